This design comes from an exercise in tuning for small area on the open sky130 flow, not from production work. Where RTL was checked, it was by simulation tests only, not by an equivalence proof against the original. The runs stand in the order in which they began. Some may have run side by side, so a run need not build on the results above it, and the first need not be the original design. Not every run is shown, and edits may drop behaviour that the tests do not exercise. The RTL of run 5 was laid out without a check of its function. The clock port is modelled as an ideal driver; clocking choices that lean on that would not hold on a real chip. No activity file was given, so power comes from the tool's default toggle rates.

--- flow/design.v ---
module clock(input clk, input reset, output clk_2hz, output clk_1hz, output fst_tick, output clk_4hz);
  reg [13:0] counter1;
  reg [12:0] counter2;  
  reg [12:0] counter4;
  reg [4:0] counterfst;
assign clk_1hz = (counter1 == 9999)? 1'b1 : 1'b0;
assign clk_2hz = (counter2 == 4999)? 1'b1 : 1'b0;
assign fst_tick = (counterfst == 19)? 1'b1 : 1'b0;
assign clk_4hz = (counter4 >= 1250)? 1'b0 : 1'b1;
  always @(posedge clk)
    begin
      if (reset) begin
        counter1 <= 0;
        counter2 <= 0;
        counter4 <= 0;
        counterfst <= 0;
      end
      else begin
        counter1 <= (counter1 + 1) % 10000;
        counter2 <= (counter2 + 1) % 5000;
        counter4 <= (counter4 + 1) % 5000;
        counterfst <= (counterfst + 1) % 20;
      end
    end
endmodule  
module count_digit #(parameter [3:0] max_val = 4'd9) (
	input clk,
	input incr,
	input select,
	input reset,
	input pause,
	input adjust,
	output reg [3:0] value,
	output reg incr_next);
	always@(posedge clk)
	begin
		if (reset) begin
			value <= 0;
			incr_next <= 0;
		end
		else if (incr) begin
			if (value == max_val)
				incr_next <= 1;
			else
				incr_next <= 0;
			value <= (value + 1) % (max_val + 1);
		end
		else
			incr_next <= 0;
	end		
endmodule
module counter(
	clk, clk_1hz, clk_2hz, fst_tick, clk_4hz,
	pause_d, rst_d, select, adj, disNum, select_digit, 
	counter_sec);
   input clk;
   input clk_1hz;
   input clk_2hz;
   input fst_tick;
   input clk_4hz;
   input pause_d;
   input rst_d;
   input select;
   input adj;
   output reg [3:0] select_digit;
   output reg [6:0] disNum;
   wire [3:0] 	counterm10;
   wire [3:0] 	counterm1;
   wire [3:0] 	counters10;
   wire [3:0] 	counters1;
   wire s1_incr;
   wire s10_incr;
   wire m1_incr;
   wire m1_interm;
   wire m10_incr;
   wire m10_of;
   output [5:0]   counter_sec;
   reg          freeze;
   function [6:0] numToLED;
      input [3:0] num;
      begin
	 case(num)
	   4'd0: numToLED = 7'h3F;  
	   4'd1: numToLED = 7'h06;  
	   4'd2: numToLED = 7'h5B;  
	   4'd3: numToLED = 7'h4F;  
	   4'd4: numToLED = 7'h66;  
	   4'd5: numToLED = 7'h6D;  
	   4'd6: numToLED = 7'h7D;  
	   4'd7: numToLED = 7'h07;  
	   4'd8: numToLED = 7'h7F;  
	   4'd9: numToLED = 7'h6F;  
	   default: numToLED = 7'h00;
	 endcase  
      end
   endfunction  
	assign counter_sec = 6'd0;
	assign s1_incr = (adj & select)? clk_2hz : clk_1hz & ~freeze;
	count_digit #(.max_val(4'b1001)) s1(
		.clk(clk),
		.incr(s1_incr),
		.select(select),
		.reset(rst_d),
		.pause(pause_d),
		.adjust(adj),
		.value(counters1),
		.incr_next(s10_incr)
	);
	count_digit #(.max_val(4'b0101)) s10(
		.clk(clk),
		.incr(s10_incr),
		.select(select),
		.reset(rst_d),
		.pause(pause_d),
		.adjust(adj),
		.value(counters10),
		.incr_next(m1_incr)
	);
	assign m1_interm = (adj & ~select)? clk_2hz : m1_incr;
	count_digit #(.max_val(4'b1001)) m1(
		.clk(clk),
		.incr(m1_interm),
		.select(select),
		.reset(rst_d),
		.pause(pause_d),
		.adjust(adj),
		.value(counterm1),
		.incr_next(m10_incr)
	);
	count_digit #(.max_val(4'b0101)) m10(
		.clk(clk),
		.incr(m10_incr),
		.select(select),
		.reset(rst_d),
		.pause(pause_d),
		.adjust(adj),
		.value(counterm10),
		.incr_next(m10_of)
	);
	always@(posedge clk)
	begin
		if (adj || 
			pause_d || 
			(counterm10 == 5 && counterm1 == 9 && counters10 == 5 && counters1 == 9))
			freeze <= 1;
		else if (rst_d)
			freeze <= 0;
		else if (~pause_d)
			freeze <= 0;
	end
	always@(posedge clk)  
	begin
		if (rst_d) begin
			disNum <= 7'b1111111;
			select_digit <= 4'b1110;
		end
		else if (fst_tick)
		case(select_digit)
		4'b0111:
		begin
			if (adj && select && clk_4hz)
				disNum <= 7'b1111111;
			else
				disNum <= ~numToLED(counters1);  
			select_digit <= 4'b1110;
		end
		4'b1110:
		begin
			if (adj && select && clk_4hz)
				disNum <= 7'b1111111;
			else
				disNum <= ~numToLED(counters10);  
			select_digit <= 4'b1101;
		end
		4'b1101:
		begin
			if (adj && ~select && clk_4hz)
				disNum <= 7'b1111111;
			else
				disNum <= ~numToLED(counterm1);  
			select_digit <= 4'b1011;
		end
		4'b1011:
		begin
			if (adj && ~select && clk_4hz)
				disNum <= 7'b1111111;
			else
				disNum <= ~numToLED(counterm10);  
			select_digit <= 4'b0111;
		end
		endcase
	end
endmodule  
`timescale 1ns / 1ps
module top_module(
    input pause,
    input reset,
    input select,
    input adjust,
    input clk,
	output [6:0] disNum,
	output [3:0] select_digit,
	output [5:0] counter_sec,
	output clk_1hz
    );
wire clk_2hz;
wire clk_4hz;
wire fst_tick;
clock clock(
	.clk(clk), 
	.reset(reset),
	.clk_1hz(clk_1hz), 
	.clk_2hz(clk_2hz), 
	.clk_4hz(clk_4hz),
	.fst_tick(fst_tick)
	);
counter counter(
	.clk(clk), 
	.clk_1hz(clk_1hz), 
	.clk_2hz(clk_2hz), 
	.fst_tick(fst_tick),
	.clk_4hz(clk_4hz),
	.pause_d(pause), 
	.rst_d(reset), 
	.select(select), 
	.adj(adjust), 
	.disNum(disNum), 
	.select_digit(select_digit),
	.counter_sec(counter_sec));
endmodule
--- flow/run.sh ---
#!/bin/bash
# synth_recipe.tcl (not shown) runs the flow's synth.tcl, then flattens the netlist and writes it again
# the make line also repeats each setting of config.mk as NAME=value (left out here)
make -C /OpenROAD-flow-scripts/flow DESIGN_CONFIG=/design/flow/config.mk WORK_HOME=/design/flow/orfs CLKGATE_MAP_FILE= SYNTH_SCRIPT=/design/flow/synth_recipe.tcl finish
--- flow/config.mk ---
export PLATFORM = sky130hd
export DESIGN_NAME = top_module
export DESIGN_NICKNAME = top_module
export VERILOG_FILES = /design/flow/design.v
export SDC_FILE = /design/flow/constraint.sdc
export NUM_CORES = 4
export LEC_CHECK = 0
export CAP_MARGIN = 20
export CORE_MARGIN = 2
export CORE_UTILIZATION = 40
export SLEW_MARGIN = 20
--- flow/constraint.sdc ---
create_clock -name core_clock -period 10.0 [get_ports {clk}]
set_input_delay 2.0000 -clock core_clock [delete_from_list [all_inputs] [get_ports {clk}]]
set_output_delay 2.0000 -clock core_clock [all_outputs]
set_load 0.01 [all_outputs]
==> results of run 1 <==
report_power, final:
part | internal (mW) | leakage (nW) | total (mW) | switching (mW)
Sequential | 0.419 | 0.842 | 0.429 | 0.0102
Clock | 0.174 | 0.145 | 0.345 | 0.171
Combinational | 0.0128 | 2.09 | 0.0347 | 0.0219
cell usage in the layout, fill, tap and decap left out, types with 5 or more instances in the layout:
cell type / n
dfxtp_1: 104
nor2_1: 78
a21oi_1: 77
nand2_1: 75
ha_1: 56
o21ai_0: 54
inv_1: 49
nand3_1: 38
xnor2_1: 30
nor3_1: 27
xor2_1: 21
nand4_1: 18
a31oi_1: 17
and2_1: 16
and3_1: 15
clkdlybuf4s50_1: 15
mux2i_1: 14
or3_1: 12
a21o_1: 11
o211ai_1: 11
o41ai_1: 11
nor4_1: 9
nor2b_1: 9
clkbuf_16: 9
or4_1: 8
nand3b_1: 8
o31ai_1: 8
nor3b_1: 7
o311ai_0: 7
nand2b_1: 7
and4_1: 6
o22ai_1: 6
o21a_1: 6
conb_1: 6
a221oi_1: 5
nand4b_1: 5
a211oi_1: 5
routing by layer:
metal  routed length (um)  up-vias  GRT usage, %
met2                 7780      159          27.0
met5                    0        -             0
met1                 8530     3169          24.5
met4                  179        0          3.37
li1                     -     3489             -
met3                  805       15          3.63
cell type report:
type                            instances  area share, %
Clock buffer                            9           2.78
Clock inverter                          7          0.786
Timing Repair Buffer                   18           2.10
Multi-Input combinational cell        765           62.8
Sequential cell                       104           25.7
Tap cell                              234           3.61
Inverter                               49           2.27
logic make-up (layout without fill, tap and decap cells):
| group | count (synthesis) | count (layout) | share of synthesized area [%] |
|---|---|---|---|
| simple gates | 367 | 367 | 25.7 |
| compound gates | 268 | 268 | 23.4 |
| buf+inv | 113 | 83 | 6.37 |
| flops | 104 | 104 | 27.2 |
| fa+ha+maj | 57 | 57 | 9.29 |
| xor+xnor | 51 | 51 | 5.84 |
| mux | 16 | 16 | 2.13 |
| other cells | 1 | 6 | 0.0490 |
metrics by stage:
| step | worst slack (ps) | cell area (um^2) | power (mW) | std cells |
|---|---|---|---|---|
| after global placement | 5450 | 7830 | 0.473 | 1170 |
| after CTS | 5580 | 8110 | 0.818 | 1186 |
| after floorplan | 6220 | 7660 | 0.466 | 982 |
| after detailed placement | 5400 | 7830 | 0.473 | 1170 |
| after global routing | 5370 | 8110 | 0.839 | 1186 |
| final | 5590 | 8110 | 0.809 | 1186 |
worst max-delay path: stages, from the launching register on:
cell and delay (ps):
dfxtp_1 410, ha_1 290, nand4_1 240, nor4_2 480, clkdlybuf4s50_1 630
worst max-delay path by stage:
stage                    to              start  slack, ps
finish              clk_1hz  clock.counter1[0]       5590
global placement       flop              reset       5450
CTS                 clk_1hz  clock.counter1[0]       5580
detailed placement     flop             adjust       5400
floorplan              flop             select       6220
global route           flop             adjust       5370
==> flow_summary.toml, run 1 <==
[status]
status = "timing/DRC/antenna clean"

[final_layout]
multiInputGateArea_um2 = 5100
antenna_cells = 0
area_growth_pct = 6.12
final_util_pct = 43.4
drive_gt1_share_pct = 5.25
fin_nets = 1008
fillers = 1866
register_area_um2 = 2080

[floorplanning]
ios = 23
die_y_um = 142
die-area_um2 = 20200
die_x_um = 142
initial_core_util_pct = 40.9
core_um2 = 18700
rows = 50

[setup_path]
crit_type = "flop to output pin"
timing.rr.start = "counter.m10.value[0]"
critPathRequiredTime_ps = 8000
cp-start-kind = "flop"
r2r_cells = 13
arrival_ps = 2410
worstPathMaxFanout = 6
cp-end-kind = "output pin"
rrSetupSlack_ps = 6040

[clock_network]
cts_made_buffers = 9
cts-root-buf = "clkbuf_16"
htreeDepth = 3
hold_buffers = 0
clk_pin_slew_ps = 80
cts_setup_buffers = 0
cts_resized = 0
clock_latency_ps = 360
cts_buffer_depth = 2
cts.sinks = 104
tritoncts = "built"

[place]
port_buffers = 16
dpl.hpwl_um = 12600
finalWeightedCongestion = 0.862

[min_path]
hold_depth = 2
min_from = "counter.disNum[0]"
hold_end = "counter.disNum[0]"
hp-class = "flop to flop"

[timing]
finalSetupViolCount = 0
fin_skew_ps = 9.05
hold_viol = 0
fin_hold_ws_ps = 473
period_needed_ps = 4410
setup_tns_ps = 0
drv_slew = 0
worst_pin_slew_ps = 975
fmaxAchievable_ghz = 0.227
rsz0062_at_grt = "false"
post-route-period-util_pct = 44.1
max_slew_margin_pct = 35.0

[yosys]
ys_seq_area_share_pct = 27.2
synth_area_um2 = 7650
synth_top_area_cell = "dfxtp_1"
syn-mean-instance-area_um2 = 7.83
yosys-top-cells-count = "dfxtp_1 (104), nor2_1 (78), a21oi_1 (77)"
ys_warn_count = 4
synth-seq-cells = 104
synth.distinct_cells = 88
yosysMostFrequentCell = "dfxtp_1"
async_flop_share_pct = 0
synth_top_flop_cell = "dfxtp_1"
synth_edf_count = 0
synth_area_leaders = "dfxtp_1 (27%), ha_1 (9.2%), a21oi_1 (5.0%), nor2_1 (3.8%), nand2_1 (3.7%)"
synth.top_cell.area_share_pct = 27.2
syn_inst = 977

[route]
drc_errors = 0
dr.first_iter.drc_count = 506
dr.pass1.iters = 5
routed_via_density = 5.76
routed_wl_um = 17300
routedWlPerCell_um = 14.6
drtAntennaViolNets = 0
vias = 6832

[global_routing]
antenna_found_initial = 0
grt_pass1_vias = 5952
grtUsageTotal_pct = 17.2
grt_max_degree = 41
overflow = 0
grt_pass1_wl_um = 29100

[power]
p_per_area_nw_per_um2 = 99.7
ir_drop_v = 0.0000730
cellLeakagePower_nw = 3.08

[job]
maxCapViolations = 0
==> run 2, diff against run 1 <==
==> flow/design.v (replaced) <==
module clock(input clk, input reset, output clk_1hz, output t2, output sc,
             output bl, output [1:0] pos);
  reg [3:0] b;
  reg [6:0] v;
  reg [2:0] k;
  wire b9   = b[3] & b[0];
  wire v124 = &v[6:2];
  always @(posedge clk) begin
    if (reset) begin
      b <= 0;
      v <= 0;
      k <= 0;
    end
    else begin
      b <= b9 ? 4'd0 : b + 4'd1;
      if (b9) begin
        v <= v124 ? 7'd0 : v + 7'd1;
        if (v124)
          k <= k + 3'd1;
      end
    end
  end
  assign t2      = b9 & v124 & k[1] & k[0];
  assign clk_1hz = t2 & k[2];
  assign bl      = ~(k[1] | k[0]);
  assign sc      = b9 & (v[0] ^ k[0]);
  wire [2:0] y = v[2:0] + {k[2] ^ k[0], k[1], k[0]};
  assign pos = y[2:1];
endmodule
module counter(input clk, input reset, input pause, input adjust, input select,
               input clk_1hz, input t2, input sc, input bl, input [1:0] pos,
               output [6:0] disNum, output [3:0] select_digit);
  reg [3:0] s1, m1;
  reg [2:0] s10, m10;
  reg       freeze;
  reg [3:0] code;    
  wire s1c  = s1[3] & s1[1];
  wire s10c = s10[2] & s10[1];
  wire m1c  = m1[3] & m1[1];
  wire inc_s1 = (adjust & select) ? t2 : (clk_1hz & ~freeze);
  wire inc_m1 = (adjust & ~select) ? t2 : s10c;
  wire at_end = s1[3] & s1[0] & s10[2] & s10[0] & m1[3] & m1[0] & m10[2] & m10[0];
  always @(posedge clk) begin
    freeze <= adjust | pause | at_end;
    if (reset) begin
      s1  <= 0;
      s10 <= 0;
      m1  <= 0;
      m10 <= 0;
    end
    else begin
      s1  <= s1c  ? 4'd0 : s1 + {3'd0, inc_s1};
      s10 <= s10c ? 3'd0 : s10 + {2'd0, s1c};
      m1  <= m1c  ? 4'd0 : m1 + {3'd0, inc_m1};
      if (m1c)
        m10 <= (m10[2] & m10[0]) ? 3'd0 : m10 + 3'd1;
    end
  end
  wire [3:0] s10x = {s10c, s10[2] & ~s10[1], s10[1], s10[0]};
  reg  [3:0] dsel;
  always @(*) begin
    case (pos)
      2'd0: dsel = s10x;
      2'd1: dsel = m1;
      2'd2: dsel = {1'b0, m10};
      default: dsel = s1;
    endcase
  end
  wire secs  = ~(pos[1] ^ pos[0]);
  wire blank = adjust & bl & ~(select ^ secs);
  always @(posedge clk) begin
    if (reset)
      code <= 4'hF;
    else if (sc)
      code <= blank ? 4'hF : dsel;
  end
  assign disNum[0] = (code[2] & ~code[1] & ~code[0]) | (code[3] & code[2]) | (~code[3] & ~code[2] & ~code[1] & code[0]);
  assign disNum[1] = ~((~code[1] & ~code[0]) | (~code[2]) | (~code[3] & code[1] & code[0]));
  assign disNum[2] = (code[3] & code[2]) | (~code[3] & ~code[2] & code[1] & ~code[0]);
  assign disNum[3] = (code[2] & ~code[1] & ~code[0]) | (code[2] & code[1] & code[0]) | (~code[3] & ~code[2] & ~code[1] & code[0]);
  assign disNum[4] = (code[0]) | (code[2] & ~code[1]);
  assign disNum[5] = (code[1] & code[0]) | (~code[3] & ~code[2] & code[0]) | (~code[3] & ~code[2] & code[1]);
  assign disNum[6] = (code[2] & code[1] & code[0]) | (code[3] & code[1]) | (~code[3] & ~code[2] & ~code[1]);
  assign select_digit = ~(4'b0001 << pos);
endmodule
module top_module(
    input pause,
    input reset,
    input select,
    input adjust,
    input clk,
    output [6:0] disNum,
    output [3:0] select_digit,
    output [5:0] counter_sec,
    output clk_1hz
    );
  wire t2, sc, bl;
  wire [1:0] pos;
  clock clock(.clk(clk), .reset(reset), .clk_1hz(clk_1hz), .t2(t2), .sc(sc),
              .bl(bl), .pos(pos));
  counter counter(.clk(clk), .reset(reset), .pause(pause), .adjust(adjust),
                  .select(select), .clk_1hz(clk_1hz), .t2(t2), .sc(sc), .bl(bl),
                  .pos(pos), .disNum(disNum), .select_digit(select_digit));
  assign counter_sec = 6'd0;
endmodule
--- a/flow/config.mk
+++ b/flow/config.mk
@@ -6,4 +6,5 @@
 export NUM_CORES = 4
 export LEC_CHECK = 0
+export ABC_AREA = 1
 export CAP_MARGIN = 20
 export CORE_MARGIN = 2
==> run 2 against run 1 <==
Clock power is 73% lower. Clock skew is 2.7 ps lower. Via count is 77% lower. Hold slack hardly changed. Critical endpoint is now select_digit[2]. Sequential share of layout area is 5.1 points higher. Largest cell class unchanged.
==> flow_summary.toml, run 2 <==
[clock_network]
clk_pin_slew_ps = 70
hold_buffers = 0
cts_setup_buffers = 0
cts.sinks = 33
cts_resized = 0
tritoncts = "built"
clock_latency_ps = 280
cts_made_buffers = 5
cts-root-buf = "clkbuf_8"
htreeDepth = 2
cts_buffer_depth = 2

[final_layout]
final_util_pct = 48.4
final_area_um2 = 2150
antenna_cells = 0
drive_gt1_share_pct = 5.71
area_growth_pct = 14.0
largest_reg_flops = 7
final_cell_mix = "nand2_1 (55), inv_1 (41), dfxtp_1 (33), nor2_1 (29), nand3_1 (19)"
largest-register = "clock.v"
final_common_cell = "nand2_1"
fin_nets = 304

[yosys]
ys_warn_count = 2
synth_top_flop_cell = "dfxtp_1"
synth_area_leaders = "dfxtp_1 (35%), ha_1 (11%), nand2_1 (11%), inv_1 (8.2%), nor2_1 (5.8%)"
synth_area_um2 = 1890
yosys-top-cells-count = "nand2_1 (55), inv_1 (41), dfxtp_1 (33)"
synth_edf_count = 0
synth_top_area_cell = "dfxtp_1"
yosysMostFrequentCell = "nand2_1"
syn-mean-instance-area_um2 = 7.23
synth.distinct_cells = 25
async_flop_share_pct = 0
ys_seq_area_share_pct = 35.0
synth.top_cell.area_share_pct = 35.0
synth-seq-cells = 33
syn_inst = 261

[setup_path]
path_buf_inv = 3
critPathRequiredTime_ps = 8000
crit_type = "flop to output pin"
worstPathMaxFanout = 5
cp-start-kind = "flop"
crit_chain = "ha_1 -> fa_1 -> xor2_1 -> xor2_1 -> inv_1 -> ha_1 -> inv_1 -> clkdlybuf4s50_1"
slowest_delay_ps = 530
crit_slowest_cell = "clkdlybuf4s50_1"
cp-end-kind = "output pin"
arrival_ps = 2680
cp_top_family = "adder cells"

[route]
routed_via_density = 4.82
routed_wl_um = 3590
routedWlPerCell_um = 10.8
dr.first_iter.drc_count = 57
dr.pass1.iters = 4
drtAntennaViolNets = 0
vias = 1601
drc_errors = 0

[timing]
worst_slack_ps = 5320
fmaxAchievable_ghz = 0.213
finalSetupViolCount = 0
fin_skew_ps = 6.34
setup_tns_ps = 0
period_needed_ps = 4680
rsz0062_at_grt = "false"
post-route-period-util_pct = 46.8
hold_viol = 0
drv_slew = 0

[floorplanning]
initial_core_util_pct = 42.5
rows = 24
die_y_um = 72.7
die-area_um2 = 5280
ios = 23
core_um2 = 4440
die_x_um = 72.7

[global_routing]
overflow = 0
grt_pass1_vias = 1522
grt_pass1_wl_um = 6460
antenna_found_initial = 0
grtUsageTotal_pct = 15.5
grt_max_degree = 10

[status]
status = "timing/DRC/antenna clean"

[place]
dpl-instance-area_um2 = 2080
finalWeightedCongestion = 0.815
port_buffers = 16
dp_slack_ps = 5610
dpl.hpwl_um = 2820

[power]
p_per_area_nw_per_um2 = 110
cellLeakagePower_nw = 0.969
ir_drop_v = 0.0000766

[job]
maxCapViolations = 0

[min_path]
hp-class = "flop to flop"
[run 2: cell types whose count changed after synthesis, moves of 16 or more]
cell      change
dfxtp_1      -71
nand2_1      -20
and2_1       -16
nand3_1      -19
o21ai_0      -43
ha_1         -39
clkbuf_1     -35
a21oi_1      -59
xnor2_1      -25
a31oi_1      -17
nor2_1       -49
xor2_1       -18
nor3_1       -24
[run 2: logic make-up (layout without fill, tap and decap cells)]
| family | count (synthesis) | after routing | share of synthesized area, % |
|---|---|---|---|
| buf+inv | 49 | 63 | 11.0 |
| flops | 33 | 33 | 35.0 |
| other cells | 1 | 6 | 0.199 |
| compound gates | 32 | 32 | 8.95 |
| simple gates | 120 | 120 | 28.8 |
| fa+ha+maj | 18 | 18 | 12.3 |
| xor+xnor | 8 | 8 | 3.71 |
[run 2: worst reg2reg max path: stages (launching register included)]
cell	delay [ps]
dfxtp_1	360
ha_1	240
fa_1	430
xor2_1	160
xor2_1	260
inv_1	130
ha_1	300
nor2_1	90
nor2_1	60
nand2_1	90
nand3_1	90
nand2_1	80
nand2_1	50
[run 2: worst paths after layout]
path | start | endpoint | slack, ps | cells past startpoint
worst min register to register | clock.b[1] | clock.b[3] | 470 | 2
worst min-delay path | clock.b[1] | clock.b[3] | 470 | 2
worst max-delay path | clock.k[0] | select_digit[2] | 5320 | 8
worst max register to register | clock.k[0] | counter.code[3] | 7570 | 12
[run 2: per-stage QoR]
step / power, mW / hold WS, ps / std cells
6_report: 0.236 / 473 / 332
3_3_place_gp: 0.146 / 462 / 326
3_5_place_dp: 0.146 / 465 / 326
5_1_grt: 0.248 / 492 / 332
2_1_floorplan: 0.144 / 437 / 266
4_1_cts: 0.239 / 475 / 332
[run 2: metal layers]
layer,part of all wire (%),vias to the layer above,GRT usage [%]
li1,-,847,-
met1,50,716,19.8
met2,44,32,25.1
met3,4.0,6,3.87
met4,1.5,0,6.17
met5,0,-,0
[run 2: where the power goes]
part / switching, mW / internal [mW] / leakage, nW / total [mW]
clock network: 0.0471 / 0.0457 / 0.0399 / 0.0929
logic: 0.00589 / 0.00339 / 0.662 / 0.00928
registers: 0.000900 / 0.133 / 0.267 / 0.134
[run 2: layout make-up]
type | instances | area, um^2
repair buffers | 16 | 160
clock buffers | 5 | 68.8
clock inverters | 1 | 5.00
fillers | 458 | 2290
inverters | 41 | 154
flip-flops and latches | 33 | 661
well taps | 52 | 65.1
multi-input cells | 184 | 1040
==> run 3, diff against run 2 <==
--- a/flow/design.v
+++ b/flow/design.v
@@ -4,25 +4,25 @@
   reg [6:0] v;
   reg [2:0] k;
-  wire b9   = b[3] & b[0];
-  wire v124 = &v[6:2];
+  wire [4:0]  bn = {1'b0, b} + 5'd1;
+  wire        cb = bn[4];
+  wire [7:0]  vn = {1'b0, v} + {7'd0, cb};
+  wire        cv = vn[7];
+  wire [2:0]  kn = k + {2'd0, cv};
   always @(posedge clk) begin
     if (reset) begin
-      b <= 0;
-      v <= 0;
-      k <= 0;
+      b <= 4'd6;
+      v <= 7'd3;
+      k <= 3'd1;
     end
     else begin
-      b <= b9 ? 4'd0 : b + 4'd1;
-      if (b9) begin
-        v <= v124 ? 7'd0 : v + 7'd1;
-        if (v124)
-          k <= k + 3'd1;
-      end
+      b <= bn[3:0] | {1'b0, cb, cb, 1'b0};
+      v <= vn[6:0] | {5'd0, cv, cv};
+      k <= kn;
     end
   end
-  assign t2      = b9 & v124 & k[1] & k[0];
-  assign clk_1hz = t2 & k[2];
-  assign bl      = ~(k[1] | k[0]);
-  assign sc      = b9 & (v[0] ^ k[0]);
+  assign t2      = cv & ~k[1] & ~k[0];
+  assign clk_1hz = t2 & ~k[2];
+  assign bl      = ~k[1] & k[0];
+  assign sc      = cb & (v[0] ^ k[0]);
   wire [2:0] y = v[2:0] + {k[2] ^ k[0], k[1], k[0]};
   assign pos = y[2:1];
==> flow/flow/run.sh (new file) <==
#!/bin/bash
# Layout flow: the standard ORFS flow (standard.sh) with
#  - synthesis: the standard flow's script, but abc maps with this folder's abc_area.script and
#    the half/full-adder extraction is skipped (ADDER_MAP_FILE empty),
#  - port buffers made from sky130_fd_sc_hd__buf_1,
#  - a small clock tree (clkbuf cells listed in CTS_ARGS, no dummy loads),
#  - one tie cell shared by the constant outputs.
set -uo pipefail
here=$(pwd)
{
  echo "proc abc {args} { set i [lsearch -exact \$args -script]; if {\$i >= 0} { lset args [expr {\$i+1}] $here/flow/abc_area.script }; yosys abc {*}\$args }"
  cat synth_recipe.tcl
} > my_synth.tcl
export BUFFER_PORTS_ARGS="-buffer_cell sky130_fd_sc_hd__buf_1"
export CTS_ARGS="-sink_clustering_enable -repair_clock_nets -buf_list sky130_fd_sc_hd__clkbuf_4 -root_buf sky130_fd_sc_hd__clkbuf_4 -dont_use_dummy_load -sink_clustering_size 50 -sink_clustering_max_diameter 200"
bash standard.sh SYNTH_SCRIPT=$here/my_synth.tcl ADDER_MAP_FILE= SKIP_REPAIR_TIE_FANOUT=1 finish > standard.log 2>&1
==> flow/flow/abc_area.script (new file) <==
strash
&get -n
&st
&dch -f
&nf -R 1000
&put
strash
&get -n
&dch -f
&nf -R 1000
&put
topo
==> flow/standard.sh (new file) <==
#!/bin/bash
# synth_recipe.tcl (not shown) runs the flow's synth.tcl, then flattens the netlist and writes it again
# the make line also repeats each setting of config.mk as NAME=value (left out here)
make -C /OpenROAD-flow-scripts/flow DESIGN_CONFIG=/design/flow/config.mk WORK_HOME=/design/flow/orfs CLKGATE_MAP_FILE= SYNTH_SCRIPT=/design/flow/synth_recipe.tcl "${@:-finish}"
removed: flow/run.sh
==> run 3 against run 2 <==
Combinational power increased to 2.6 times the previous value. Critical path depth did not move. Count of clock-buffer cells in the layout did not move. Area after synthesis down 19%. Utilization shrank 3.7 points. Highest routed layer unchanged. Routed wire length decreased by 13%. Total power fell by 5.4%. Die area shrank 18%. First-iteration DRC count down 7.0%. Final cell count shrank 25%. Still clean.
==> flow_summary.toml, run 3 <==
[status]
status = "timing/DRC/antenna clean"

[place]
dp_slack_ps = 5940
dpl-instance-area_um2 = 1600
port_buffers = 16
finalWeightedCongestion = 0.843
dpl.hpwl_um = 2320
placed_cells = 245

[yosys]
ys_seq_area_share_pct = 43.4
synthSimpleGateAreaFrac_pct = 24.2
synth_area_leaders = "dfxtp_1 (43%), a21oi_1 (7.9%), nor2_1 (6.2%), xnor2_1 (5.8%), and3_1 (4.1%)"
synth_edf_count = 0
synth_top_flop_cell = "dfxtp_1"
yosys-top-cells-count = "dfxtp_1 (33), nor2_1 (25), a21oi_1 (24)"
synthAdderAreaFrac_pct = 0
synth_top_area_cell = "dfxtp_1"
async_flop_share_pct = 0
syn_inst = 187
synth-seq-cells = 33
yosysMostFrequentCell = "dfxtp_1"
synth.distinct_cells = 28
synth_top_family_by_area = "simple AND/OR/NAND/NOR gates"
ys_warn_count = 2
synth_area_um2 = 1520
synth_xor_area_share_pct = 8.63
syn-mean-instance-area_um2 = 8.14
synth_compound_area_share_pct = 19.3
synth.top_cell.area_share_pct = 43.4
synth.area.mux_share_pct = 0

[timing]
fin_skew_ps = 8.66
rsz0062_at_grt = "false"
fmaxAchievable_ghz = 0.226
period_needed_ps = 4430
max_slew_margin_pct = 44.4
post-route-period-util_pct = 44.3
finalSetupViolCount = 0
worst_pin_slew_ps = 834
setup_tns_ps = 0
worst_slack_ps = 5570
hold_viol = 0
drv_slew = 0

[job]
maxCapViolations = 0

[final_layout]
final_cell_mix = "dfxtp_1 (33), nor2_1 (25), a21oi_1 (24), buf_1 (16), nand2_1 (14)"
finalNonFillerCells = 250
final_common_cell = "dfxtp_1"
fillers = 379
drive_gt1_share_pct = 2.48
largest-register = "clock.v"
largest_reg_flops = 7
final_area_um2 = 1640
antenna_cells = 0
fin_nets = 209
area_growth_pct = 7.40

[route]
drtAntennaViolNets = 0
routed_via_density = 5.36
dr.first_iter.drc_count = 53
dr.pass1.iters = 4
routed_wl_um = 3120
drc_errors = 0
vias = 1341
routedWlPerCell_um = 12.5

[power]
intPower_mw = 0.166
power_mw = 0.223
clkPwrFrac_pct = 28.4
p_seq_share_pct = 60.9
cellLeakagePower_nw = 0.606
p_per_area_nw_per_um2 = 136
ir_drop_v = 0.0000781
comb_power_share_pct = 10.8
netSwitchingFraction_pct = 25.7
p_switching_mw = 0.0574

[clock_network]
cts.sinks = 33
cts_resized = 0
tritoncts = "built"
clock_latency_ps = 330
cts_buffer_depth = 2
cts_setup_buffers = 0
htreeDepth = 2
hold_buffers = 0
cts-root-buf = "clkbuf_4"
cts_made_buffers = 5
clk_pin_slew_ps = 80

[floorplanning]
die-area_um2 = 4320
rows = 22
ios = 23
die_y_um = 65.7
core_um2 = 3660
die_x_um = 65.7
initial_core_util_pct = 41.6

[global_routing]
grtUsageTotal_pct = 16.5
antenna_found_initial = 0
grt_pass1_vias = 1302
overflow = 0
grt_pass1_wl_um = 5510
grt_max_degree = 20

[setup_path]
critPathRequiredTime_ps = 8000
arrival_ps = 2430
cp-start-kind = "flop"
crit_type = "flop to output pin"
cp-end-kind = "output pin"
worstPathMaxFanout = 5

[min_path]
hp-class = "flop to flop"
-- run 3: cell count changes after synthesis, moves of 5 or more --
cell | previous run | this run
ha_1 | 17 | 0
nand3_1 | 19 | 6
clkinv_1 | 0 | 5
nand2_1 | 55 | 14
inv_1 | 41 | 0
a21oi_1 | 18 | 24
nor3_1 | 3 | 9
xnor2_1 | 5 | 10
and3_1 | 0 | 10
-- run 3: metrics by stage --
step | hold slack [ps] | util, %
after global placement | 444 | 43.6
after global routing | 500 | 44.7
after detailed placement | 465 | 43.6
final | 481 | 44.7
after floorplan | 433 | -
after CTS | 485 | 44.7
-- run 3: cell type report --
class | count | area (um^2) | area share [%]
multi-input combinational | 143 | 798 | 48.8
tap | 48 | 60.1 | 3.67
inverter | 5 | 18.8 | 1.15
clock buffer | 5 | 37.5 | 2.30
timing repair buffer | 16 | 60.1 | 3.67
sequential | 33 | 661 | 40.4
-- run 3: cells by family after synthesis --
group	after synthesis
simple gates	77
compound gates	50
flops	33
xor+xnor	15
buf+inv	11
other cells	1
-- run 3: path summary, 6_finish.rpt --
| check | startpoint | end | slack [ps] | cells past startpoint |
|---|---|---|---|---|
| setup reg to reg | clock.b[0] | counter.m1[2] | 7220 | 10 |
| hold / removal | clock.b[0] | clock.b[0] | 480 | 1 |
| setup / recovery | clock.b[0] | clk_1hz | 5570 | 8 |
| hold reg to reg | clock.b[0] | clock.b[0] | 480 | 1 |
-- run 3: power by group through the flow --
stage	logic, mW	clock network, mW	registers (mW)
after floorplan	0.0189	0	0.138
after global placement	0.0234	0	0.139
after detailed placement	0.0238	0	0.139
after CTS	0.0240	0.0661	0.136
after global routing	0.0272	0.0709	0.136
final	0.0240	0.0633	0.136
-- run 3: metal layers --
metal / GRT usage [%] / vias up / routed length [um]
met4: 10.2 / 0 / 72
met3: 3.25 / 7 / 178
li1: - / 686 / -
met1: 20.4 / 609 / 1460
met2: 26.4 / 39 / 1420
met5: 0 / - / 0
-- run 3: critical path: stages, from the launching register on --
cell and delay, ps:
dfxtp_1 390, and3_1 220, and3_1 240, and3_1 250, and3_1 250, nand3_1 150
or3_1 340, nor2_1 100, buf_1 150
==> run 4, diff against run 3 <==
--- a/flow/design.v
+++ b/flow/design.v
@@ -2,29 +2,27 @@
              output bl, output [1:0] pos);
   reg [3:0] b;
-  reg [6:0] v;
-  reg [2:0] k;
-  wire [4:0]  bn = {1'b0, b} + 5'd1;
-  wire        cb = bn[4];
-  wire [7:0]  vn = {1'b0, v} + {7'd0, cb};
-  wire        cv = vn[7];
-  wire [2:0]  kn = k + {2'd0, cv};
+  reg [2:0] yl;
+  reg [6:0] yh;
+  wire [4:0] bn = {1'b0, b} + 5'd1;
+  wire       cb = bn[4];
+  wire [7:0] hn = {1'b0, yh} + {7'd0, cb};
+  wire       ch = hn[7];
   always @(posedge clk) begin
     if (reset) begin
-      b <= 4'd6;
-      v <= 7'd3;
-      k <= 3'd1;
+      b  <= 4'd6;
+      yl <= 3'd0;
+      yh <= 7'd3;
     end
     else begin
-      b <= bn[3:0] | {1'b0, cb, cb, 1'b0};
-      v <= vn[6:0] | {5'd0, cv, cv};
-      k <= kn;
+      b  <= bn[3:0] | {1'b0, cb, cb, 1'b0};
+      yl <= yl + {2'd0, cb};
+      yh <= hn[6:0] | {5'd0, ch, ch};
     end
   end
-  assign t2      = cv & ~k[1] & ~k[0];
-  assign clk_1hz = t2 & ~k[2];
-  assign bl      = ~k[1] & k[0];
-  assign sc      = cb & (v[0] ^ k[0]);
-  wire [2:0] y = v[2:0] + {k[2] ^ k[0], k[1], k[0]};
-  assign pos = y[2:1];
+  assign t2      = ch & yl[1] & yl[0];
+  assign clk_1hz = t2 & yl[2];
+  assign sc      = cb & yl[0];
+  assign pos     = yl[2:1];
+  assign bl      = (yl[0] ^ yh[0]) & ~(yl[1] ^ yh[1] ^ yh[0]);
 endmodule
 module counter(input clk, input reset, input pause, input adjust, input select,
==> run 4 against run 3 <==
Hold slack lost 12 ps. Register-to-register slack worse by 80 ps. Sequential share of layout area increased by 1.3 points. Still clean on timing, DRC and antenna. Setup slack worse by 190 ps.
==> flow_summary.toml, run 4 <==
[global_routing]
grt_max_degree = 20
overflow = 0
grt_pass1_vias = 1232
grt_pass1_wl_um = 5090
antenna_found_initial = 0
grtUsageTotal_pct = 15.6

[timing]
period_needed_ps = 4620
fin_skew_ps = 20.8
worst_slack_ps = 5380
rsz0062_at_grt = "false"
worst_pin_slew_ps = 833
hold_viol = 0
finalSetupViolCount = 0
post-route-period-util_pct = 46.2
fmaxAchievable_ghz = 0.216
setup_tns_ps = 0
drv_slew = 0
max_slew_margin_pct = 44.5

[yosys]
synth.top_cell.area_share_pct = 44.9
synth_area_leaders = "dfxtp_1 (45%), nor2_1 (9.2%), xnor2_1 (5.4%), a21oi_1 (4.8%), nor3_1 (3.7%)"
synth_top_flop_cell = "dfxtp_1"
syn-mean-instance-area_um2 = 8.09
ys_seq_area_share_pct = 44.9
synth-seq-cells = 33
async_flop_share_pct = 0
synth_area_um2 = 1470
synth_edf_count = 0
syn_inst = 182
synth_top_area_cell = "dfxtp_1"
yosysMostFrequentCell = "nor2_1"
synth.distinct_cells = 31
yosys-top-cells-count = "nor2_1 (36), dfxtp_1 (33), a21oi_1 (14)"
ys_warn_count = 2

[place]
placed_cells = 240
port_buffers = 16
dp_slack_ps = 5730
dpl.hpwl_um = 2220
finalWeightedCongestion = 0.803

[floorplanning]
die_x_um = 64.7
die_y_um = 64.7
ios = 23
die-area_um2 = 4180
rows = 22
initial_core_util_pct = 40.8
core_um2 = 3610

[route]
dr.first_iter.drc_count = 60
dr.pass1.iters = 6
routed_via_density = 5.32
vias = 1304
routedWlPerCell_um = 12.0
drc_errors = 0
drtAntennaViolNets = 0
routed_wl_um = 2950

[clock_network]
cts_resized = 0
clk_pin_slew_ps = 100
cts_made_buffers = 5
htreeDepth = 2
cts_buffer_depth = 2
cts-root-buf = "clkbuf_4"
clock_latency_ps = 330
tritoncts = "built"
cts_setup_buffers = 0
hold_buffers = 0
cts.sinks = 33

[final_layout]
final_common_cell = "nor2_1"
final_util_pct = 44.0
final_cell_mix = "nor2_1 (36), dfxtp_1 (33), buf_1 (16), a21oi_1 (14), nand2_1 (13)"
finalNonFillerCells = 245
antenna_cells = 0
largest-register = "clock.yh"
fin_nets = 204
largest_reg_flops = 7
area_growth_pct = 7.65
drive_gt1_share_pct = 2.54

[setup_path]
cp-end-kind = "output pin"
path_buf_inv = 1
cp-start-kind = "flop"
timing.rr.start = "clock.b[0]"
crit_top_cell = "nor2_1"
worstPathMaxFanout = 9
cp_top_family = "simple AND/OR/NAND/NOR gates"
slowest_delay_ps = 450
r2r_end = "counter.m1[3]"
startpoint = "clock.b[0]"
rrSetupSlack_ps = 7140
crit_slowest_cell = "nor2_1"
crit_chain = "nand3_1 -> nor2_1 -> nand2_1 -> nor2_1 -> and3_1 -> and3_1 -> nand3_1 -> nor2_1 -> buf_1"
crit_path_end = "clk_1hz"
critPathRequiredTime_ps = 8000
crit_type = "flop to output pin"
arrival_ps = 2620
r2r_cells = 12
path_depth = 9

[min_path]
hp-class = "flop to flop"

[status]
status = "timing/DRC/antenna clean"

[job]
maxCapViolations = 0

[power]
p_per_area_nw_per_um2 = 135
cellLeakagePower_nw = 0.575
ir_drop_v = 0.0000754
run 4: routing by layer:
metal  GRT usage, %  share of wire, %  wire length (um)  vias to the layer above
met5              0                 0                 0                        -
met4           6.38               1.6                46                        0
met3           4.86               5.0               148                        5
met2           26.8                46              1370                       31
met1           18.0                47              1390                      601
li1               -                 -                 -                      667
run 4: logic make-up after synthesis:
| family | count (synthesis) | share of synthesized area [%] |
|---|---|---|
| flops | 33 | 44.9 |
| simple gates | 87 | 27.2 |
| buf+inv | 12 | 4.59 |
| xor+xnor | 11 | 6.54 |
| compound gates | 38 | 16.6 |
| other cells | 1 | 0.255 |
run 4: layout make-up:
| cell class | instances | area [um^2] |
|---|---|---|
| fill | 399 | 2020 |
| timing repair buffer | 16 | 60.1 |
| inverter | 6 | 22.5 |
| multi-input combinational | 137 | 744 |
| sequential | 33 | 661 |
| tap | 48 | 60.1 |
| clock buffer | 5 | 37.5 |
run 4: worst min-delay path by stage:
| stage | end | cells past startpoint | start | slack [ps] |
|---|---|---|---|---|
| floorplan | clock.yh[6] | 1 | clock.yh[6] | 430 |
| global placement | clock.yh[6] | 1 | clock.yh[6] | 440 |
| detailed placement | clock.yh[6] | 1 | clock.yh[6] | 450 |
| CTS | clock.yh[6] | 1 | clock.yh[6] | 470 |
| global route | clock.yh[6] | 1 | clock.yh[6] | 480 |
| finish | clock.yh[6] | 1 | clock.yh[6] | 470 |
run 4: power by group:
part | internal (mW) | switching, mW
sequential | 0.135 | 0.00345
clock | 0.0234 | 0.0394
combinational | 0.00523 | 0.00789
run 4: through the flow:
stage / instance area (um^2) / power (mW) / hold WS [ps]
3_5_place_dp: 1550 / 0.154 / 449
6_report: 1590 / 0.214 / 469
5_1_grt: 1590 / 0.224 / 484
4_1_cts: 1590 / 0.217 / 470
3_3_place_gp: 1550 / 0.153 / 443
2_1_floorplan: 1470 / 0.152 / 432
==> run 5, diff against run 4 <==
--- a/flow/design.v
+++ b/flow/design.v
@@ -55,9 +55,8 @@
     end
   end
-  wire [3:0] s10x = {s10c, s10[2] & ~s10[1], s10[1], s10[0]};
   reg  [3:0] dsel;
   always @(*) begin
     case (pos)
-      2'd0: dsel = s10x;
+      2'd0: dsel = {1'b0, s10};
       2'd1: dsel = m1;
       2'd2: dsel = {1'b0, m10};
@@ -73,11 +72,11 @@
       code <= blank ? 4'hF : dsel;
   end
-  assign disNum[0] = (code[2] & ~code[1] & ~code[0]) | (code[3] & code[2]) | (~code[3] & ~code[2] & ~code[1] & code[0]);
+  assign disNum[0] = (code[2] & ~code[1] & ~code[0]) | (code[3] & code[1]) | (~code[3] & ~code[2] & ~code[1] & code[0]);
   assign disNum[1] = ~((~code[1] & ~code[0]) | (~code[2]) | (~code[3] & code[1] & code[0]));
-  assign disNum[2] = (code[3] & code[2]) | (~code[3] & ~code[2] & code[1] & ~code[0]);
+  assign disNum[2] = (~code[2] & code[1] & ~code[0]) | (code[3] & code[1]);
   assign disNum[3] = (code[2] & ~code[1] & ~code[0]) | (code[2] & code[1] & code[0]) | (~code[3] & ~code[2] & ~code[1] & code[0]);
   assign disNum[4] = (code[0]) | (code[2] & ~code[1]);
-  assign disNum[5] = (code[1] & code[0]) | (~code[3] & ~code[2] & code[0]) | (~code[3] & ~code[2] & code[1]);
-  assign disNum[6] = (code[2] & code[1] & code[0]) | (code[3] & code[1]) | (~code[3] & ~code[2] & ~code[1]);
+  assign disNum[5] = (code[1] & code[0]) | (~code[2] & code[1]) | (~code[3] & ~code[2] & code[0]);
+  assign disNum[6] = (code[2] & code[1] & code[0]) | (~code[3] & ~code[2] & ~code[1]);
   assign select_digit = ~(4'b0001 << pos);
 endmodule
==> flow/flow/run.sh (replaced) <==
#!/bin/bash
# Layout flow: the standard ORFS flow (standard.sh) with
#  - synthesis: the standard flow's script, but abc maps with this folder's abc_area.script,
#    and the half/full-adder extraction is skipped (ADDER_MAP_FILE empty);
#  - port buffers made from sky130_fd_sc_hd__buf_1;
#  - one tie cell shared by the constant outputs;
#  - the clock buffered by clk_tree.tcl (a few clock buffers fed by the clock
#    port, one per compact group of flip-flops) instead of CTS's H-tree; the
#    smallest choice whose estimated clock-pin slew is within CLK_SLEW_LIMIT.
# Each tool's output goes to a log file in this folder.
set -uo pipefail
here=$(pwd)
export FLOWDIR=$here/flow
export RESULTS=$here/orfs/results/sky130hd/top_module/base
{
  echo "proc abc {args} { set i [lsearch -exact \$args -script]; if {\$i >= 0} { lset args [expr {\$i+1}] $FLOWDIR/abc_area.script }; yosys abc {*}\$args }"
  cat synth_recipe.tcl
} > my_synth.tcl
export BUFFER_PORTS_ARGS="-buffer_cell sky130_fd_sc_hd__buf_1"
export CTS_ARGS="-sink_clustering_enable -repair_clock_nets -buf_list sky130_fd_sc_hd__clkbuf_4 -root_buf sky130_fd_sc_hd__clkbuf_4 -dont_use_dummy_load"
args=(SYNTH_SCRIPT=$here/my_synth.tcl ADDER_MAP_FILE= SKIP_REPAIR_TIE_FANOUT=1)

bash standard.sh "${args[@]}" place > standard_place.log 2>&1 || exit 1

export CLK_SLEW_LIMIT=0.108
pick=""
for c in "3 clkbuf_4" "1 clkbuf_16" "2 clkbuf_8" "4 clkbuf_4" "3 clkbuf_8"; do
  set -- $c
  s=$(CLK_GROUPS=$1 CLK_BUF=$2 openroad -no_init -exit $FLOWDIR/clk_pick.tcl 2>&1 | tee -a clk_pick.log | sed -n 's/^SLEW //p')
  echo "choice $c: slew $s" >> clk_pick.log
  if [[ -n "$s" ]] && awk -v s="$s" -v l="$CLK_SLEW_LIMIT" 'BEGIN { exit !(s <= l) }'; then pick="$c"; break; fi
done
[[ -z "$pick" ]] && pick="4 clkbuf_8"
echo "picked $pick" >> clk_pick.log
set -- $pick
export CLK_GROUPS=$1 CLK_BUF=$2
export PRE_CTS_TCL=$FLOWDIR/clk_tree.tcl

bash standard.sh "${args[@]}" finish > standard.log 2>&1
==> flow/flow/abc_area.script (replaced) <==
strash
&get -n
&deepsyn -T 30
&dch -f
&nf -p -R 1000
&put
topo
==> flow/flow/clk_pick.tcl (new file) <==
# Estimate, on the placed design, the worst flip-flop clock-pin slew that
# clk_tree.tcl gives with CLK_GROUPS buffers of type CLK_BUF (placement parasitics).
set P $::env(FLOW_HOME)/platforms/sky130hd
set R $::env(RESULTS)
read_lef $P/lef/sky130_fd_sc_hd.tlef
read_lef $P/lef/sky130_fd_sc_hd_merged.lef
read_liberty $P/lib/sky130_fd_sc_hd__tt_025C_1v80.lib
read_db $R/3_place.odb
read_sdc $R/3_place.sdc
source $P/setRC.tcl
source $::env(FLOWDIR)/clk_tree.tcl
set_propagated_clock [all_clocks]
estimate_parasitics -placement
set mx 0
foreach p [get_pins -hierarchical */CLK] {
  foreach s [list [get_property $p slew_max_rise] [get_property $p slew_max_fall]] { if {$s > $mx} { set mx $s } }
}
puts "SLEW $mx"
==> flow/flow/clk_tree.tcl (new file) <==
# Clock buffering (sourced before CTS): split the clock sinks into CLK_GROUPS
# compact groups (recursive median cuts on x and y) and drive each group from one
# CLK_BUF clock buffer at its centroid, fed straight from the clock port. CTS
# then finds the clock already buffered and leaves it.
set K $::env(CLK_GROUPS)
set cell sky130_fd_sc_hd__$::env(CLK_BUF)
set block [ord::get_db_block]
set sinks {}
foreach it [[$block findNet clk] getITerms] {
  set bb [[$it getInst] getBBox]
  lappend sinks [list [expr {([$bb xMin] + [$bb xMax]) / 2}] [expr {([$bb yMin] + [$bb yMax]) / 2}] [[$it getInst] getName] [[$it getMTerm] getName]]
}
proc cut {sinks k} {
  if {$k <= 1} { return [list $sinks] }
  set xs [lsort -integer [lmap s $sinks {lindex $s 0}]]
  set ys [lsort -integer [lmap s $sinks {lindex $s 1}]]
  set idx [expr {([lindex $xs end] - [lindex $xs 0]) >= ([lindex $ys end] - [lindex $ys 0]) ? 0 : 1}]
  set sorted [lsort -integer -index $idx $sinks]
  set k1 [expr {$k / 2}]
  set n1 [expr {int(round(double([llength $sinks]) * $k1 / $k))}]
  return [concat [cut [lrange $sorted 0 [expr {$n1 - 1}]] $k1] [cut [lrange $sorted $n1 end] [expr {$k - $k1}]]]
}
set g 0
foreach grp [cut $sinks $K] {
  set sx 0; set sy 0; set pins {}
  foreach s $grp {
    set sx [expr {$sx + [lindex $s 0]}]; set sy [expr {$sy + [lindex $s 1]}]
    lappend pins [get_pins "[lindex $s 2]/[lindex $s 3]"]
  }
  set m [llength $grp]
  insert_buffer -buffer_cell $cell -net clk -load_pins $pins -buffer_name clkbuf_g$g -net_name clk_g$g \
    -location [list [expr {$sx / $m / 1000.0}] [expr {$sy / $m / 1000.0}]]
  incr g
}
==> run 5 against run 4 <==
Area after synthesis is 3.9% lower. Total power rose by 24%. Via count fell by 3.8%. Clock skew is 4.7 ps higher. Routed wire length hardly changed. Register-to-register slack improved by 50 ps. Largest power group unchanged. Critical path type unchanged. Combinational power is 58% higher. Sequential power about the same. Still clean on timing, DRC and antenna. Largest cell class unchanged.
==> flow_summary.toml, run 5 <==
[timing]
period_needed_ps = 4860
post-route-period-util_pct = 48.6
fmaxAchievable_ghz = 0.206
worst_pin_slew_ps = 734
setup_tns_ps = 0
max_slew_margin_pct = 51.1
rsz0062_at_grt = "false"
drv_slew = 0
fin_skew_ps = 25.5
finalSetupViolCount = 0
worst_slack_ps = 5140
hold_viol = 0

[power]
p_per_area_nw_per_um2 = 168
intPower_mw = 0.201
cellLeakagePower_nw = 0.584
clkPwrFrac_pct = 39.7
p_switching_mw = 0.0649
ir_drop_v = 0.000116
power_mw = 0.266
p_seq_share_pct = 52.6
netSwitchingFraction_pct = 24.4
comb_power_share_pct = 7.8

[floorplanning]
die_y_um = 63.5
initial_core_util_pct = 42.1
die-area_um2 = 4030
ios = 23
rows = 21
core_um2 = 3360
die_x_um = 63.5

[clock_network]
clock_latency_ps = 640
cts_resized = 0
tritoncts = "built"
hold_buffers = 0
clk_pin_slew_ps = 90
cts_setup_buffers = 0

[job]
maxCapViolations = 0

[setup_path]
crit_chain = "nand3_1 -> nor2b_1 -> and3_1 -> and3_1 -> and3_1 -> and2_0 -> nand3_1 -> nor2_1 -> buf_1"
arrival_ps = 2860
cp-end-kind = "output pin"
crit_slowest_cell = "dfxtp_1"
worstPathMaxFanout = 7
critPathRequiredTime_ps = 8000
crit_type = "flop to output pin"
path_buf_inv = 1
cp_top_family = "simple AND/OR/NAND/NOR gates"
slowest_delay_ps = 410
crit_top_cell = "and3_1"
cp-start-kind = "flop"

[final_layout]
area_growth_pct = 11.8
largest_reg_flops = 7
fillers = 383
final_common_cell = "dfxtp_1"
final_cell_mix = "dfxtp_1 (33), nor2_1 (29), buf_1 (16), nand2_1 (12), a21oi_1 (12)"
drive_gt1_share_pct = 5.73
largest-register = "clock.yh"
multiInputGateArea_um2 = 702
register_area_um2 = 661
antenna_cells = 0
fin_nets = 199

[route]
drc_errors = 0
routed_wl_um = 2950
dr.first_iter.drc_count = 62
dr.pass1.iters = 4
routedWlPerCell_um = 12.4
routed_via_density = 5.27
vias = 1254
drtAntennaViolNets = 0

[yosys]
synth.top_cell.area_share_pct = 46.7
synth.distinct_cells = 28
synth_top_area_cell = "dfxtp_1"
syn_inst = 171
async_flop_share_pct = 0
syn-mean-instance-area_um2 = 8.28
synth_edf_count = 0
synth_top_flop_cell = "dfxtp_1"
yosys-top-cells-count = "dfxtp_1 (33), nor2_1 (29), a21oi_1 (12), nand2_1 (12), o21ai_0 (10)"
synth_area_um2 = 1420
synth-seq-cells = 33
synth_area_leaders = "dfxtp_1 (47%), nor2_1 (7.7%), a21oi_1 (4.2%), o21a_1 (3.7%), o21ai_0 (3.5%)"
ys_seq_area_share_pct = 46.7
ys_warn_count = 2
yosysMostFrequentCell = "dfxtp_1"

[global_routing]
antenna_found_initial = 0
grt_max_degree = 18
grtUsageTotal_pct = 16.0
overflow = 0
grt_pass1_wl_um = 5040
grt_pass1_vias = 1227

[place]
port_buffers = 16
dp_slack_ps = 5820
dpl.hpwl_um = 2130
finalWeightedCongestion = 0.832

[status]
status = "timing/DRC/antenna clean"

[min_path]
hp-class = "flop to flop"
run 5: cell types whose count changed in the layout (fill, tap and decap cells not counted), moves of 5 or more:
cell	before	now
xnor2_1	9	2
o21a_1	1	7
o22ai_1	0	6
nor2_1	36	29
o21ai_0	5	10
run 5: cell families after synthesis:
family	after synthesis	share of synthesized area (%)
buffers and inverters	8	3.71
other	1	0.265
DFF	33	46.7
AOI/OAI and AO/OA	45	19.5
xor gates and xnor gates	6	3.71
and+or+nand+nor	78	26.2
run 5: area by class of cell, clock buffers not listed:
type | count | share of cell area [%]
inverter | 2 | 0.474
multi-input combinational | 130 | 44.3
sequential | 33 | 41.7
tap | 46 | 3.64
timing repair buffer | 16 | 3.79
run 5: stage by stage:
stage / util [%] / instances / instance area (um^2) / hold WS (ps)
2_1_floorplan: - / 171 / 1420 / 434
3_3_place_gp: 44.2 / 227 / 1490 / 451
3_5_place_dp: 44.2 / 227 / 1490 / 460
4_1_cts: 47.1 / 238 / 1580 / 484
5_1_grt: 47.1 / 238 / 1580 / 522
6_report: 47.1 / 238 / 1580 / 478
run 5: worst paths after layout:
kind | cells after the start | slack (ps) | startpoint | endpoint
setup reg to reg | 12 | 7190 | clock.b[0] | counter.m1[2]
hold / removal | 1 | 480 | clock.yh[6] | clock.yh[6]
setup / recovery | 9 | 5140 | clock.b[0] | clk_1hz
hold reg to reg | 1 | 480 | clock.yh[6] | clock.yh[6]
run 5: routing by layer:
layer | global-route usage [%] | vias up | share of wire, %
li1 | - | 641 | -
met3 | 5.71 | 6 | 7.3
met4 | 7.07 | 0 | 1.2
met2 | 27.4 | 38 | 47
met5 | 0 | - | 0
met1 | 17.7 | 569 | 45
run 5: power by group through the flow:
stage                     clock, mW  combinational, mW  sequential (mW)
after detailed placement          0             0.0205            0.143
after CTS                     0.108             0.0206            0.140
after floorplan                   0             0.0167            0.142
after global routing          0.118             0.0231            0.141
after global placement            0             0.0200            0.143
final                         0.105             0.0207            0.140
==> run 6, diff against run 5 <==
--- a/flow/design.v
+++ b/flow/design.v
@@ -36,9 +36,9 @@
   wire s10c = s10[2] & s10[1];
   wire m1c  = m1[3] & m1[1];
-  wire inc_s1 = (adjust & select) ? t2 : (clk_1hz & ~freeze);
+  wire at_end = s1[3] & s1[0] & s10[2] & s10[0] & m1[3] & m1[0] & m10[2] & m10[0];
+  wire inc_s1 = (adjust & select) ? t2 : (clk_1hz & ~freeze & ~at_end);
   wire inc_m1 = (adjust & ~select) ? t2 : s10c;
-  wire at_end = s1[3] & s1[0] & s10[2] & s10[0] & m1[3] & m1[0] & m10[2] & m10[0];
   always @(posedge clk) begin
-    freeze <= adjust | pause | at_end;
+    freeze <= adjust | pause;
     if (reset) begin
       s1  <= 0;
--- a/flow/flow/run.sh
+++ b/flow/flow/run.sh
@@ -18,5 +18,4 @@
 } > my_synth.tcl
 export BUFFER_PORTS_ARGS="-buffer_cell sky130_fd_sc_hd__buf_1"
-export CTS_ARGS="-sink_clustering_enable -repair_clock_nets -buf_list sky130_fd_sc_hd__clkbuf_4 -root_buf sky130_fd_sc_hd__clkbuf_4 -dont_use_dummy_load"
 args=(SYNTH_SCRIPT=$here/my_synth.tcl ADDER_MAP_FILE= SKIP_REPAIR_TIE_FANOUT=1)
 
@@ -36,4 +35,6 @@
 export CLK_GROUPS=$1 CLK_BUF=$2
 export PRE_CTS_TCL=$FLOWDIR/clk_tree.tcl
+# CTS leaves nets already driven by a buffer from its list
+export CTS_ARGS="-buf_list sky130_fd_sc_hd__$CLK_BUF -root_buf sky130_fd_sc_hd__$CLK_BUF -dont_use_dummy_load"
 
 bash standard.sh "${args[@]}" finish > standard.log 2>&1
==> run 6 against run 5 <==
Utilization shrank 1.9 points. Final cell count is 3.4% lower. Area after synthesis rose by 0.27%. Critical path type unchanged. Critical endpoint unchanged. Highest routed layer unchanged.
==> flow_summary.toml, run 6 <==
[timing]
max_slew_margin_pct = 52.5
drv_slew = 0
hold_viol = 0
worst_pin_slew_ps = 713
post-route-period-util_pct = 44.8
fmaxAchievable_ghz = 0.223
fin_skew_ps = 10.8
setup_tns_ps = 0
fin_hold_ws_ps = 472
finalSetupViolCount = 0
rsz0062_at_grt = "false"
period_needed_ps = 4480

[clock_network]
cts_setup_buffers = 0
hold_buffers = 0
clock_latency_ps = 160
cts_resized = 0
clk_pin_slew_ps = 100

[setup_path]
path_buf_inv = 1
slowest_delay_ps = 410
worstPathMaxFanout = 7
cp_top_family = "simple AND/OR/NAND/NOR gates"
crit_type = "flop to output pin"
crit_slowest_cell = "dfxtp_1"
timing.rr.start = "clock.b[0]"
cp-end-kind = "output pin"
r2r_end = "counter.m1[2]"
cp-start-kind = "flop"
rrSetupSlack_ps = 7150
r2r_cells = 12
critPathRequiredTime_ps = 8000
crit_top_cell = "and3_1"
arrival_ps = 2480
crit_chain = "nand3_1 -> nor2b_1 -> and3_1 -> and3_1 -> and3_1 -> and2_0 -> and3_1 -> and2_0 -> buf_1"

[yosys]
syn-mean-instance-area_um2 = 8.25
yosys-top-cells-count = "dfxtp_1 (33), nor2_1 (22), a21oi_1 (16)"
synth.top_cell.area_share_pct = 46.6
ys_seq_area_share_pct = 46.6
synth_area_um2 = 1420
synth-seq-cells = 33
synth.distinct_cells = 28
yosysMostFrequentCell = "dfxtp_1"
synth_top_area_cell = "dfxtp_1"
synth_edf_count = 0
ys_warn_count = 2
syn_inst = 172
async_flop_share_pct = 0
synth_top_flop_cell = "dfxtp_1"
synth_area_leaders = "dfxtp_1 (47%), nor2_1 (5.8%), a21oi_1 (5.6%), and3_1 (4.0%), nor3_1 (3.9%)"

[final_layout]
largest_reg_flops = 7
antenna_cells = 0
final_area_um2 = 1520
final_common_cell = "dfxtp_1"
fin_nets = 191
final_cell_mix = "dfxtp_1 (33), nor2_1 (22), a21oi_1 (16), buf_1 (16), nand2_1 (14)"
fillers = 369
drive_gt1_share_pct = 1.09
area_growth_pct = 7.05
largest-register = "clock.yh"

[floorplanning]
initial_core_util_pct = 42.2
core_um2 = 3360
ios = 23
die-area_um2 = 4040
die_x_um = 63.6
die_y_um = 63.6
rows = 21

[power]
ir_drop_v = 0.0000529
cellLeakagePower_nw = 0.575
p_per_area_nw_per_um2 = 138

[global_routing]
grt_pass1_wl_um = 4800
antenna_found_initial = 0
grtUsageTotal_pct = 14.1
grt_max_degree = 18
overflow = 0
grt_pass1_vias = 1102

[route]
routed_via_density = 5.30
drc_errors = 0
drtAntennaViolNets = 0
routedWlPerCell_um = 12.2
routed_wl_um = 2800
dr.pass1.iters = 4
dr.first_iter.drc_count = 96
vias = 1218

[job]
maxCapViolations = 0

[min_path]
min_from = "clock.yh[6]"
hold_depth = 1
hp-class = "flop to flop"
hold_end = "clock.yh[6]"

[place]
port_buffers = 16
dpl-instance-area_um2 = 1490
finalWeightedCongestion = 0.807
dpl.hpwl_um = 2180

[status]
status = "timing/DRC/antenna clean"
==> run 6: cell count changes in the layout (fill, tap and decap cells not counted), sizes merged, moves of 4 or more <==
cell	delta
nand3	-4
nor2b	-4
a21oi	+4
and3	+4
nor2	-7
clkbuf	-9
==> run 6: cell families after synthesis <==
family / Yosys count / synth area share [%]
AOI/OAI and AO/OA: 46 / 19.0
buffers and inverters: 11 / 4.50
and+or+nand+nor: 75 / 25.9
other: 1 / 0.264
DFF: 33 / 46.6
xor gates and xnor gates: 6 / 3.70
==> run 6: where the power goes <==
group | internal (mW) | switching [mW] | total (mW)
Combinational | 0.00755 | 0.0119 | 0.0194
Sequential | 0.135 | 0.00417 | 0.139
Clock | 0.0186 | 0.0324 | 0.0510
==> run 6: worst max-delay path by stage <==
stage / start / slack, ps / cells past startpoint / end
after detailed placement: clock.b[0] / 5690 / 9 / clk_1hz
final: clock.b[0] / 5520 / 9 / clk_1hz
after global routing: clock.b[0] / 5240 / 9 / clk_1hz
after floorplan: clock.b[0] / 6030 / 8 / clk_1hz
after global placement: clock.b[0] / 5800 / 9 / clk_1hz
after CTS: clock.b[0] / 5670 / 9 / clk_1hz
==> run 6: cell type report, clock buffers not listed <==
class	instances	area (um^2)	share of cell area (%)
sequential	33	661	43.5
timing repair buffer	16	60.1	3.95
tap	46	57.6	3.79
inverter	5	18.8	1.24
multi-input combinational	128	694	45.7
==> run 6: metrics by stage <==
| step | util [%] | setup slack [ps] | total power, mW | std cells |
|---|---|---|---|---|
| 3_5_place_dp | 44.3 | 5690 | 0.161 | 228 |
| 2_1_floorplan | - | 6030 | 0.157 | 172 |
| 3_3_place_gp | 44.3 | 5800 | 0.161 | 228 |
| 5_1_grt | 45.2 | 5240 | 0.221 | 230 |
| 6_report | 45.2 | 5520 | 0.209 | 230 |
| 4_1_cts | 45.2 | 5670 | 0.200 | 230 |
==> run 6: routing by layer <==
layer / up-vias / routed length [um] / part of all wire, % / global-route usage (%)
met1: 555 / 1370 / 49 / 20.1
met4: 0 / 20 / 0.71 / 1.09
met2: 37 / 1240 / 44 / 24.5
met5: - / 0 / 0 / 0
met3: 3 / 175 / 6.2 / 0.714
li1: 623 / - / - / -
==> run 6: worst reg2reg max path: cells and delay by family (launching register included) <==
family / cells / cell delay (ps)
AND/OR/NAND/NOR: 10 / 1990
flip-flops: 1 / 410
AO/OA/AOI/OAI: 1 / 200
XOR/XNOR: 1 / 150
==> run 7, diff against run 6 <==
--- a/flow/design.v
+++ b/flow/design.v
@@ -4,16 +4,16 @@
   reg [2:0] yl;
   reg [6:0] yh;
-  wire [4:0] bn = {1'b0, b} + 5'd1;
-  wire       cb = bn[4];
+  wire       fb = ~((b[3] & ~b[0]) | (~b[3] & b[1] & b[0]));
+  wire       cb = b[3] & ~b[2] & ~b[0];       
   wire [7:0] hn = {1'b0, yh} + {7'd0, cb};
   wire       ch = hn[7];
   always @(posedge clk) begin
     if (reset) begin
-      b  <= 4'd6;
+      b  <= 4'd0;
       yl <= 3'd0;
       yh <= 7'd3;
     end
     else begin
-      b  <= bn[3:0] | {1'b0, cb, cb, 1'b0};
+      b  <= {b[2:0], fb};
       yl <= yl + {2'd0, cb};
       yh <= hn[6:0] | {5'd0, ch, ch};
--- a/flow/flow/run.sh
+++ b/flow/flow/run.sh
@@ -1,5 +1,6 @@
 #!/bin/bash
 # Layout flow: the standard ORFS flow (standard.sh) with
-#  - synthesis: the standard flow's script, but abc maps with this folder's abc_area.script,
+#  - synthesis: the standard flow's script, but abc maps with each of this folder's
+#    abc_*.script files and keeps the smallest mapping (abc_pick.tcl),
 #    and the half/full-adder extraction is skipped (ADDER_MAP_FILE empty);
 #  - port buffers made from sky130_fd_sc_hd__buf_1;
@@ -14,5 +15,5 @@
 export RESULTS=$here/orfs/results/sky130hd/top_module/base
 {
-  echo "proc abc {args} { set i [lsearch -exact \$args -script]; if {\$i >= 0} { lset args [expr {\$i+1}] $FLOWDIR/abc_area.script }; yosys abc {*}\$args }"
+  cat $FLOWDIR/abc_pick.tcl
   cat synth_recipe.tcl
 } > my_synth.tcl
==> flow/flow/abc_ds1.script (new file) <==
strash
&get -n
&deepsyn -T 30 -S 1
&dch -f
&nf -p -R 1000
&put
topo
==> flow/flow/abc_ds2.script (new file) <==
strash
&get -n
&deepsyn -T 30 -S 2
&dch -f
&nf -p -R 1000
&put
topo
==> flow/flow/abc_ds3.script (new file) <==
strash
&get -n
&deepsyn -T 30 -S 3
&dch -f
&nf -p -R 1000
&put
topo
==> flow/flow/abc_ds4.script (new file) <==
strash
&get -n
&deepsyn -T 30 -S 4
&dch -f
&nf -p -R 1000
&put
topo
==> flow/flow/abc_nf.script (new file) <==
strash
&get -n
&st
&dch -f
&nf -p -R 1000
&put
strash
&get -n
&dch -f
&nf -p -R 1000
&put
topo
==> flow/flow/abc_pick.tcl (new file) <==
# Sourced before the standard flow's synthesis script: abc maps the design once with each of
# this folder's abc_*.script files and keeps the mapping with the smallest area.
proc abc {args} {
  set si [lsearch -exact $args -script]
  set lib [lindex $args [expr {[lsearch -exact $args -liberty] + 1}]]
  design -save abc_pre
  set best_area 1e18
  foreach s [lsort [glob $::env(FLOWDIR)/abc_*.script]] {
    design -load abc_pre
    lset args [expr {$si + 1}] $s
    yosys abc {*}$args
    set st [tee -q -s result.string stat -liberty $lib]
    if {![regexp {Chip area for module '[^']*': ([0-9.]+)} $st -> a]} { continue }
    puts "abc with [file tail $s]: area $a"
    if {$a < $best_area} {
      set best_area $a
      design -save abc_best
    }
  }
  design -load abc_best
  puts "abc kept area $best_area"
}
removed: flow/flow/abc_area.script
==> run 7 against run 6 <==
Setup slack improved by 140 ps. Routed wire length increased by 0.25%. Flip-flop and latch count unchanged. Register-to-register slack got worse by 70 ps. Hold slack got worse by 0.87 ps. Sequential share of layout area increased by 0.18 points. Largest power group unchanged.
==> flow_summary.toml, run 7 <==
[min_path]
hp-class = "flop to flop"
min_from = "clock.b[1]"

[route]
drc_errors = 0
drtAntennaViolNets = 0
routed_wl_um = 2810
dr.pass1.iters = 4
routed_via_density = 5.27
dr.first_iter.drc_count = 63
routedWlPerCell_um = 12.7
vias = 1170

[setup_path]
startpoint = "clock.b[3]"
timing.rr.start = "clock.b[3]"
rrSetupSlack_ps = 7080
cp-end-kind = "output pin"
worstPathMaxFanout = 8
critPathRequiredTime_ps = 8000
crit_type = "flop to output pin"
cp-start-kind = "flop"
arrival_ps = 2340

[timing]
drv_slew = 0
hold_viol = 0
finalSetupViolCount = 0
rsz0062_at_grt = "false"
setup_tns_ps = 0
max_slew_margin_pct = 40.4
post-route-period-util_pct = 43.4
period_needed_ps = 4340
worst_pin_slew_ps = 894
fin_hold_ws_ps = 471
fmaxAchievable_ghz = 0.230
fin_skew_ps = 5.91

[global_routing]
antenna_found_initial = 0
overflow = 0
grtUsageTotal_pct = 14.2
grt_pass1_wl_um = 4820
grt_max_degree = 21
grt_pass1_vias = 1123

[power]
netSwitchingFraction_pct = 19.8
ir_drop_v = 0.0000487
p_seq_share_pct = 69.7
cellLeakagePower_nw = 0.540
comb_power_share_pct = 3.9
clkPwrFrac_pct = 26.4
power_mw = 0.192
p_switching_mw = 0.0379
intPower_mw = 0.154
p_per_area_nw_per_um2 = 127

[yosys]
synth_area_leaders = "dfxtp_1 (47%), a21oi_1 (6.0%), nor3_1 (4.3%), nand2b_1 (4.0%), nor2_1 (3.7%)"
async_flop_share_pct = 0
synth.top_cell.area_share_pct = 46.8
synth_top_area_cell = "dfxtp_1"
syn_inst = 164
synth.area.mux_share_pct = 0
synth-seq-cells = 33
synthAdderAreaFrac_pct = 0
synth_xor_area_share_pct = 3.10
syn-mean-instance-area_um2 = 8.61
synth_top_family_by_area = "simple AND/OR/NAND/NOR gates"
yosysMostFrequentCell = "dfxtp_1"
ys_seq_area_share_pct = 46.8
synthSimpleGateAreaFrac_pct = 26.4
synth_area_um2 = 1410
synth_compound_area_share_pct = 20.0
synth.distinct_cells = 29
synth_edf_count = 0
yosys-top-cells-count = "dfxtp_1 (33), a21oi_1 (17), nor2_1 (14)"
ys_warn_count = 2
synth_top_flop_cell = "dfxtp_1"

[place]
port_buffers = 16
dpl.hpwl_um = 2100
finalWeightedCongestion = 0.847
dpl-instance-area_um2 = 1490

[clock_network]
cts_setup_buffers = 0
cts_resized = 0
hold_buffers = 0
clk_pin_slew_ps = 100
clock_latency_ps = 160

[final_layout]
largest-register = "clock.yh"
largest_reg_flops = 7
final_cell_mix = "dfxtp_1 (33), a21oi_1 (17), buf_1 (16), nor2_1 (14), nor3_1 (12)"
final_util_pct = 45.0
final_common_cell = "dfxtp_1"
final_area_um2 = 1510
area_growth_pct = 7.09
fin_nets = 183
antenna_cells = 0
drive_gt1_share_pct = 1.14
fillers = 379

[job]
maxCapViolations = 0

[floorplanning]
die-area_um2 = 4020
rows = 21
die_y_um = 63.4
die_x_um = 63.4
ios = 23
core_um2 = 3360
initial_core_util_pct = 42.0

[status]
status = "timing/DRC/antenna clean"
-- run 7: critical path: stages (launching register included) --
cell     delay [ps]
dfxtp_1         340
nor2b_1         160
nor2b_1         470
and4_1          350
and3_1          210
and2_0          220
nand3_1         150
nor2b_1         130
buf_1           160
-- run 7: power by group through the flow --
stage                     logic (mW)  registers [mW]  clock network (mW)
final                        0.00747           0.134              0.0506
after global routing         0.00848           0.134              0.0586
after CTS                    0.00754           0.137              0.0383
after detailed placement     0.00749           0.137                   0
after global placement       0.00736           0.137                   0
after floorplan              0.00656           0.136                   0
-- run 7: stage by stage --
step,worst slack [ps],instances
global placement,5960,220
floorplan,6180,164
CTS,5840,222
finish,5660,222
global route,5320,222
detailed placement,5850,220
-- run 7: cells by family (layout without fill, tap and decap cells) --
logic type | after synthesis | after routing
other | 1 | 1
XOR/XNOR | 5 | 5
AND/OR/NAND/NOR | 71 | 71
buffers and inverters | 7 | 19
flip-flops | 33 | 33
AO/OA/AOI/OAI | 47 | 47
-- run 7: layout make-up, clock buffers not listed --
type	count	area, um^2	share of cell area (%)
inverters	1	3.75	0.248
multi-input cells	124	703	46.5
flip-flops and latches	33	661	43.7
well taps	46	57.6	3.80
repair buffers	16	60.1	3.97
-- run 7: layer usage --
| layer | routed length [um] | vias to the layer above | global-route usage [%] |
|---|---|---|---|
| met5 | 0 | - | 0 |
| met4 | 53 | 0 | 3.26 |
| met3 | 122 | 6 | 0.893 |
| met2 | 1330 | 27 | 25.4 |
| met1 | 1310 | 529 | 18.6 |
| li1 | - | 608 | - |
-- run 7: final timing paths --
check             depth (start not counted)             to
setup / recovery                          8        clk_1hz
hold / removal                            1     clock.b[2]
setup reg to reg                         10  counter.m1[2]
hold reg to reg                           1     clock.b[2]
==> run 8, diff against run 7 <==
==> flow/flow/abc_ds5.script (new file) <==
strash
&get -n
&deepsyn -T 30 -S 5
&dch -f
&nf -p -R 1000
&put
topo
==> flow/flow/abc_ds6.script (new file) <==
strash
&get -n
&deepsyn -T 30 -S 6
&dch -f
&nf -p -R 1000
&put
topo
==> flow/flow/abc_ds7.script (new file) <==
strash
&get -n
&deepsyn -T 30 -S 7
&dch -f
&nf -p -R 1000
&put
topo
==> flow/flow/abc_ds8.script (new file) <==
strash
&get -n
&deepsyn -T 30 -S 8
&dch -f
&nf -p -R 1000
&put
topo
==> run 8 against run 7 <==
Utilization unchanged. Die area unchanged. First-iteration DRC count unchanged. Sequential share of layout area unchanged. Combinational power about the same. Sequential power about the same. Fmax unchanged. Setup slack unchanged. Routed wire length unchanged. Design area unchanged. Hold slack unchanged. Flip-flop and latch count unchanged.
==> flow_summary.toml, run 8 <==
[setup_path]
critPathRequiredTime_ps = 8000
arrival_ps = 2340
r2r_end = "counter.m1[2]"
cp-start-kind = "flop"
worstPathMaxFanout = 8
r2r_cells = 10
timing.rr.start = "clock.b[3]"
rrSetupSlack_ps = 7080
crit_type = "flop to output pin"
cp-end-kind = "output pin"

[power]
cellLeakagePower_nw = 0.540
ir_drop_v = 0.0000487
p_seq_share_pct = 69.7
clkPwrFrac_pct = 26.4
intPower_mw = 0.154
comb_power_share_pct = 3.9
p_per_area_nw_per_um2 = 127
netSwitchingFraction_pct = 19.8
power_mw = 0.192
p_switching_mw = 0.0379

[floorplanning]
die_x_um = 63.4
core_um2 = 3360
die-area_um2 = 4020
die_y_um = 63.4
initial_core_util_pct = 42.0
rows = 21
ios = 23

[route]
vias = 1170
routedWlPerCell_um = 12.7
drtAntennaViolNets = 0
routedLengthMet1_um = 1310
routed_wl_um = 2810
drc_errors = 0
wl_met3_um = 122
route.met2.wl_um = 1330
routed_via_density = 5.27
top_layer_used = "met4"
dr.first_iter.drc_count = 63
dr.pass1.iters = 4

[global_routing]
grtUsageTotal_pct = 14.2
overflow = 0
grt_max_degree = 21
antenna_found_initial = 0
grt_pass1_wl_um = 4820
grt_pass1_vias = 1123

[yosys]
ys_warn_count = 2
synth_top_flop_cell = "dfxtp_1"
synth.top_cell.area_share_pct = 46.8
yosysMostFrequentCell = "dfxtp_1"
syn_inst = 164
ys_seq_area_share_pct = 46.8
syn-mean-instance-area_um2 = 8.61
synth-seq-cells = 33
synth_area_leaders = "dfxtp_1 (47%), a21oi_1 (6.0%), nor3_1 (4.3%), nand2b_1 (4.0%), nor2_1 (3.7%)"
synth_area_um2 = 1410
synth_edf_count = 0
yosys-top-cells-count = "dfxtp_1 (33), a21oi_1 (17), nor2_1 (14)"
synth.distinct_cells = 29
synth_top_area_cell = "dfxtp_1"
async_flop_share_pct = 0

[final_layout]
area_growth_pct = 7.09
final_util_pct = 45.0
multiInputGateArea_um2 = 703
final_cell_mix = "dfxtp_1 (33), a21oi_1 (17), buf_1 (16), nor2_1 (14), nor3_1 (12)"
largest-register = "clock.yh"
fin_nets = 183
antenna_cells = 0
fillers = 379
largest_reg_flops = 7
final_common_cell = "dfxtp_1"
drive_gt1_share_pct = 1.14
register_area_um2 = 661

[timing]
post-route-period-util_pct = 43.4
hold_viol = 0
drv_slew = 0
rsz0062_at_grt = "false"
worst_pin_slew_ps = 894
setup_tns_ps = 0
finalSetupViolCount = 0
max_slew_margin_pct = 40.4
fin_skew_ps = 5.91
fmaxAchievable_ghz = 0.230
period_needed_ps = 4340

[clock_network]
clk_pin_slew_ps = 100
clock_latency_ps = 160
hold_buffers = 0
cts_setup_buffers = 0
cts_resized = 0

[place]
port_buffers = 16
dpl.hpwl_um = 2100
finalWeightedCongestion = 0.847

[min_path]
min_from = "clock.b[1]"
hp-class = "flop to flop"
hold_end = "clock.b[2]"
hold_depth = 1

[job]
maxCapViolations = 0

[status]
status = "timing/DRC/antenna clean"
[run 8: cell counts after synthesis]
No cell type changed its count.
[run 8: worst max-delay path by stage]
stage / start / to / slack [ps] / depth (start not counted)
2_1_floorplan: clock.b[3] / clk_1hz / 6180 / 7
3_3_place_gp: clock.b[3] / clk_1hz / 5960 / 8
3_5_place_dp: clock.b[3] / clk_1hz / 5850 / 8
4_1_cts: clock.b[3] / clk_1hz / 5840 / 8
5_1_grt: clock.b[3] / clk_1hz / 5320 / 8
6_report: clock.b[3] / clk_1hz / 5660 / 8
[run 8: critical path, stage by stage (launching register included)]
cell	delay [ps]
dfxtp_1	340
nor2b_1	160
nor2b_1	470
and4_1	350
and3_1	210
and2_0	220
nand3_1	150
nor2b_1	130
buf_1	160
[run 8: metal layers]
| layer | vias to the layer above | track usage (%) |
|---|---|---|
| li1 | 608 | - |
| met1 | 529 | 18.6 |
| met2 | 27 | 25.4 |
| met3 | 6 | 0.893 |
| met4 | 0 | 3.26 |
| met5 | - | 0 |
[run 8: cells by family after synthesis]
kind of cell,after synthesis,synth area share (%)
AND/OR/NAND/NOR,71,26.4
other,1,0.265
XOR/XNOR,5,3.10
AO/OA/AOI/OAI,47,20.0
buffers and inverters,7,3.45
flip-flops,33,46.8
[run 8: power groups by stage]
stage	logic (mW)	registers (mW)	clock network, mW
2_1_floorplan	0.00656	0.136	0
3_3_place_gp	0.00736	0.137	0
3_5_place_dp	0.00749	0.137	0
4_1_cts	0.00754	0.137	0.0383
5_1_grt	0.00848	0.134	0.0586
6_report	0.00747	0.134	0.0506
[run 8: layout make-up, clock buffers not listed]
type | instances | share of cell area, %
repair buffers | 16 | 3.97
flip-flops and latches | 33 | 43.7
multi-input cells | 124 | 46.5
well taps | 46 | 3.80
inverters | 1 | 0.248
[run 8: metrics by stage]
step           instance area (um^2)  cells  hold slack [ps]  setup WS (ps)
6_report                       1510    222              471           5660
5_1_grt                        1510    222              492           5320
4_1_cts                        1510    222              460           5840
3_5_place_dp                   1490    220              461           5850
3_3_place_gp                   1490    220              454           5960
2_1_floorplan                  1410    164              430           6180
==> run 9, diff against run 8 <==
--- a/flow/design.v
+++ b/flow/design.v
@@ -24,5 +24,5 @@
   assign sc      = cb & yl[0];
   assign pos     = yl[2:1];
-  assign bl      = (yl[0] ^ yh[0]) & ~(yl[1] ^ yh[1] ^ yh[0]);
+  assign bl      = ~yh[0] & ~(yl[1] ^ yh[1]);
 endmodule
 module counter(input clk, input reset, input pause, input adjust, input select,
--- a/flow/flow/run.sh
+++ b/flow/flow/run.sh
@@ -23,5 +23,5 @@
 bash standard.sh "${args[@]}" place > standard_place.log 2>&1 || exit 1
 
-export CLK_SLEW_LIMIT=0.108
+export CLK_SLEW_LIMIT=0.112
 pick=""
 for c in "3 clkbuf_4" "1 clkbuf_16" "2 clkbuf_8" "4 clkbuf_4" "3 clkbuf_8"; do
--- a/flow/config.mk
+++ b/flow/config.mk
@@ -10,3 +10,4 @@
 export CORE_MARGIN = 2
 export CORE_UTILIZATION = 40
+export PLACE_DENSITY = 0.9
 export SLEW_MARGIN = 20
==> run 9 against run 8 <==
Critical path depth did not move. Die area unchanged. Synthesized cell count unchanged. Sequential share of layout area unchanged. Final cell count unchanged. Routed wire length fell by 8.6%. Setup slack worse by 18 ps. Hold slack improved by 7.9 ps. Critical endpoint unchanged.
==> flow_summary.toml, run 9 <==
[status]
status = "timing/DRC/antenna clean"

[power]
cellLeakagePower_nw = 0.540
p_per_area_nw_per_um2 = 127
ir_drop_v = 0.0000379
power_mw = 0.192

[floorplanning]
die-area_um2 = 4020
ios = 23
initial_core_util_pct = 42.0
die_y_um = 63.4
rows = 21
core_um2 = 3360
die_x_um = 63.4

[yosys]
synth-seq-cells = 33
async_flop_share_pct = 0
syn-mean-instance-area_um2 = 8.61
synth.top_cell.area_share_pct = 46.8
yosysMostFrequentCell = "dfxtp_1"
synth_area_leaders = "dfxtp_1 (47%), a21oi_1 (6.0%), nor3_1 (4.3%), nand2b_1 (4.0%), nor2_1 (3.7%)"
syn_inst = 164
ys_seq_area_share_pct = 46.8
synth.distinct_cells = 29
ys_warn_count = 2
synth_area_um2 = 1410
synth_top_flop_cell = "dfxtp_1"
synth_edf_count = 0
yosys-top-cells-count = "dfxtp_1 (33), a21oi_1 (17), nor2_1 (14)"
synth_top_area_cell = "dfxtp_1"

[final_layout]
multiInputGateArea_um2 = 703
largest-register = "clock.yh"
area_growth_pct = 7.09
final_common_cell = "dfxtp_1"
register_area_um2 = 661
fillers = 357
antenna_cells = 0
drive_gt1_share_pct = 1.14
final_cell_mix = "dfxtp_1 (33), a21oi_1 (17), buf_1 (16), nor2_1 (14), nor3_1 (12)"
largest_reg_flops = 7
fin_nets = 183
final_area_um2 = 1510

[setup_path]
cp-end-kind = "output pin"
cp_top_family = "simple AND/OR/NAND/NOR gates"
r2r_end = "counter.m1[2]"
crit_type = "flop to output pin"
critPathRequiredTime_ps = 8000
path_depth = 8
crit_path_end = "clk_1hz"
path_buf_inv = 1
worstPathMaxFanout = 8
rrSetupSlack_ps = 7180
slowest_delay_ps = 450
r2r_cells = 10
crit_top_cell = "nor2b_1"
arrival_ps = 2360
timing.rr.start = "clock.b[3]"
cp-start-kind = "flop"
crit_slowest_cell = "nor2b_1"
crit_chain = "nor2b_1 -> nor2b_1 -> and4_1 -> and3_1 -> and2_0 -> nand3_1 -> nor2b_1 -> buf_1"
startpoint = "clock.b[3]"

[timing]
post-route-period-util_pct = 43.6
worst_slack_ps = 5640
setup_tns_ps = 0
finalSetupViolCount = 0
hold_viol = 0
rsz0062_at_grt = "false"
worst_pin_slew_ps = 850
period_needed_ps = 4360
fmaxAchievable_ghz = 0.229
max_slew_margin_pct = 43.4
drv_slew = 0
fin_skew_ps = 8.47

[job]
maxCapViolations = 0

[clock_network]
hold_buffers = 0
clock_latency_ps = 160
clk_pin_slew_ps = 90
cts_setup_buffers = 0
cts_resized = 0

[place]
dpl.hpwl_um = 1930
dpl-instance-area_um2 = 1490
finalWeightedCongestion = 0.782
dp_slack_ps = 5810
port_buffers = 16

[global_routing]
antenna_found_initial = 0
grt_max_degree = 21
overflow = 0
grtUsageTotal_pct = 13.1
grt_pass1_wl_um = 4570
grt_pass1_vias = 1057

[route]
vias = 1143
drtAntennaViolNets = 0
dr.pass1.iters = 4
routed_via_density = 5.15
routed_wl_um = 2570
dr.first_iter.drc_count = 24
routedWlPerCell_um = 11.6
drc_errors = 0

[min_path]
hp-class = "flop to flop"
-- run 9: cell counts after synthesis --
Identical to the previous run, type by type.
-- run 9: cell families (layout without fill, tap and decap cells) --
family | Yosys count | in the layout | synth area share (%)
simple gates | 71 | 71 | 26.4
compound gates | 47 | 47 | 20.0
flops | 33 | 33 | 46.8
buf+inv | 7 | 19 | 3.45
xor+xnor | 5 | 5 | 3.10
other cells | 1 | 1 | 0.265
-- run 9: layout make-up, clock buffers not listed --
type | instances | share of cell area [%]
well taps | 46 | 3.80
flip-flops and latches | 33 | 43.7
repair buffers | 16 | 3.97
multi-input cells | 124 | 46.5
inverters | 1 | 0.248
-- run 9: per-layer routing --
metal  GRT usage [%]  part of all wire, %
met1            17.9                   50
met2            23.3                   46
met3           0.714                  3.2
met4            1.63                  1.4
met5               0                    0
-- run 9: through the flow --
| stage | utilization, % | cells | hold WS, ps |
|---|---|---|---|
| 2_1_floorplan | - | 164 | 430 |
| 3_3_place_gp | 44.2 | 220 | 460 |
| 3_5_place_dp | 44.2 | 220 | 458 |
| 4_1_cts | 45.0 | 222 | 465 |
| 5_1_grt | 45.0 | 222 | 503 |
| 6_report | 45.0 | 222 | 479 |
-- run 9: power by group --
group          total (mW)  switching (mW)  internal [mW]  leakage, nW
combinational     0.00744         0.00491        0.00253        0.259
clock              0.0511          0.0325         0.0186       0.0144
sequential          0.134        0.000862          0.133        0.267
-- run 9: how the worst min path moves through the flow --
stage / startpoint / end / slack, ps / depth (start not counted)
2_1_floorplan: clock.b[1] / clock.b[2] / 430 / 1
4_1_cts: clock.b[2] / clock.b[3] / 460 / 1
3_3_place_gp: clock.b[0] / clock.b[1] / 460 / 1
6_report: clock.b[0] / clock.b[1] / 480 / 1
3_5_place_dp: clock.b[2] / clock.b[3] / 460 / 1
5_1_grt: clock.b[0] / clock.b[1] / 500 / 1
==> run 10, diff against run 9 <==
--- a/flow/flow/run.sh
+++ b/flow/flow/run.sh
@@ -23,7 +23,7 @@
 bash standard.sh "${args[@]}" place > standard_place.log 2>&1 || exit 1
 
-export CLK_SLEW_LIMIT=0.112
+export CLK_SLEW_LIMIT=0.118
 pick=""
-for c in "3 clkbuf_4" "1 clkbuf_16" "2 clkbuf_8" "4 clkbuf_4" "3 clkbuf_8"; do
+for c in "4 clkbuf_2" "3 clkbuf_4" "1 clkbuf_16" "2 clkbuf_8" "4 clkbuf_4" "3 clkbuf_8"; do
   set -- $c
   s=$(CLK_GROUPS=$1 CLK_BUF=$2 openroad -no_init -exit $FLOWDIR/clk_pick.tcl 2>&1 | tee -a clk_pick.log | sed -n 's/^SLEW //p')
==> run 10 against run 9 <==
Via count is 0.70% higher. First-iteration DRC count stayed put. Final cell count is 0.45% higher. Synthesized cell count stayed put. Combinational power hardly changed. Total power is 2.9% lower. Design area is 0.33% lower. Routed wire length is 1.1% lower. Clock power is 11% lower. Die area stayed put. Critical path type unchanged. Largest power group unchanged.
==> flow_summary.toml, run 10 <==
[min_path]
hold_depth = 1
hp-class = "flop to flop"

[timing]
drv_slew = 0
period_needed_ps = 4380
finalSetupViolCount = 0
fin_skew_ps = 4.86
worst_pin_slew_ps = 852
hold_viol = 0
worst_slack_ps = 5620
max_slew_margin_pct = 43.2
rsz0062_at_grt = "false"
fmaxAchievable_ghz = 0.228
post-route-period-util_pct = 43.8
setup_tns_ps = 0

[yosys]
synth_top_area_cell = "dfxtp_1"
ys_warn_count = 2
syn-mean-instance-area_um2 = 8.61
synth.distinct_cells = 29
synth_top_flop_cell = "dfxtp_1"
async_flop_share_pct = 0
synth_area_leaders = "dfxtp_1 (47%), a21oi_1 (6.0%), nor3_1 (4.3%), nand2b_1 (4.0%), nor2_1 (3.7%)"
syn_inst = 164
synth-seq-cells = 33
synth_edf_count = 0
synth_area_um2 = 1410
ys_seq_area_share_pct = 46.8
yosysMostFrequentCell = "dfxtp_1"
synth.top_cell.area_share_pct = 46.8
yosys-top-cells-count = "dfxtp_1 (33), a21oi_1 (17), nor2_1 (14)"

[place]
dpl-instance-area_um2 = 1490
finalWeightedCongestion = 0.782
port_buffers = 16
dp_slack_ps = 5810
dpl.hpwl_um = 1930

[clock_network]
cts_setup_buffers = 0
hold_buffers = 0
clk_pin_slew_ps = 100
cts_resized = 0
clock_latency_ps = 170

[power]
netSwitchingFraction_pct = 19.8
comb_power_share_pct = 4.0
ir_drop_v = 0.0000691
cellLeakagePower_nw = 0.540
clkPwrFrac_pct = 24.4
power_mw = 0.187
p_seq_share_pct = 71.6
p_switching_mw = 0.0369
p_per_area_nw_per_um2 = 124
intPower_mw = 0.150

[floorplanning]
core_um2 = 3360
rows = 21
initial_core_util_pct = 42.0
die_y_um = 63.4
ios = 23
die_x_um = 63.4
die-area_um2 = 4020

[setup_path]
crit_top_cell = "nor2b_1"
critPathRequiredTime_ps = 8000
cp-start-kind = "flop"
path_depth = 8
crit_slowest_cell = "nor2b_1"
arrival_ps = 2380
crit_type = "flop to output pin"
worstPathMaxFanout = 8
cp-end-kind = "output pin"
slowest_delay_ps = 460
crit_chain = "nor2b_1 -> nor2b_1 -> and4_1 -> and3_1 -> and2_0 -> nand3_1 -> nor2b_1 -> buf_1"
path_buf_inv = 1
r2r_cells = 10
cp_top_family = "simple AND/OR/NAND/NOR gates"

[route]
drtAntennaViolNets = 0
dr.first_iter.drc_count = 24
routedWlPerCell_um = 11.4
vias = 1151
drc_errors = 0
dr.pass1.iters = 4
routed_via_density = 5.16
routed_wl_um = 2540

[job]
maxCapViolations = 0

[final_layout]
final_util_pct = 44.8
area_growth_pct = 6.73
final_area_um2 = 1510
fillers = 361
final_common_cell = "dfxtp_1"
final_cell_mix = "dfxtp_1 (33), a21oi_1 (17), buf_1 (16), nor2_1 (14), nor3_1 (12)"
fin_nets = 184
largest-register = "clock.yh"
drive_gt1_share_pct = 1.69
antenna_cells = 0
largest_reg_flops = 7

[status]
status = "timing/DRC/antenna clean"

[global_routing]
grtUsageTotal_pct = 13.0
grt_max_degree = 21
grt_pass1_vias = 1068
antenna_found_initial = 0
grt_pass1_wl_um = 4570
overflow = 0
run 10: cell counts after synthesis:
Identical to the previous run, type by type.
run 10: final cells by class, clock buffers not listed:
cell class | instances | area (um^2) | share of cell area, %
Inverter | 1 | 3.75 | 0.249
Multi-Input combinational cell | 124 | 703 | 46.6
Sequential cell | 33 | 661 | 43.8
Tap cell | 46 | 57.6 | 3.82
Timing Repair Buffer | 16 | 60.1 | 3.98
run 10: power by group through the flow:
stage                     combinational, mW  sequential [mW]  clock, mW
after global placement              0.00726            0.137          0
after CTS                           0.00750            0.137     0.0344
after floorplan                     0.00656            0.136          0
after global routing                0.00848            0.134     0.0541
final                               0.00746            0.134     0.0456
after detailed placement            0.00744            0.137          0
run 10: per-stage QoR:
stage	std cells	hold slack, ps
6_report	223	479
5_1_grt	223	505
4_1_cts	223	465
3_5_place_dp	220	458
3_3_place_gp	220	460
2_1_floorplan	164	430
run 10: worst reg2reg max path, delay by kind of cell, from the launching register on:
kind | cells | cell delay [ps]
AO/OA/AOI/OAI | 3 | 600
flip-flops | 1 | 330
AND/OR/NAND/NOR | 7 | 1860
run 10: final timing paths:
kind	startpoint	endpoint	slack, ps
worst min-delay path	clock.b[2]	clock.b[3]	480
worst max-delay path	clock.b[3]	clk_1hz	5620
worst min register to register	clock.b[2]	clock.b[3]	480
worst max register to register	clock.b[3]	counter.m1[2]	7170
run 10: metal layers:
metal | GRT usage [%] | wire [um] | vias to the layer above
met5 | 0 | 0 | -
met4 | 1.36 | 26 | 0
met3 | 0.893 | 89 | 2
met2 | 23.3 | 1180 | 18
met1 | 17.8 | 1240 | 522
li1 | - | - | 609
run 10: kinds of logic after synthesis:
group                     after synthesis  synth area share [%]
DFF                                    33                  46.8
and+or+nand+nor                        71                  26.4
buffers and inverters                   7                  3.45
xor gates and xnor gates                5                  3.10
AOI/OAI and AO/OA                      47                  20.0
other                                   1                 0.265
==> run 11, diff against run 10 <==
==> flow/flow/abc_am1.script (new file) <==
strash
&get -n
&deepsyn -T 30 -S 1
&put
dch -f
amap
topo
==> flow/flow/abc_am2.script (new file) <==
strash
&get -n
&deepsyn -T 30 -S 2
&put
dch -f
amap
topo
==> flow/flow/abc_am3.script (new file) <==
strash
&get -n
&deepsyn -T 30 -S 3
&put
dch -f
amap
topo
==> flow/flow/abc_am4.script (new file) <==
strash
&get -n
&deepsyn -T 30 -S 4
&put
dch -f
amap
topo
==> flow/flow/abc_nx1.script (new file) <==
strash
&get -n
&deepsyn -T 30 -S 1
&dch -f
&nf -p -R 1000 -F 8 -A 8 -C 32
&put
topo
==> flow/flow/abc_nx2.script (new file) <==
strash
&get -n
&deepsyn -T 30 -S 2
&dch -f
&nf -p -R 1000 -F 8 -A 8 -C 32
&put
topo
==> flow/flow/abc_nx3.script (new file) <==
strash
&get -n
&deepsyn -T 30 -S 3
&dch -f
&nf -p -R 1000 -F 8 -A 8 -C 32
&put
topo
==> flow/flow/abc_nx4.script (new file) <==
strash
&get -n
&deepsyn -T 30 -S 4
&dch -f
&nf -p -R 1000 -F 8 -A 8 -C 32
&put
topo
removed: flow/flow/abc_ds5.script
removed: flow/flow/abc_ds6.script
removed: flow/flow/abc_ds7.script
removed: flow/flow/abc_ds8.script
==> run 11 against run 10 <==
Die area fell by 0.25%. Critical path type unchanged. Hold slack gained 0.82 ps. Register-to-register slack gained 110 ps. Combinational power rose by 62%. First-iteration DRC count rose by 50%. Global-route usage shrank 0.22 points. Total power increased by 3.2%. Via count rose by 1.7%. Fmax grew 3.3%. Area after synthesis shrank 0.27%. Clock skew shrank 1.3 ps. Sequential power about the same.
==> flow_summary.toml, run 11 <==
[global_routing]
grt_max_degree = 17
grt_pass1_vias = 1001
grt_pass1_wl_um = 4400
overflow = 0
grtUsageTotal_pct = 12.8
antenna_found_initial = 0

[power]
clkPwrFrac_pct = 23.6
ir_drop_v = 0.0000633
intPower_mw = 0.152
comb_power_share_pct = 6.3
p_seq_share_pct = 70.2
cellLeakagePower_nw = 0.537
netSwitchingFraction_pct = 21.0
p_per_area_nw_per_um2 = 128
p_switching_mw = 0.0406

[clock_network]
cts_resized = 0
cts_setup_buffers = 0
hold_buffers = 0
clk_pin_slew_ps = 110
clock_latency_ps = 170

[timing]
post-route-period-util_pct = 42.4
worst_pin_slew_ps = 742
hold_viol = 0
drv_slew = 0
period_needed_ps = 4240
fin_skew_ps = 3.59
finalSetupViolCount = 0
fin_hold_ws_ps = 480
max_slew_margin_pct = 50.5
setup_tns_ps = 0
fmaxAchievable_ghz = 0.236
rsz0062_at_grt = "false"

[route]
drtAntennaViolNets = 0
routed_via_density = 5.16
vias = 1171
dr.pass1.iters = 4
dr.first_iter.drc_count = 36
drc_errors = 0
routedWlPerCell_um = 11.5
routed_wl_um = 2620

[status]
status = "timing/DRC/antenna clean"

[yosys]
synth.top_cell.area_share_pct = 46.9
synth_top_flop_cell = "dfxtp_1"
ys_seq_area_share_pct = 46.9
synth_area_um2 = 1410
async_flop_share_pct = 0
synth.distinct_cells = 29
yosysMostFrequentCell = "dfxtp_1"
ys_warn_count = 2
yosys-top-cells-count = "dfxtp_1 (33), nor2_1 (24), nand2_1 (16)"
synth_area_leaders = "dfxtp_1 (47%), nor2_1 (6.4%), nand2_1 (4.3%), nor3_1 (3.9%), o21a_1 (3.7%)"
syn_inst = 168
synth_top_area_cell = "dfxtp_1"
synth-seq-cells = 33
syn-mean-instance-area_um2 = 8.39
synth_edf_count = 0

[final_layout]
fin_nets = 188
final_common_cell = "dfxtp_1"
largest_reg_flops = 7
drive_gt1_share_pct = 1.66
final_util_pct = 44.7
area_growth_pct = 6.75
final_cell_mix = "dfxtp_1 (33), nor2_1 (24), nand2_1 (16), buf_1 (16), nor3_1 (11)"
fillers = 349
largest-register = "clock.yh"
antenna_cells = 0

[setup_path]
cp-end-kind = "output pin"
r2r_end = "counter.m1[2]"
timing.rr.start = "clock.b[3]"
rrSetupSlack_ps = 7280
critPathRequiredTime_ps = 8000
cp-start-kind = "flop"
r2r_cells = 10
worstPathMaxFanout = 6
crit_type = "flop to output pin"
arrival_ps = 2240

[place]
finalWeightedCongestion = 0.799
dpl.hpwl_um = 2000
port_buffers = 16

[floorplanning]
rows = 21
die_x_um = 63.3
initial_core_util_pct = 41.9
die_y_um = 63.3
die-area_um2 = 4010
ios = 23
core_um2 = 3360

[min_path]
hold_end = "clock.b[1]"
hp-class = "flop to flop"
hold_depth = 1
min_from = "clock.b[0]"

[job]
maxCapViolations = 0
[run 11: cell types whose count changed in the layout (fill, tap and decap cells not counted), moves of 2 or more]
cell      change
nor2_1       +10
nand2_1       +6
a211oi_1      -2
nand3_1       +2
a21oi_1       -9
o21a_1        +2
nand2b_1      -4
nor2b_1       -2
[run 11: through the flow]
step	area, um^2	setup WS [ps]	instances	power (mW)
final	1500	5760	227	0.193
after global routing	1500	5590	227	0.201
after CTS	1500	5970	227	0.185
after detailed placement	1480	5990	224	0.150
after global placement	1480	6060	224	0.150
after floorplan	1410	6240	168	0.148
[run 11: metal layers]
layer  wire length (um)  part of all wire (%)  GRT usage [%]
met2               1130                    43           22.1
met3                131                   5.0          0.893
met4                 42                   1.6           1.90
met1               1320                    50           17.9
met5                  0                     0              0
[run 11: area by class of cell, clock buffers not listed]
type	count	area, um^2	area share, %
repair buffers	16	60.1	3.99
multi-input cells	127	696	46.3
well taps	46	57.6	3.83
inverters	2	7.51	0.499
flip-flops and latches	33	661	43.9
[run 11: how the worst max path moves through the flow]
| stage | startpoint | end | slack, ps | depth (start not counted) |
|---|---|---|---|---|
| 4_1_cts | clock.b[3] | clk_1hz | 5970 | 8 |
| 2_1_floorplan | clock.b[3] | clk_1hz | 6240 | 7 |
| 5_1_grt | clock.b[3] | clk_1hz | 5590 | 8 |
| 3_3_place_gp | clock.b[3] | clk_1hz | 6060 | 8 |
| 6_report | clock.b[3] | clk_1hz | 5760 | 8 |
| 3_5_place_dp | clock.b[3] | clk_1hz | 5990 | 8 |
[run 11: logic make-up after synthesis]
family	Yosys count	synth area share, %
multiplexers	1	0.799
other	1	0.266
AO/OA/AOI/OAI	37	16.3
flip-flops	33	46.9
XOR/XNOR	5	3.11
buffers and inverters	8	3.73
AND/OR/NAND/NOR	83	28.9
[run 11: power by group through the flow]
| stage | Clock [mW] | Sequential [mW] | Combinational, mW |
|---|---|---|---|
| final | 0.0454 | 0.135 | 0.0121 |
| after detailed placement | 0 | 0.138 | 0.0120 |
| after global placement | 0 | 0.138 | 0.0116 |
| after floorplan | 0 | 0.138 | 0.0101 |
| after global routing | 0.0519 | 0.136 | 0.0136 |
| after CTS | 0.0344 | 0.138 | 0.0120 |
[run 11: worst max-delay path: stages, from the launching register on]
cell and delay, ps:
dfxtp_1 330, nor2b_1 150, nor2b_1 360, and4_1 340, and3_1 220, and2_0 230
nand4_1 160, nor2_1 120, buf_1 160

==> separate check: timing with driven ports <==
How much do the figures lean on ideal ports? The routed layouts below were timed once more, with nothing changed but the port constraints.
Step 1: set_driving_cell puts a clkbuf_16 on clk and a buf_2 on each other input, an assumption about the parent block.
Step 2 times the ports against the registers' clock, not the clock port: input delays grow and output delays shrink by t, the midpoint of the rising clock arrivals with the driver on.
a / b / c = no drivers / after step 1 / after step 2; a / b = the first two.
run | t, ns | setup slack, ns | clock arrival spread, ns
run 1 | 0.396 | 5.589 / 5.547 / 5.323 | 0.009 / 0.010
run 2 | 0.306 | 5.315 / 5.291 / 5.597 | 0.006 / 0.006
run 3 | 0.348 | 5.570 / 5.547 / 5.895 | 0.009 / 0.009
run 4 | 0.344 | 5.381 / 5.358 / 5.701 | 0.020 / 0.021
run 5 | 0.649 | 5.140 / 5.119 / 5.768 | 0.025 / 0.025
run 6 | 0.186 | 5.517 / 5.485 / 5.671 | 0.010 / 0.011
run 7 | 0.184 | 5.657 / 5.626 / 5.811 | 0.007 / 0.007
run 8 | 0.184 | 5.657 / 5.626 / 5.811 | 0.007 / 0.007
run 9 | 0.192 | 5.639 / 5.601 / 5.793 | 0.009 / 0.008
run 10 | 0.200 | 5.623 / 5.589 / 5.788 | 0.005 / 0.005
run 11 | 0.202 | 5.761 / 5.723 / 5.925 | 0.004 / 0.004
After both steps every run listed still meets setup and hold. For run 1, which loses most, drivers alone change the setup slack by -0.042 ns; drivers and shift together by -0.266 ns.
